From an optimization exercise on the open Yosys and OpenROAD flow, aimed at small area; shortcuts taken in it are not production practice.
RTL that was checked went through simulation tests only; none was proved equivalent to the original.
The runs stand in the order in which they began. Some may have run side by side, so a run need not build on the results above it, and the first need not be the original design.
Not every run is shown, and edits may drop behaviour that the tests do not exercise.
Function not checked in runs 4 and 5: the RTL went through the layout flow alone.

===== design/flow/design.v =====
module flash_bus_controller #(
	parameter PERIOD			= 8,
	parameter NUM_OF_CHIPS 			= 4,
	parameter OP_WIDTH			= 5,
	parameter BUS_ADDR_WIDTH		= 40,
	parameter LENGTH_WIDTH			= 15
)
(
	input 	i_clk,
	input 	i_rst,
	output reg				o_busy,		 
	input 	[OP_WIDTH-1:0] 			i_operation,	 
	input 	[log2(NUM_OF_CHIPS)-1:0]	i_chip,		 
	input 	[BUS_ADDR_WIDTH-1:0] 		i_addr,		 
	input 	[LENGTH_WIDTH-1:0]		i_length,	 
	input 					i_start,	 
        output  [LENGTH_WIDTH-1:0]              o_sample_count,  
        output	[NUM_OF_CHIPS-1:0] 		o_chip_ready,	 
	output	[NUM_OF_CHIPS-1:0] 		o_chip_result,	 
	output	[NUM_OF_CHIPS-1:0] 		o_chip_exists,	 
        input [15:0] i_adc_sample_fifo_data,
        input        i_adc_sample_fifo_almost_empty,
        input        i_adc_sample_fifo_empty,
        output       o_adc_sample_fifo_re,
        input        i_adc_sample_fifo_valid,
	output [12:0] o_wr_buffer_addr,
	input  [15:0] i_wr_buffer_data,
	output [12:0] o_rd_buffer_addr,
	output [15:0] o_rd_buffer_data,
	output	      o_rd_buffer_we,
	input 	[7:0] 		  i_bus_data,
	output	[7:0]	 	  o_bus_data,
	output		 	  o_bus_data_tri_n,
	output			  o_bus_we_n,
	output			  o_bus_re_n,
	output [NUM_OF_CHIPS-1:0] o_bus_ces_n,
	output			  o_bus_cle,
	output			  o_bus_ale
);
function integer log2;
	input integer value;
begin
	if (value <= 2) begin
		log2 = 1;
	end else begin
		for (log2 = 0; value > 1; log2 = log2 + 1)
			value = value >> 1;
	end
end
endfunction
function integer ceil_division;
	input [31:0] a, b;
	integer remainder;
begin
	remainder = a % b;
	if (remainder != 0)
		ceil_division = (a-remainder)/b + 1;
	else
		ceil_division = a/b;
end
endfunction
localparam NAND_MFR_TOSHIBA  =      8'h98;
localparam NAND_MFR_TOSHIBA2 = 		8'h94;
localparam NAND_MFR_TOSHIBA3 =      8'h84;
localparam NAND_MFR_SAMSUNG  =      8'hec;
localparam NAND_MFR_FUJITSU  =      8'h04;
localparam NAND_MFR_NATIONAL =      8'h8f;
localparam NAND_MFR_RENESAS  =      8'h07;
localparam NAND_MFR_STMICRO  =      8'h20;
localparam NAND_MFR_HYNIX    =      8'had;
localparam NAND_MFR_MICRON   =      8'h2c;
localparam	DELAY_tADL				= ceil_division(70,PERIOD);	 
localparam 	DELAY_tALS 				= ceil_division(10,PERIOD);	 
localparam	DELAY_tALH				= ceil_division(5,PERIOD);	 
localparam 	DELAY_tCLS 				= ceil_division(10,PERIOD);	 
localparam	DELAY_tCLH				= ceil_division(5,PERIOD);	 
localparam	DELAY_tCLR				= ceil_division(10,PERIOD);	 
localparam	DELAY_tWW				= ceil_division(10,PERIOD);	 
localparam	DELAY_tRR				= ceil_division(20,PERIOD);	 
localparam	DELAY_tWHR				= ceil_division(60,PERIOD);	 
localparam	DELAY_tRHW				= ceil_division(100,PERIOD);	 
localparam	DELAY_tWB				= ceil_division(100,PERIOD);	 
localparam	DELAY_tWH				= ceil_division(10,PERIOD);	 
localparam	DELAY_tWP				= ceil_division(16,PERIOD);	 
localparam	DELAY_tWC				= ceil_division(44,PERIOD);	 
localparam	DELAY_tRP				= ceil_division(16,PERIOD);	 
localparam	DELAY_tREH				= ceil_division(10,PERIOD);	 
localparam	DELAY_tRC				= ceil_division(44,PERIOD);	 
localparam	DELAY_CMD_WELOW			= 30;	
localparam	DELAY_CMD_WEHIGH		= 30;	
localparam	DELAY_ADDR_WELOW		= 30;	
localparam	DELAY_ADDR_WEHIGH		= 30;	
localparam	DELAY_CMD_CLELOW		= 20;	
localparam	DELAY_ADDR_ALELOW		= 20;	
localparam	DELAY_tDBSY				= 200; 	 
localparam	DELAY_tADL_minus_tWC	= DELAY_tADL-DELAY_tWH-DELAY_tWP;	 
localparam	CMD_READID						= 8'h90;
localparam	CMD_RESET						= 8'hFF;
localparam	CMD_BLOCKERASE0					= 8'h60;
localparam	CMD_BLOCKERASE1					= 8'hD0;
localparam	CMD_WRITEPAGE0					= 8'h80;
localparam	CMD_WRITEPAGE1					= 8'h10;
localparam  CMD_PROGRAM_PAGE_CACHE_SEQ		= 8'h15;
localparam 	CMD_PROGRAM_PAGE_CACHE_0		= 8'h80;
localparam 	CMD_PROGRAM_PAGE_CACHE_1		= 8'h15;
localparam	CMD_READ_MODE					= 8'h00;
localparam	CMD_READPAGE0					= 8'h00;
localparam	CMD_READPAGE1					= 8'h30;
localparam 	CMD_READ_PAGE_CACHE_SEQUENTIAL	= 8'h31;
localparam 	CMD_READ_PAGE_CACHE_RANDOM_0	= 8'h00;
localparam 	CMD_READ_PAGE_CACHE_RANDOM_1	= 8'h31;
localparam 	CMD_READ_PAGE_CACHE_LAST		= 8'h3F;
localparam 	CMD_READ_PARAMPAGE				= 8'hEC;
localparam 	CMD_TWOPLANEBLOCKERASE0			= 8'h60;
localparam	CMD_TWOPLANEBLOCKERASE1 		= 8'h60;
localparam 	CMD_TWOPLANEBLOCKERASE2 		= 8'hD0;
localparam 	CMD_TWOPLANEWRITEPAGE0			= 8'h80;
localparam 	CMD_TWOPLANEWRITEPAGE1			= 8'h11;
localparam	CMD_TWOPLANEWRITEPAGE2			= 8'h80;
localparam	CMD_TWOPLANEWRITEPAGE3			= 8'h10;
localparam	CMD_TWOPLANEREADPAGE0			= 8'h00;
localparam	CMD_TWOPLANEREADPAGE1			= 8'h00;
localparam	CMD_TWOPLANEREADPAGE2			= 8'h30;
localparam	CMD_TWOPLANEREADPAGE3			= 8'h06;
localparam	CMD_TWOPLANEREADPAGE4			= 8'hE0;
localparam 	CMD_STATUS						= 8'h70;
localparam 	CMD_STATUS_ENHANCED				= 8'h78;
localparam 	CMD_SETFEATURES					= 8'hEF;
localparam	CMD_READPAGE_TOSH0				= 8'h00;
localparam 	CMD_READPAGE_TOSH1				= 8'h01;
localparam OP_READSTATUS 			= 0;
localparam OP_JUSTREADSTATUS 			= 1;
localparam OP_RESET 				= 2;
localparam OP_SET_TIMING_MODE			= 3;
localparam OP_STARTREAD 			= 4;
localparam OP_COMPLETEREAD 			= 5;
localparam OP_PROGRAM 				= 6;
localparam OP_ERASE 				= 7;
localparam OP_READID 				= 8;
localparam OP_READPARAM 			= 9;
localparam OP_CHECK_EXISTS      		= 10;
localparam OP_READ_ADC_SAMPLES      		= 11;
	localparam DIR_OUT = 0;
	localparam DIR_IN  = 1;
	integer i;
	reg [NUM_OF_CHIPS-1:0] chip_ready_reg, chip_ready_next;
	reg [NUM_OF_CHIPS-1:0] chip_result_reg, chip_result_next;
	reg [NUM_OF_CHIPS-1:0] chip_exists_reg, chip_exists_next;
	reg [OP_WIDTH-1:0]	     op_reg, op_next;
	reg [LENGTH_WIDTH-1:0]	     length_reg, length_next;
	reg [log2(NUM_OF_CHIPS)-1:0] chip_reg, chip_next;
	reg [BUS_ADDR_WIDTH-1:0]     addr_reg, addr_next;
	reg              [7:0] bus_data_in_reg;
	reg	               bus_dir_reg, bus_dir_next;
	reg              [7:0] bus_data_out_reg, bus_data_out_next;
	reg	               bus_we_n_reg, bus_we_n_next;
	reg	               bus_re_n_reg, bus_re_n_next;
	reg [NUM_OF_CHIPS-1:0] bus_ces_n_reg, bus_ces_n_next;
	reg	               bus_cle_reg, bus_cle_next;
	reg	               bus_ale_reg, bus_ale_next;
        reg adc_sample_fifo_re_reg, adc_sample_fifo_re_next;
        reg [13:0] wr_buffer_addr_reg, wr_buffer_addr_next;  
        wire [7:0] wr_buffer_data_out_byte;  
        reg [12:0] rd_buffer_addr_reg, rd_buffer_addr_next;  
        reg [15:0] rd_buffer_data_reg, rd_buffer_data_next;
        reg        rd_buffer_we_reg, rd_buffer_we_next;  
        localparam STATE_RESET              = 0;
        localparam STATE_STARTUP_0          = 1;
        localparam STATE_STARTUP_1          = 2;
        localparam STATE_IDLE               = 3;
        localparam STATE_SEND_COMMAND_0     = 4;
        localparam STATE_SEND_ADDRESS       = 5;
        localparam STATE_SEND_COMMAND_1     = 6;
        localparam STATE_READ_STATUS        = 7;
        localparam STATE_DELAY_ADL          = 8;
        localparam STATE_DELAY_WHR          = 9;
        localparam STATE_DELAY_RHW          = 10;
        localparam STATE_DELAY_WB           = 11;
        localparam STATE_WRITE_DATA         = 12;
        localparam STATE_READ_DATA          = 13;
        localparam STATE_READ_ADC_SAMPLES_0 = 14;
        localparam STATE_READ_ADC_SAMPLES_1 = 15;
        reg [4:0] state_reg, state_next;
	localparam DELAY_STATE_CTRL_RESET   = ceil_division(1000000,PERIOD);
        localparam DELAY_STATE_SEND_COMMAND = DELAY_tWC;  
        localparam DELAY_STATE_SEND_ADDRESS = DELAY_tWC;  
        localparam DELAY_STATE_READ_DATA = DELAY_tRC;  
        localparam DELAY_STATE_WRITE_DATA = DELAY_tWC;  
        localparam DELAY_STATE_WHR = DELAY_tWHR; 
        localparam DELAY_STATE_ADL = DELAY_tADL;  
        localparam DELAY_STATE_RHW = DELAY_tRHW; 
        localparam DELAY_STATE_WB = DELAY_tWB; 
        reg [19:0]  state_delay_count_reg;
	reg [LENGTH_WIDTH-1:0]	byte_count_reg, byte_count_next;
	reg [LENGTH_WIDTH-1:0]	sample_count_reg, sample_count_next;
	reg [39:0]		addr_out_reg, addr_out_next;  
	reg [2:0]		addr_bytes_reg, addr_bytes_next;  
        reg [log2(NUM_OF_CHIPS)-1:0] chip_counter_reg, chip_counter_next;
        reg [1:0] startup_op_reg, startup_op_next;
        reg  reading_status_reg, reading_status_next;
        wire [NUM_OF_CHIPS-1:0] chip_decode = 4'h1 << chip_reg;
        wire [NUM_OF_CHIPS-1:0] chip_decode_n = ~chip_decode;
	always @(posedge i_clk or posedge i_rst) begin
		if (i_rst) begin
			state_reg <= STATE_RESET;
                        chip_ready_reg <= 0;
                        chip_result_reg <= 0;
                        chip_exists_reg <= 0;
			op_reg <= 0;
			length_reg <= 0;
			chip_reg <= 0;
			addr_reg <= 0;
			byte_count_reg <= 0;
			sample_count_reg <= 0;
			addr_out_reg <= 0;
			addr_bytes_reg <= 0;
			bus_data_in_reg <= 0;
			bus_dir_reg <= DIR_OUT;
			bus_data_out_reg <= 0;
			bus_we_n_reg <= 1;
			bus_re_n_reg <= 1;
			bus_ces_n_reg <= 0;
			bus_cle_reg <= 0;
			bus_ale_reg <= 0;
		        adc_sample_fifo_re_reg <= 0;
                        wr_buffer_addr_reg <= 0;
		        rd_buffer_addr_reg <= 0;
		        rd_buffer_data_reg <= 0;
		        rd_buffer_we_reg <= 0;
                        chip_counter_reg <= 0;
                        startup_op_reg <= 0;
                        reading_status_reg <= 0;
                end else begin
			state_reg <= state_next;
                        chip_ready_reg <= chip_ready_next;
                        chip_result_reg <= chip_result_next;
                        chip_exists_reg <= chip_exists_next;
			op_reg <= op_next;
			length_reg <= length_next;
			chip_reg <= chip_next;
			addr_reg <= addr_next;
			byte_count_reg <= byte_count_next;
			sample_count_reg <= sample_count_next;
			addr_out_reg <= addr_out_next;
			addr_bytes_reg <= addr_bytes_next;
			bus_data_in_reg <= i_bus_data;
			bus_data_out_reg <= bus_data_out_next;
			bus_dir_reg <= bus_dir_next;
			bus_we_n_reg <= bus_we_n_next;
			bus_re_n_reg <= bus_re_n_next;
			bus_ces_n_reg <= bus_ces_n_next;
			bus_cle_reg <= bus_cle_next;
			bus_ale_reg <= bus_ale_next;
		        adc_sample_fifo_re_reg <= adc_sample_fifo_re_next;
		        wr_buffer_addr_reg <= wr_buffer_addr_next;
		        rd_buffer_addr_reg <= rd_buffer_addr_next;
		        rd_buffer_data_reg <= rd_buffer_data_next;
		        rd_buffer_we_reg <= rd_buffer_we_next;
                        chip_counter_reg <= chip_counter_next;
                        startup_op_reg <= startup_op_next;
                        reading_status_reg <= reading_status_next;
                end
	end
	always @* begin
		state_next = state_reg;
                chip_ready_next = chip_ready_reg;
                chip_result_next = chip_result_reg;
                chip_exists_next = chip_exists_reg;
                op_next = op_reg;
		length_next = length_reg;
		chip_next = chip_reg;
		addr_next = addr_reg;
                byte_count_next = byte_count_reg;
                sample_count_next = sample_count_reg;
		addr_out_next = addr_out_reg;
		addr_bytes_next = addr_bytes_reg;
		o_busy = 1'b1;
                adc_sample_fifo_re_next = 1'b0;
                wr_buffer_addr_next = wr_buffer_addr_reg;
                rd_buffer_addr_next[2:0] = (rd_buffer_we_reg) ? rd_buffer_addr_reg[2:0] - 3'd1 : rd_buffer_addr_reg[2:0];
                rd_buffer_addr_next[12:3] = (rd_buffer_we_reg && (rd_buffer_addr_reg[2:0] == 3'd0)) ? rd_buffer_addr_reg[12:3] + 10'd1 : rd_buffer_addr_reg[12:3];
		rd_buffer_data_next[15:8] = (!byte_count_reg[0]) ? bus_data_in_reg : rd_buffer_data_reg[15:8];
		rd_buffer_data_next[7:0] = (byte_count_reg[0]) ? bus_data_in_reg : rd_buffer_data_reg[7:0];
		rd_buffer_we_next = 1'b0;
                chip_counter_next = chip_counter_reg;
                startup_op_next = startup_op_reg;
                reading_status_next = reading_status_reg;
		case(state_reg)
                        STATE_RESET: begin  
                            if (state_delay_count_reg == DELAY_STATE_CTRL_RESET-1) begin
                                chip_ready_next = {NUM_OF_CHIPS{1'b1}};
                                chip_exists_next = 0;
                                chip_counter_next = 0;
                                startup_op_next = 0;
                                state_next = STATE_STARTUP_0;
                            end
			end
                        STATE_STARTUP_0: begin
                            if (startup_op_reg == 2'd3) begin
                                state_next = STATE_IDLE;
                            end else if (chip_ready_reg[chip_counter_reg]) begin
                                reading_status_next = 0;
                                state_next = STATE_STARTUP_1;
                            end else begin
                                reading_status_next = 1;
                                chip_next = chip_counter_reg;
                                op_next = (reading_status_reg) ? OP_JUSTREADSTATUS : OP_READSTATUS;
                                state_next = (reading_status_reg) ? STATE_READ_STATUS : STATE_SEND_COMMAND_0;
                            end
                        end
                        STATE_STARTUP_1: begin
                            op_next = (startup_op_reg == 2'd0) ? OP_RESET           :
                                      (startup_op_reg == 2'd1) ? OP_SET_TIMING_MODE : OP_CHECK_EXISTS;
                            chip_next = chip_counter_reg;
                            chip_counter_next = chip_counter_reg + 1;
                            startup_op_next = (chip_counter_reg == NUM_OF_CHIPS-1) ? startup_op_reg + 2'd1 : startup_op_reg;
                            state_next = STATE_SEND_COMMAND_0;
                        end
			STATE_IDLE: begin
                            o_busy = 0;
                            op_next = i_operation;
                            chip_next = i_chip;
                            addr_next = i_addr;
                            length_next = i_length;
                            rd_buffer_addr_next = 13'd7;
                            wr_buffer_addr_next = 14'd15;
                            if (i_start) begin
                                state_next = (i_operation == OP_JUSTREADSTATUS)   ? STATE_READ_STATUS        : 
                                             (i_operation == OP_READ_ADC_SAMPLES) ? STATE_READ_ADC_SAMPLES_0 : STATE_SEND_COMMAND_0;
                            end
			end
                        STATE_SEND_COMMAND_0: begin
                            addr_bytes_next = (op_reg == OP_SET_TIMING_MODE) ? 3'd1 : 
                                              (op_reg == OP_READID)          ? 3'd1 : 
                                              (op_reg == OP_CHECK_EXISTS)    ? 3'd1 : 
                                              (op_reg == OP_ERASE)           ? 3'd3 : 
                                              (op_reg == OP_READPARAM)       ? 3'd1 : 3'd5;
                            addr_out_next = (op_reg == OP_SET_TIMING_MODE) ? {32'h0, 8'h01}           :
                                            (op_reg == OP_READID)          ? {32'h0, 8'h00}           :
                                            (op_reg == OP_CHECK_EXISTS)    ? {32'h0, 8'h00}           :
                                            (op_reg == OP_READPARAM)       ? {32'h0, 8'h00}           :
                                            (op_reg == OP_ERASE)           ? {16'h0, addr_reg[39:16]} : addr_reg;
                            chip_ready_next[chip_reg] = (op_reg == OP_RESET) ? 0 : chip_ready_reg[chip_reg];
                            if (state_delay_count_reg == DELAY_STATE_SEND_COMMAND-1) begin                      
                                state_next = (op_reg == OP_READSTATUS)   ? STATE_DELAY_WHR    : 
                                             (op_reg == OP_RESET)        ? STATE_DELAY_WB     :
                                             (op_reg == OP_COMPLETEREAD) ? STATE_DELAY_WHR    : STATE_SEND_ADDRESS;
                            end
                        end
                        STATE_SEND_ADDRESS: begin
                            chip_ready_next[chip_reg] = (op_reg == OP_READPARAM) ? 1'b0 : chip_ready_reg[chip_reg];
                            if (state_delay_count_reg == DELAY_STATE_SEND_ADDRESS-1) begin
				if (addr_bytes_reg == 1) begin
                                    state_next = (op_reg == OP_PROGRAM)         ? STATE_DELAY_ADL :
                                                 (op_reg == OP_SET_TIMING_MODE) ? STATE_DELAY_ADL :
                                                 (op_reg == OP_READPARAM)       ? STATE_DELAY_WB  :
                                                 (op_reg == OP_READID)          ? STATE_DELAY_WHR : 
                                                 (op_reg == OP_CHECK_EXISTS)    ? STATE_DELAY_WHR : STATE_SEND_COMMAND_1;
				end else begin
                                    addr_bytes_next = addr_bytes_reg - 1;
                                    addr_out_next = {8'h0, addr_out_reg[39:8]};
				end
                            end
			end
                        STATE_SEND_COMMAND_1: begin
                            chip_ready_next[chip_reg] = (op_reg == OP_ERASE)     ? 1'b0 : 
                                                        (op_reg == OP_STARTREAD) ? 1'b0 : chip_ready_reg[chip_reg];
                            if (state_delay_count_reg == DELAY_STATE_SEND_COMMAND-1) begin
                               state_next = (op_reg == OP_ERASE)     ? STATE_DELAY_WB : 
                                            (op_reg == OP_PROGRAM)   ? STATE_DELAY_WB : 
                                            (op_reg == OP_STARTREAD) ? STATE_DELAY_WB : STATE_IDLE;
                            end
                        end
                        STATE_DELAY_WHR: begin
                            byte_count_next = (op_reg == OP_READID)       ? 3'd6 :
			                      (op_reg == OP_CHECK_EXISTS) ? 3'd6 : length_reg;
                            if (state_delay_count_reg == DELAY_STATE_WHR-1) begin
                                state_next = (op_reg == OP_READSTATUS)   ? STATE_READ_STATUS : 
                                             (op_reg == OP_READID)       ? STATE_READ_DATA   :
                                             (op_reg == OP_CHECK_EXISTS) ? STATE_READ_DATA   :
                                             (op_reg == OP_COMPLETEREAD) ? STATE_READ_DATA   : STATE_IDLE;
                            end
                        end
			STATE_READ_STATUS: begin
                            if (state_delay_count_reg == DELAY_STATE_READ_DATA-1) begin
                                chip_ready_next[chip_reg] = bus_data_in_reg[6];
                                chip_result_next[chip_reg] = bus_data_in_reg[0];
                                state_next = STATE_DELAY_RHW;
                            end
			end		
                        STATE_DELAY_ADL: begin
                            if (state_delay_count_reg == DELAY_STATE_ADL-1) begin
                                wr_buffer_addr_next[3:0] = wr_buffer_addr_reg[3:0] - 4'd1;
                                wr_buffer_addr_next[13:4] = (wr_buffer_addr_reg[3:0] == 4'd0) ? wr_buffer_addr_reg[13:4] +10'd1 : wr_buffer_addr_reg[13:4];
                                state_next = STATE_WRITE_DATA;
                                byte_count_next = (op_reg == OP_SET_TIMING_MODE) ? 4 : length_reg;
                            end
                        end
                        STATE_DELAY_RHW: begin
                            if (state_delay_count_reg == DELAY_STATE_RHW-1) begin
                                state_next = (startup_op_reg != 2'd3) ? STATE_STARTUP_0 : STATE_IDLE;
                            end
                        end
                        STATE_DELAY_WB: begin
                            if (state_delay_count_reg == DELAY_STATE_WB-1) begin
                                state_next = (startup_op_reg != 2'd3) ? STATE_STARTUP_0 : STATE_IDLE;
                            end
                        end
                        STATE_WRITE_DATA: begin
                            chip_ready_next[chip_reg] = 0;
                            if (state_delay_count_reg == DELAY_STATE_WRITE_DATA-1) begin
                                wr_buffer_addr_next[3:0] = wr_buffer_addr_reg[3:0] - 4'd1;
                                wr_buffer_addr_next[13:4] = (wr_buffer_addr_reg[3:0] == 4'd0) ? wr_buffer_addr_reg[13:4] +10'd1 : wr_buffer_addr_reg[13:4];
                                byte_count_next = byte_count_reg - 1;
                                if (byte_count_reg == 1) begin
                                    state_next = (op_reg == OP_PROGRAM)         ? STATE_SEND_COMMAND_1 :
                                                 (op_reg == OP_SET_TIMING_MODE) ? STATE_DELAY_WB       : STATE_IDLE;
                                end
                            end
                        end
			STATE_READ_DATA: begin
                            if (state_delay_count_reg == DELAY_STATE_READ_DATA-1) begin
                                rd_buffer_we_next = (op_reg == OP_CHECK_EXISTS) ? 1'b0 : (byte_count_reg[0]) ? 1'b1 : 1'b0;
                                if (((op_reg == OP_READID) || (op_reg == OP_CHECK_EXISTS)) && (byte_count_reg == 5) && (bus_data_in_reg != 0)) begin 
                                    chip_exists_next[chip_reg] = 1;
                                end
                                byte_count_next = byte_count_reg - 1;
                                if (byte_count_reg == 1) begin
                                    state_next = STATE_DELAY_RHW;
                                end
                            end
                        end
			STATE_READ_ADC_SAMPLES_0: begin
                            if (i_adc_sample_fifo_empty) begin
                                sample_count_next = 0;
                                state_next = STATE_READ_ADC_SAMPLES_1;
                            end else if (adc_sample_fifo_re_reg && i_adc_sample_fifo_valid) begin
                                rd_buffer_data_next = i_adc_sample_fifo_data;
                                rd_buffer_we_next = 1'b1;
                                sample_count_next = sample_count_reg + 1;
                                if (i_adc_sample_fifo_almost_empty) begin
                                    state_next = STATE_READ_ADC_SAMPLES_1;
                                end else begin
                                    adc_sample_fifo_re_next = 1'b1;
                                end
                            end else begin
                                sample_count_next = 0;
                                adc_sample_fifo_re_next = 1'b1;
                            end
                        end
			STATE_READ_ADC_SAMPLES_1: begin
                            rd_buffer_data_next = 16'hFFFF;
                            rd_buffer_we_next = 1'b1;
                            sample_count_next = sample_count_reg + 1;
                            state_next = STATE_IDLE;
                        end
		endcase
	end
        assign wr_buffer_data_out_byte = (byte_count_reg[0]) ? i_wr_buffer_data[7:0] : i_wr_buffer_data[15:8];  
        always @* begin
	    case (state_reg)
                STATE_RESET, STATE_STARTUP_0, STATE_STARTUP_1, STATE_IDLE, STATE_DELAY_WB, STATE_DELAY_RHW, STATE_READ_ADC_SAMPLES_0, STATE_READ_ADC_SAMPLES_1: begin
                    bus_dir_next = DIR_IN;
                    bus_data_out_next = 8'h0;
                    bus_we_n_next = 1;
                    bus_re_n_next = 1;
                    bus_ces_n_next = {NUM_OF_CHIPS{1'b1}};
                    bus_cle_next = 0;
                    bus_ale_next = 0;
                end
                STATE_SEND_COMMAND_0: begin 
                    bus_dir_next = DIR_OUT;
                    bus_data_out_next = (op_reg == OP_READSTATUS)      ? CMD_STATUS         :
                                        (op_reg == OP_RESET)           ? CMD_RESET          : 
                                        (op_reg == OP_READID)          ? CMD_READID         : 
                                        (op_reg == OP_CHECK_EXISTS)    ? CMD_READID         : 
                                        (op_reg == OP_READPARAM)       ? CMD_READ_PARAMPAGE : 
                                        (op_reg == OP_PROGRAM)         ? CMD_WRITEPAGE0     : 
                                        (op_reg == OP_STARTREAD)       ? CMD_READPAGE0      : 
                                        (op_reg == OP_COMPLETEREAD)    ? CMD_READ_MODE      : 
                                        (op_reg == OP_ERASE)           ? CMD_BLOCKERASE0    : 
                                        (op_reg == OP_SET_TIMING_MODE) ? CMD_SETFEATURES    : 8'h00;
                    bus_we_n_next = (state_delay_count_reg < DELAY_tWP) ? 0 : 1;
                    bus_re_n_next = 1;
                    bus_ces_n_next = chip_decode_n;
                    bus_cle_next = 1;
                    bus_ale_next = 0;
                end
                STATE_SEND_COMMAND_1: begin 
                    bus_dir_next = DIR_OUT;
                    bus_data_out_next = (op_reg == OP_STARTREAD)    ? CMD_READPAGE1   :
                                        (op_reg == OP_PROGRAM)      ? CMD_WRITEPAGE1  : 
                                        (op_reg == OP_ERASE)        ? CMD_BLOCKERASE1 : 8'h00;
                    bus_we_n_next = (state_delay_count_reg < DELAY_tWP) ? 0 : 1;
                    bus_re_n_next = 1;
                    bus_ces_n_next = chip_decode_n;
                    bus_cle_next = 1;
                    bus_ale_next = 0;
                end
                STATE_SEND_ADDRESS: begin
                    bus_dir_next = DIR_OUT;
                    bus_data_out_next = addr_out_reg[7:0];
                    bus_we_n_next = (state_delay_count_reg < DELAY_tWP) ? 0 : 1;
                    bus_re_n_next = 1;
                    bus_ces_n_next = chip_decode_n;
                    bus_cle_next = 0;
                    bus_ale_next = 1;
                end
                STATE_READ_STATUS, STATE_READ_DATA: begin
                    bus_dir_next = DIR_IN;
                    bus_data_out_next = 8'h00;
                    bus_we_n_next = 1;
                    bus_re_n_next = (state_delay_count_reg < DELAY_tRP) ? 0 : 1;
                    bus_ces_n_next = chip_decode_n;
                    bus_cle_next = 0;
                    bus_ale_next = 0;
                end
                STATE_WRITE_DATA: begin
                    bus_dir_next = DIR_OUT;
                    bus_data_out_next = (op_reg == OP_SET_TIMING_MODE) ? ((byte_count_reg == 4) ? 8'h04 : 8'h00) : wr_buffer_data_out_byte;
                    bus_we_n_next = (state_delay_count_reg < DELAY_tWP) ? 0 : 1;
                    bus_re_n_next = 1;
                    bus_ces_n_next = chip_decode_n;
                    bus_cle_next = 0;
                    bus_ale_next = 0;
                end
                default: begin
                    bus_dir_next = DIR_IN;
                    bus_data_out_next = 8'h0;
                    bus_we_n_next = 1;
                    bus_re_n_next = 1;
                    bus_ces_n_next = chip_decode_n;
                    bus_cle_next = 0;
                    bus_ale_next = 0;
                end
            endcase
        end
        always @(posedge i_clk or posedge i_rst) begin
            if (i_rst) begin
                state_delay_count_reg <= 0;
            end else begin
                state_delay_count_reg <= state_delay_count_reg + 1;
                case (state_reg)
                    STATE_RESET: begin
                        if (state_delay_count_reg == DELAY_STATE_CTRL_RESET-1) begin
                            state_delay_count_reg <= 0;
                        end
                    end
                    STATE_SEND_COMMAND_0, STATE_SEND_COMMAND_1: begin
                        if (state_delay_count_reg == DELAY_STATE_SEND_COMMAND-1) begin
                            state_delay_count_reg <= 0;
                        end
                    end
                    STATE_SEND_ADDRESS: begin
                        if (state_delay_count_reg == DELAY_STATE_SEND_ADDRESS-1) begin
                            state_delay_count_reg <= 0;
                        end
                    end
                    STATE_READ_STATUS, STATE_READ_DATA: begin
                        if (state_delay_count_reg == DELAY_STATE_READ_DATA-1) begin
                            state_delay_count_reg <= 0;
                        end
                    end
                    STATE_DELAY_WHR: begin
                        if (state_delay_count_reg == DELAY_STATE_WHR-1) begin
                            state_delay_count_reg <= 0;
                        end
                    end
                    STATE_DELAY_ADL: begin
                        if (state_delay_count_reg == DELAY_STATE_ADL-1) begin
                            state_delay_count_reg <= 0;
                        end
                    end
                    STATE_DELAY_RHW: begin
                        if (state_delay_count_reg == DELAY_STATE_RHW-1) begin
                            state_delay_count_reg <= 0;
                        end
                    end
                    STATE_DELAY_WB: begin
                        if (state_delay_count_reg == DELAY_STATE_WB-1) begin
                            state_delay_count_reg <= 0;
                        end
                    end
                    STATE_WRITE_DATA: begin
                        if (state_delay_count_reg == DELAY_STATE_WRITE_DATA-1) begin
                            state_delay_count_reg <= 0;
                        end
                    end
                    default: begin
                        state_delay_count_reg <= 0;
                    end
                endcase
            end
        end
	assign o_sample_count = sample_count_reg;
        assign o_adc_sample_fifo_re = adc_sample_fifo_re_reg;
        assign o_bus_data 	= bus_data_out_reg;
	assign o_bus_data_tri_n = bus_dir_reg;
	assign o_bus_we_n 	= bus_we_n_reg;
	assign o_bus_re_n 	= bus_re_n_reg;
	assign o_bus_ces_n 	= bus_ces_n_reg;
	assign o_bus_cle 	= bus_cle_reg;
	assign o_bus_ale 	= bus_ale_reg;
        assign o_chip_ready = chip_ready_reg;
        assign o_chip_result = chip_result_reg;
        assign o_chip_exists = chip_exists_reg;
        assign o_wr_buffer_addr = wr_buffer_addr_reg[13:1];
        assign o_rd_buffer_addr = rd_buffer_addr_reg;
        assign o_rd_buffer_data = rd_buffer_data_reg;
        assign o_rd_buffer_we = rd_buffer_we_reg;
endmodule

===== design/flow/run.sh =====
#!/bin/bash
# synth_recipe.tcl (not shown) runs the flow's synth.tcl, then flattens the netlist and writes it again
# the make line also repeats each setting of config.mk as NAME=value (left out here)
make -C /OpenROAD-flow-scripts/flow DESIGN_CONFIG=/design/flow/config.mk WORK_HOME=/design/flow/orfs CLKGATE_MAP_FILE= SYNTH_SCRIPT=/design/flow/synth_recipe.tcl finish

===== design/flow/config.mk =====
export PLATFORM = sky130hd
export DESIGN_NAME = flash_bus_controller
export DESIGN_NICKNAME = flash_bus_controller
export VERILOG_FILES = /design/flow/design.v
export SDC_FILE = /design/flow/constraint.sdc
export NUM_CORES = 4
export LEC_CHECK = 0
export CAP_MARGIN = 20
export CORE_MARGIN = 2
export CORE_UTILIZATION = 40
export SLEW_MARGIN = 20

===== design/flow/constraint.sdc =====
create_clock -name core_clock -period 8.0 [get_ports {i_clk}]
set_input_delay 1.6000 -clock core_clock [delete_from_list [all_inputs] [get_ports {i_clk}]]
set_output_delay 1.6000 -clock core_clock [all_outputs]
set_load 0.01 [all_outputs]

==> impl_results.md, run 1 <==
- Worst hold endpoint: length_reg[12]
- Status: no timing/DRC/antenna violations
- Drt initial violations: 789
- Worst path arrival time: 2.54 ns
- Final hold violation count: 0
- Final core occ: approximately 50%
- Grt ovf: 0
- Share of cells above drive strength 1: under 10%
- Final worst path period share: about half
- Clk Latency, worst-skew pair: about 0.54 ns
- CTS Root Cell: clkbuf_16
- Storage cell area: 6160 µm²
- RePlAce Congestion: slightly above 0.9
- Fmax: approximately 240 MHz
- #FFs+latches synth: roughly 250
- Ports: 197
- CTS resizes: 0
- Critical path fanouts, max: 30
- Die ar.: 33500 µm²
- Worst clock skew: roughly 0.0096 ns
- Synth unique cells: between 80 and 90
- Headroom to the max-slew limit: approximately 30%
- Drt total wl: approximately 35000 µm
- R2R Setup Slk: 4.29 ns
- First-pass GRT wire length: about 57000 µm
- DRC violations left: 0
- Startpoint types: register
- Worst-path clk slew: around 0.06 ns
- Async S/R FF share, synth: between 90% and 100%
- Core ar.: 31600 µm²
- Vias in the first global route: around 10000
- Cell area after synthesis: between 10000 and 15000 µm²
- Post-synth EDFFs: 0
- Maximum clock insertion buffer count: 3
- Initial antenna violation count: 0
- CTS buffer count: 28
- Setup Buffers After CTS: 0
- GRT Util Overall: a little over a fifth
- Reg-to-Reg End: state_reg[2]
- Crit end category: output pin
- H-tree levels: 1
- Yosys warning count: 1
- Number of nets in the layout: ~1700
- Crit path time final: slightly above 4 ns
- Largest net degree at the start of global routing: between 150 and 200
- Routed length per instance: 17.6 µm
- Synth Instances: 1442
- Die width: between 150 and 200 µm
- Design Area, Final: 15900 µm²
- Port bufs: roughly 200
- Origin of the critical flop-to-flop path: state_reg[1]
- Seq/Total Area, Yosys: between 40% and 50%
- Worst Hold Class: register to register
- Unrepaired setup endpoints after global routing: no
- Antenna cells: 0
- Hold Startpoint: length_reg[12]
- Die Ht: 183 µm
- Max-cap violations: 0
- Initial Utilization: 40.7%
- WP data required: 6.40 ns
- Dpl hpwl: between 20000 and 25000 µm
- Hold path depth: 2
- Setup TNS: 0 ns
- Fillers: between 2000 and 3000
- Area occupied by multi-input gates: ~6100 µm²
- # rows: 65
- Cell Area, Placed: around 15000 µm²
- Routed vias: between 10000 and 15000
- Drt via density: about 5.4
- Mapped Avg Cell Area: approximately 9 µm²
- Reg2reg path depth: 8
- Min Hold Slack: 0.474 ns
- Predominant post-synthesis flop cell: dfrtp_1
- Critical path class: register to output pin
- Clock sinks: approximately 250
- CTS tree: yes
- Worst Tran Pin Value: 1.05 ns
- Final setup fails: 0
- Cts hold-fix bufs: 0
- Count of pins over their slew limit: 0
- Antenna viol nets, final: 0
- P&R area growth vs syn: 24.2%
- DRT Pass-1 Iters: 7
stage by stage:
step / worst slack (ns) / cells
floorplan: 3.17 / 1442
global placement: 3.96 / 1958
detailed placement: 3.93 / 1958
CTS: 3.88 / 2008
global route: 3.71 / 2008
finish: 3.86 / 2008
cells in the final DEF (no fill, tap or decap), types with 13 or more instances in the layout:
cell type / n
a21oi_1: 54
a22oi_1: 13
a31oi_1: 14
clkbuf_16: 29
clkdlybuf4s50_1: 196
dfrtp_1: 244
ha_1: 26
inv_1: 33
mux2i_1: 55
nand2_1: 313
nand2b_1: 13
nand3_1: 45
nand4_1: 18
nor2_1: 143
nor3_1: 26
nor4_1: 15
o211ai_1: 13
o21ai_0: 119
xor2_1: 21
routing by layer:
metal / share of wire [%] / vias to the layer above / GRT usage, % / routed length, µm
met5: 0 / - / 0 / 0
met4: 2.6 / 0 / 5.44 / 905
met3: 5.5 / 60 / 2.86 / 1930
met2: 46 / 318 / 33.7 / 16300
met1: 46 / 5197 / 29.5 / 16200
li1: - / 5284 / - / -
worst max-delay path by stage:
stage / slack, ns / start / endpoint / cells after the start
after detailed placement: 3.93 / i_adc_sample_fifo_empty / sample_count_reg[10] / 6
after global placement: 3.96 / i_adc_sample_fifo_empty / sample_count_reg[10] / 6
after global routing: 3.71 / state_reg[1] / o_busy / 4
final: 3.86 / state_reg[1] / o_busy / 4
after floorplan: 3.17 / i_rst / adc_sample_fifo_re_reg / 1
after CTS: 3.88 / state_reg[1] / o_busy / 4
Yosys cell counts, drive strengths merged (12+ instances only):
cell type  instances  area share (%)
a31oi             14            0.68
mux2i             55             4.3
o21ai            131             5.1
a22oi             13            0.76
nand2            313             9.2
a21oi             56             2.2
clkbuf            51             1.5
ha                26             2.5
dfrtp            244              48
buf               44             2.0
inv               36             1.1
nand3             45             1.8
nor4              20             1.3
o211ai            14            0.86
nand2b            14            0.74
nor2             145             4.3
nand4             19            0.97
and3              12            0.58
nor3              28             1.2
xor2              21             1.4
final cells by class:
| type | instances | share of cell area, % |
|---|---|---|
| flip-flops and latches | 246 | 38.6 |
| multi-input cells | 1064 | 38.3 |
| repair buffers | 209 | 13.0 |
| clock buffers | 41 | 5.27 |
| well taps | 402 | 3.15 |
| inverters | 37 | 0.894 |
| clock inverters | 9 | 0.785 |
cell families after synthesis:
group / Yosys count / synth area share [%]
compound gates: 311 / 15.5
xor+xnor: 30 / 2.05
fa+ha+maj: 26 / 2.53
buf+inv: 132 / 4.62
flops: 246 / 48.0
mux: 61 / 4.99
simple gates: 636 / 22.3
critical path: stages (launching register included):
cell and delay [ns]:
dfrtp_1 0.99, nand2_1 0.27, nor2_4 0.15, inv_2 0.09, clkdlybuf4s50_1 0.49
Power of run 1 is not shown: the default activity estimate is doubtful for this run.
==> run 2: changes to the inputs <==
==> design/flow/design.v (replaced) <==
module flash_bus_controller #(
	parameter PERIOD			= 8,
	parameter NUM_OF_CHIPS 			= 4,
	parameter OP_WIDTH			= 5,
	parameter BUS_ADDR_WIDTH		= 40,
	parameter LENGTH_WIDTH			= 15
)
(
	input 	i_clk,
	input 	i_rst,
	output reg				o_busy,		 
	input 	[OP_WIDTH-1:0] 			i_operation,	 
	input 	[log2(NUM_OF_CHIPS)-1:0]	i_chip,		 
	input 	[BUS_ADDR_WIDTH-1:0] 		i_addr,		 
	input 	[LENGTH_WIDTH-1:0]		i_length,	 
	input 					i_start,	 
        output  [LENGTH_WIDTH-1:0]              o_sample_count,  
        output	[NUM_OF_CHIPS-1:0] 		o_chip_ready,	 
	output	[NUM_OF_CHIPS-1:0] 		o_chip_result,	 
	output	[NUM_OF_CHIPS-1:0] 		o_chip_exists,	 
        input [15:0] i_adc_sample_fifo_data,
        input        i_adc_sample_fifo_almost_empty,
        input        i_adc_sample_fifo_empty,
        output       o_adc_sample_fifo_re,
        input        i_adc_sample_fifo_valid,
	output [12:0] o_wr_buffer_addr,
	input  [15:0] i_wr_buffer_data,
	output [12:0] o_rd_buffer_addr,
	output [15:0] o_rd_buffer_data,
	output	      o_rd_buffer_we,
	input 	[7:0] 		  i_bus_data,
	output	[7:0]	 	  o_bus_data,
	output		 	  o_bus_data_tri_n,
	output			  o_bus_we_n,
	output			  o_bus_re_n,
	output [NUM_OF_CHIPS-1:0] o_bus_ces_n,
	output			  o_bus_cle,
	output			  o_bus_ale
);
function integer log2;
	input integer value;
begin
	if (value <= 2) begin
		log2 = 1;
	end else begin
		for (log2 = 0; value > 1; log2 = log2 + 1)
			value = value >> 1;
	end
end
endfunction
	localparam S_RESET = 4'd0;
	localparam S_SU0   = 4'd1;
	localparam S_SU1   = 4'd2;
	localparam S_IDLE  = 4'd3;
	localparam S_ADC0  = 4'd4;
	localparam S_ADC1  = 4'd5;
	localparam S_WB    = 4'd6;
	localparam S_RHW   = 4'd7;
	localparam S_ADL   = 4'd8;
	localparam S_WHR   = 4'd9;
	localparam S_RSTAT = 4'd10;
	localparam S_RDATA = 4'd11;
	localparam S_CMD0  = 4'd12;
	localparam S_CMD1  = 4'd13;
	localparam S_ADDR  = 4'd14;
	localparam S_WDATA = 4'd15;
	reg [3:0]  state;
	reg [3:0]  cnt;            
	reg [3:0]  op;             
	reg [1:0]  chip;
	reg [39:0] addr;
	reg [2:0]  ab;             
	reg [13:0] hi;             
	reg        b0;             
	reg        l0;             
	reg [1:0]  cc;             
	reg [1:0]  so;             
	reg        rs;             
	reg [3:0]  ready, result, exists;
	reg [14:0] scount;
	reg        adc_re;
	reg [13:0] wra;
	reg [12:0] rda;
	reg [15:0] rdd;
	reg        rdwe;
	reg [7:0]  bin;
	reg [7:0]  dout;
	reg        cle, ale, wd, act;
	wire is_w   = state[3] & state[2];
	wire is_r   = state[3] & ~state[2] & state[1];
	wire c12    = (cnt == 4'd1) | (cnt == 4'd2);
	wire op_rs  = (op == 4'd0);
	wire op_rst = (op == 4'd2);
	wire op_st  = (op == 4'd3);
	wire op_sr  = (op == 4'd4);
	wire op_cr  = (op == 4'd5);
	wire op_pg  = (op == 4'd6);
	wire op_er  = (op == 4'd7);
	wire op_id  = (op == 4'd8);
	wire op_rp  = (op == 4'd9);
	wire op_ck  = (op == 4'd10);
	wire [14:0] bc    = {hi, b0};
	wire [14:0] bc_m1 = bc - 15'd1;
	wire        bc_is1 = (hi == 14'd0) & b0;
	wire end6  = (cnt == 4'd5);
	wire end8  = (cnt == 4'd7);
	wire end9  = (cnt == 4'd8);
	wire end13 = (cnt == 4'd12);
	wire endrst = (cnt == 4'd7) & (hi == 14'd8572);
	wire [3:0] dec = 4'b0001 << chip;
	wire [7:0] abyte = (ab == 3'd5) ? addr[7:0]   :
	                   (ab == 3'd4) ? addr[15:8]  :
	                   (ab == 3'd3) ? addr[23:16] :
	                   (ab == 3'd2) ? addr[31:24] : addr[39:32];
	reg [3:0]  state_n, cnt_n, op_n;
	reg [1:0]  chip_n, cc_n, so_n;
	reg        rs_n;
	reg [2:0]  ab_n;
	reg [13:0] hi_n;
	reg        b0_n, l0_n;
	reg [3:0]  ready_n, result_n, exists_n;
	reg [14:0] scount_n;
	reg        adc_re_n;
	reg [13:0] wra_n;
	reg [12:0] rda_n;
	reg [15:0] rdd_n;
	reg        rdwe_n;
	reg [7:0]  dout_n;
	reg        wra_step;
	always @* begin
		state_n  = state;
		cnt_n    = cnt + 4'd1;
		op_n     = op;
		chip_n   = chip;
		cc_n     = cc;
		so_n     = so;
		rs_n     = rs;
		ab_n     = ab;
		hi_n     = hi;
		b0_n     = b0;
		l0_n     = l0;
		ready_n  = ready;
		result_n = result;
		exists_n = exists;
		scount_n = scount;
		adc_re_n = 1'b0;
		wra_step = 1'b0;
		rda_n[2:0]  = rdwe ? rda[2:0] - 3'd1 : rda[2:0];
		rda_n[12:3] = (rdwe && rda[2:0] == 3'd0) ? rda[12:3] + 10'd1 : rda[12:3];
		rdd_n[15:8] = b0 ? rdd[15:8] : bin;
		rdd_n[7:0]  = b0 ? bin : rdd[7:0];
		rdwe_n   = 1'b0;
		dout_n   = 8'h00;
		o_busy   = 1'b1;
		case (state)
		S_RESET: begin
			if (cnt == 4'd15)
				hi_n = hi - 14'd1;
			if (endrst) begin
				ready_n = 4'hF;
				cnt_n   = 4'd0;
				state_n = S_SU0;
			end
		end
		S_SU0: begin
			cnt_n = 4'd0;
			op_n  = 4'd0;
			if (so == 2'd3) begin
				state_n = S_IDLE;
			end else if (ready[cc]) begin
				rs_n    = 1'b0;
				state_n = S_SU1;
			end else begin
				rs_n    = 1'b1;
				chip_n  = cc;
				state_n = rs ? S_RSTAT : S_CMD0;
			end
		end
		S_SU1: begin
			cnt_n   = 4'd0;
			op_n    = (so == 2'd0) ? 4'd2 : (so == 2'd1) ? 4'd3 : 4'd10;
			chip_n  = cc;
			cc_n    = cc + 2'd1;
			if (cc == 2'd3)
				so_n = so + 2'd1;
			state_n = S_CMD0;
		end
		S_IDLE: begin
			cnt_n  = 4'd0;
			o_busy = 1'b0;
			op_n   = {i_operation[3] | i_operation[4], i_operation[2] | i_operation[4], i_operation[1:0]};
			chip_n = i_chip;
			hi_n   = i_length[14:1];
			l0_n   = i_length[0];
			rda_n  = 13'd7;
			if (i_start)
				state_n = (i_operation == 5'd1)  ? S_RSTAT :
				          (i_operation == 5'd11) ? S_ADC0  : S_CMD0;
		end
		S_CMD0: begin
			dout_n = op_rs  ? 8'h70 :
			         op_rst ? 8'hFF :
			         (op_id | op_ck) ? 8'h90 :
			         op_rp  ? 8'hEC :
			         op_pg  ? 8'h80 :
			         op_er  ? 8'h60 :
			         op_st  ? 8'hEF : 8'h00;
			ab_n = (op_st | op_id | op_ck | op_rp) ? 3'd1 : op_er ? 3'd3 : 3'd5;
			if (op_rst)
				ready_n = ready & ~dec;
			if (end6) begin
				cnt_n   = 4'd0;
				state_n = (op_rs | op_cr) ? S_WHR : op_rst ? S_WB : S_ADDR;
			end
		end
		S_ADDR: begin
			dout_n = (op_st | op_id | op_ck | op_rp) ? {7'd0, op_st} : abyte;
			if (op_rp)
				ready_n = ready & ~dec;
			if (end6) begin
				cnt_n = 4'd0;
				if (ab == 3'd1)
					state_n = (op_pg | op_st) ? S_ADL :
					          op_rp ? S_WB :
					          (op_id | op_ck) ? S_WHR : S_CMD1;
				else
					ab_n = ab - 3'd1;
			end
		end
		S_CMD1: begin
			dout_n = op_sr ? 8'h30 : op_pg ? 8'h10 : op_er ? 8'hD0 : 8'h00;
			if (op_er | op_sr)
				ready_n = ready & ~dec;
			if (end6) begin
				cnt_n   = 4'd0;
				state_n = (op_er | op_pg | op_sr) ? S_WB : S_IDLE;
			end
		end
		S_WHR: begin
			if (op_id | op_ck) begin
				hi_n = 14'd3;
				b0_n = 1'b0;
			end else begin
				b0_n = l0;
			end
			if (end8) begin
				cnt_n   = 4'd0;
				state_n = op_rs ? S_RSTAT : S_RDATA;
			end
		end
		S_RSTAT: begin
			if (end6) begin
				ready_n  = (ready  & ~dec) | (dec & {4{bin[6]}});
				result_n = (result & ~dec) | (dec & {4{bin[0]}});
				cnt_n    = 4'd0;
				state_n  = S_RHW;
			end
		end
		S_ADL: begin
			if (end9) begin
				wra_step = 1'b1;
				cnt_n    = 4'd0;
				state_n  = S_WDATA;
				if (op_st) begin
					hi_n = 14'd2;
					b0_n = 1'b0;
				end else begin
					b0_n = l0;
				end
			end
		end
		S_RHW, S_WB: begin
			if (end13) begin
				cnt_n   = 4'd0;
				state_n = (so != 2'd3) ? S_SU0 : S_IDLE;
			end
		end
		S_WDATA: begin
			dout_n  = op_st ? {5'd0, hi[1], 2'd0} : (b0 ? i_wr_buffer_data[7:0] : i_wr_buffer_data[15:8]);
			ready_n = ready & ~dec;
			if (end6) begin
				wra_step = 1'b1;
				{hi_n, b0_n} = bc_m1;
				cnt_n = 4'd0;
				if (bc_is1)
					state_n = op_pg ? S_CMD1 : S_WB;
			end
		end
		S_RDATA: begin
			if (end6) begin
				rdwe_n = ~op_ck & b0;
				if ((op_id | op_ck) && hi[1:0] == 2'd2 && b0 && bin != 8'd0)
					exists_n = exists | dec;
				{hi_n, b0_n} = bc_m1;
				cnt_n = 4'd0;
				if (bc_is1)
					state_n = S_RHW;
			end
		end
		S_ADC0: begin
			cnt_n = 4'd0;
			if (i_adc_sample_fifo_empty) begin
				scount_n = 15'd0;
				state_n  = S_ADC1;
			end else if (adc_re && i_adc_sample_fifo_valid) begin
				rdd_n    = i_adc_sample_fifo_data;
				rdwe_n   = 1'b1;
				scount_n = scount + 15'd1;
				if (i_adc_sample_fifo_almost_empty)
					state_n = S_ADC1;
				else
					adc_re_n = 1'b1;
			end else begin
				scount_n = 15'd0;
				adc_re_n = 1'b1;
			end
		end
		S_ADC1: begin
			cnt_n    = 4'd0;
			rdd_n    = 16'hFFFF;
			rdwe_n   = 1'b1;
			scount_n = scount + 15'd1;
			state_n  = S_IDLE;
		end
		endcase
		if (state == S_IDLE)
			wra_n = 14'd15;
		else if (wra_step) begin
			wra_n[3:0]  = wra[3:0] - 4'd1;
			wra_n[13:4] = (wra[3:0] == 4'd0) ? wra[13:4] + 10'd1 : wra[13:4];
		end else
			wra_n = wra;
	end
	always @(posedge i_clk or posedge i_rst) begin
		if (i_rst) begin
			state  <= S_RESET;
			cnt    <= 4'd0;
			hi     <= 14'd0;
			b0     <= 1'b0;
			l0     <= 1'b0;
			cc     <= 2'd0;
			so     <= 2'd0;
			rs     <= 1'b0;
			ready  <= 4'd0;
			result <= 4'd0;
			exists <= 4'd0;
			scount <= 15'd0;
			adc_re <= 1'b0;
			wra    <= 14'd0;
			rda    <= 13'd0;
			rdd    <= 16'd0;
			rdwe   <= 1'b0;
			bin    <= 8'd0;
			dout   <= 8'd0;
			cle    <= 1'b0;
			ale    <= 1'b0;
			wd     <= 1'b1;
			act    <= 1'b1;
		end else begin
			state  <= state_n;
			cnt    <= cnt_n;
			hi     <= hi_n;
			b0     <= b0_n;
			l0     <= l0_n;
			cc     <= cc_n;
			so     <= so_n;
			rs     <= rs_n;
			ready  <= ready_n;
			result <= result_n;
			exists <= exists_n;
			scount <= scount_n;
			adc_re <= adc_re_n;
			wra    <= wra_n;
			rda    <= rda_n;
			rdd    <= rdd_n;
			rdwe   <= rdwe_n;
			bin    <= i_bus_data;
			dout   <= dout_n;
			cle    <= (state == S_CMD0) | (state == S_CMD1);
			ale    <= (state == S_ADDR);
			wd     <= (state == S_WDATA);
			act    <= state[3];
		end
	end
	always @(posedge i_clk) begin
		op   <= op_n;
		chip <= chip_n;
		ab   <= ab_n;
		if (state == S_IDLE)
			addr <= i_addr;
	end
	assign o_sample_count       = scount;
	assign o_adc_sample_fifo_re = adc_re;
	assign o_bus_data           = dout;
	assign o_bus_data_tri_n     = ~(cle | ale | wd);
	assign o_bus_we_n           = ~(is_w & c12);
	assign o_bus_re_n           = ~(is_r & c12);
	assign o_bus_ces_n          = ~({4{act}} & ({4{state == S_RESET}} | dec));
	assign o_bus_cle            = cle;
	assign o_bus_ale            = ale;
	assign o_chip_ready         = ready;
	assign o_chip_result        = result;
	assign o_chip_exists        = exists;
	assign o_wr_buffer_addr     = wra[13:1];
	assign o_rd_buffer_addr     = rda;
	assign o_rd_buffer_data     = rdd;
	assign o_rd_buffer_we       = rdwe;
endmodule
==> impl_results.md, run 2 <==
- Startpoint types: register
- Initial antenna violation count: 0
- Routed vias: between 8000 and 9000
- Reg2reg path depth: 8
- Crit end category: output pin
- Cell taking the most area after synthesis: dfrtp_1
- Drt via density: around 5.4
- Port bufs: slightly below 200
- Setup TNS: 0 ns
- Hold path depth: 2
- P&R area growth vs syn: 28.8%
- CTS Root Cell: clkbuf_16
- Synth top area share: around a third
- GRT Util Overall: 21.6%
- Grt ovf: 0
- DRC violations left: 0
- WP depth: 4
- Max reg flops: 40
- Number of nets in the layout: 1271
- Critical path class: register to output pin
- Die Ht: ~160 µm
- Post-synth top cells: dfrtp_1, nand2_1, nor2_1
- Synth unique cells: 76
- Cts hold-fix bufs: 0
- Post-synth EDFFs: 49
- Seq/Total Area, Yosys: between 40% and 50%
- Largest net degree at the start of global routing: 63
- Dpl hpwl: between 15000 and 20000 µm
- Yosys warning count: 1
- Origin of the critical flop-to-flop path: state[3]
- Worst path arrival time: ~2.9 ns
- Vias in the first global route: between 7000 and 8000
- Routed length per instance: between 15 and 20 µm
- DRT Pass-1 Iters: 5
- Status: no timing/DRC/antenna violations
- Critical path fanouts, max: 25
- Area contributors post-synth: dfrtp_1, edfxtp_1, o21ai_0, a21oi_1, nand2_1
- Mapped Avg Cell Area: between 9 and 10 µm²
- First-pass GRT wire length: ~42000 µm
- Reg-to-Reg End: hi[9]
- Worst clock skew: slightly below 0.01 ns
- # rows: 56
- Worst setup path start: state[2]
- Crit-path leading delay family: simple AND/OR/NAND/NOR gates
- Final hold violation count: 0
- Crit path buf inv count: 1
- Antenna cells: 0
- Max-cap violations: 0
- H-tree levels: 4
- CTS buffer count: 17
- Drt initial violations: around 460
- Synth Instances: between 900 and 1000
- Ports: around 200
- CP Capture Point: o_bus_ces_n[3]
- RePlAce Congestion: approximately 0.86
- Count of pins over their slew limit: 0
- Unrepaired setup endpoints after global routing: no
- #FFs+latches synth: 170
- CP max-delay cell: dfrtp_1
- Maximum clock insertion buffer count: 2
- Final worst path period share: 55.9%
- Setup Buffers After CTS: 0
- CTS tree: yes
- Final setup fails: 0
- Predominant post-synthesis flop cell: dfrtp_1
- Share of cells above drive strength 1: approximately 6.9%
- Most common cell after layout, fill and taps aside: clkdlybuf4s50_1
- CP Cell Sequence: or2_2, nor3_1, o21ai_0, clkdlybuf4s50_1
- Core ar.: 23300 µm²
- Die ar.: between 20000 and 25000 µm²
- Crit path time final: about 4.5 ns
- Headroom to the max-slew limit: 25.6%
- Drt total wl: 26500 µm
- Clock sinks: between 150 and 200
- Clk Latency, worst-skew pair: around 0.43 ns
- Cell area after synthesis: 9380 µm²
- CP max stage delay: 0.67 ns
- Initial Utilization: approximately two fifths
- Antenna viol nets, final: 0
- WP data required: around 6.4 ns
- Worst Tran Pin Value: about 1.1 ns
- Commonest cells after routing, fill and taps aside: clkdlybuf4s50_1, dfrtp_1, nand2_1
- Async S/R FF share, synth: between 70% and 80%
- CTS resizes: 0
- Fmax: ~220 MHz
- Largest register by flop count: addr
- Fillers: roughly 2200
- Most frequent cell after synthesis: dfrtp_1
- Worst-path clk slew: around 0.070 ns
- Die width: around 160 µm
- Worst Hold Class: register to register
- R2R Setup Slk: 4.34 ns
==> run 2: how the worst min path moves through the flow <==
stage,start,to,slack [ns]
floorplan,state[3],act,0.39
global placement,exists[0],exists[0],0.45
detailed placement,exists[0],exists[0],0.45
CTS,exists[0],exists[0],0.47
global route,exists[0],exists[0],0.51
finish,exists[0],exists[0],0.47
==> run 2: per-layer routing <==
metal,part of all wire (%),up-vias,global-route usage (%),wire (µm)
met3,5.5,11,5.07,1460
li1,-,3876,-,-
met1,45,3921,29.3,12000
met5,0,-,0,0
met4,0.78,0,3.77,206
met2,48,207,36.0,12800
==> run 2: cell families (layout without fill, tap and decap cells) <==
group	Yosys count	count (layout)	synth area share, %
buffers and inverters	103	267	4.81
AND/OR/NAND/NOR	355	355	18.9
XOR/XNOR	37	37	3.45
flip-flops	170	170	48.0
multiplexers	33	33	3.73
adder cells (fa/ha/maj)	24	24	3.17
AO/OA/AOI/OAI	267	267	17.9
==> run 2: layout make-up <==
cell class,count,area [µm²],share of cell area [%]
flip-flops and latches,170,4500,37.3
repair buffers,206,2040,16.9
clock inverters,15,173,1.43
inverters,29,111,0.921
multi-input cells,716,4440,36.7
clock buffers,17,425,3.52
well taps,319,399,3.30
==> run 2: metrics by stage <==
| step | cells | instance area [µm²] | setup WS [ns] | hold WS (ns) | utilization [%] |
|---|---|---|---|---|---|
| 3_5_place_dp | 1440 | 11500 | 4.02 | 0.452 | 49.3 |
| 3_3_place_gp | 1440 | 11500 | 4.13 | 0.453 | 49.3 |
| 6_report | 1472 | 12100 | 3.53 | 0.465 | 52.0 |
| 4_1_cts | 1472 | 12100 | 3.56 | 0.469 | 51.9 |
| 5_1_grt | 1472 | 12100 | 3.35 | 0.514 | 52.0 |
| 2_1_floorplan | 989 | 9380 | 3.19 | 0.388 | - |
==> run 2: worst min-delay path, cell delays in order (launching register included) <==
cell     delay (ns)
dfrtp_1        0.34
inv_1          0.04
o31ai_1        0.05
Power of run 2 is not shown: the default activity estimate is doubtful for this run.
==> run 3: changes to the inputs <==
==> design/flow/flow/run.sh (new file) <==
#!/bin/bash
# Own layout flow: the standard synthesis unchanged, then the standard ORFS
# steps with smaller port buffers and no CTS dummy loads.
set -euo pipefail
bash standard.sh synth > synth_tool.log 2>&1
bash standard.sh \
  "BUFFER_PORTS_ARGS=-buffer_cell sky130_fd_sc_hd__buf_1" \
  "CTS_ARGS=-sink_clustering_enable -repair_clock_nets -dont_use_dummy_load" \
  finish > layout_tool.log 2>&1
==> design/flow/standard.sh (new file) <==
#!/bin/bash
# synth_recipe.tcl (not shown) runs the flow's synth.tcl, then flattens the netlist and writes it again
# the make line also repeats each setting of config.mk as NAME=value (left out here)
make -C /OpenROAD-flow-scripts/flow DESIGN_CONFIG=/design/flow/config.mk WORK_HOME=/design/flow/orfs CLKGATE_MAP_FILE= SYNTH_SCRIPT=/design/flow/synth_recipe.tcl "${@:-finish}"
removed: design/flow/run.sh
==> impl_results.md, run 3 <==
- Status: no timing/DRC/antenna violations
- Max-cap violations: 0
- Count of pins over their slew limit: 0
- WP data required: 6.40 ns
- CTS tree: yes
- Cell taking the most area after synthesis: dfrtp_1
- Drt initial violations: around 590
- Maximum clock insertion buffer count: 2
- Setup Buffers After CTS: 0
- Max reg flops: 40
- Inst Count DP: around 1400
- Crit end category: output pin
- Worst clock skew: around 0.034 ns
- Cts hold-fix bufs: 0
- Initial antenna violation count: 0
- Initial Utilization: 40.3%
- Final setup fails: 0
- Worst Hold Class: register to register
- Grt ovf: 0
- Headroom to the max-slew limit: ~34%
- Critical path class: register to output pin
- Async S/R FF share, synth: between 70 and 80%
- Routed length per instance: between 15 and 20 µm
- Worst Tran Pin Value: about 0.98 ns
- Synth top area share: a little under a third
- Number of nets in the layout: around 1300
- Crit path time final: 4.08 ns
- Die Ht: 157 µm
- Antenna cells: 0
- Mapped Avg Cell Area: roughly 9.5 µm²
- Unrepaired setup endpoints after global routing: no
- Antenna viol nets, final: 0
- Most common cell after layout, fill and taps aside: buf_1
- Vias in the first global route: between 7000 and 8000
- Ports: 197
- Startpoint types: register
- #FFs+latches synth: between 150 and 200
- DRT Pass-1 Iters: 5
- Core ar.: between 20000 and 25000 µm²
- First-pass GRT wire length: between 40000 and 50000 µm
- Die width: between 150 and 200 µm
- Origin of the critical flop-to-flop path: state[2]
- Setup TNS: 0 ns
- H-tree levels: 4
- Worst path arrival time: 2.48 ns
- Most frequent cell after synthesis: dfrtp_1
- Hold path depth: 2
- Reg2reg path depth: 7
- R2R Setup Slk: approximately 4.5 ns
- Synth Instances: between 900 and 1000
- Cell area after synthesis: about 9400 µm²
- Fillers: 2327
- Hold Startpoint: exists[0]
- Largest register by flop count: addr
- CTS buffer count: 17
- Post-synth EDFFs: 49
- Predominant post-synthesis flop cell: dfrtp_1
- Drt total wl: roughly 26000 µm
- Post-synth top cells: dfrtp_1, nand2_1, nor2_1
- CTS resizes: 0
- Non-Filler Instances: approximately 1500
- Fmax: around 250 MHz
- # rows: 56
- Yosys warning count: 1
- P&R area growth vs syn: 14.0%
- Clk Latency, worst-skew pair: 0.44 ns
- Setup ws final: between 3 and 4 ns
- Share of cells above drive strength 1: between 5 and 6%
- Setup WS pre-CTS: 4.37 ns
- Final hold violation count: 0
- Final worst path period share: 51.0%
- Clock sinks: 170
- GRT Util Overall: between 20% and 30%
- Worst-path clk slew: about 0.06 ns
- Port bufs: slightly below 200
- Dpl hpwl: approximately 18000 µm
- Seq/Total Area, Yosys: between 40% and 50%
- Die ar.: about 25000 µm²
- Area contributors post-synth: dfrtp_1, edfxtp_1, o21ai_0, a21oi_1, nand2_1
- DRC violations left: 0
- CTS Root Cell: clkbuf_16
- Largest net degree at the start of global routing: 66
- Routed vias: between 7000 and 8000
- RePlAce Congestion: about 0.86
- Synth unique cells: 76
- Commonest cells after routing, fill and taps aside: buf_1, dfrtp_1, nand2_1
- Drt via density: ~5.4
- Critical path fanouts, max: 25
- Worst setup path start: state[2]
[run 3: final cells by class]
class                   count  area, µm²  area share [%]
clock buffers              17        425            3.98
inverters                  29        111            1.04
multi-input cells         716       4430            41.4
flip-flops and latches    170       4500            42.1
well taps                 319        399            3.73
repair buffers            208        826            7.72
[run 3: metal layers]
layer | global-route usage [%] | vias up | share of wire (%)
met5 | 0 | - | 0
met3 | 4.85 | 23 | 6.3
li1 | - | 3848 | -
met1 | 28.9 | 3787 | 45
met2 | 33.4 | 244 | 47
met4 | 5.28 | 0 | 1.2
[run 3: cells by family after synthesis]
family          after synthesis  share of synthesized area, %
simple gates                355                          18.9
compound gates              267                          17.9
flops                       170                          48.0
buf+inv                     103                          4.81
xor+xnor                     37                          3.45
mux                          33                          3.73
fa+ha+maj                    24                          3.17
[run 3: worst max-delay path: stages (launching register included)]
cell,delay (ns)
dfrtp_1,0.66
or2_2,0.47
nor3_1,0.58
o21ai_0,0.19
buf_1,0.17
[run 3: worst paths after layout]
path | end
max reg2reg | hi[9]
min | exists[0]
min in group asynchronous | wra[4]
min reg2reg | exists[0]
max in group asynchronous | b0
max | o_bus_ces_n[3]
[run 3: metrics by stage]
step | area, µm² | utilization (%) | hold slack [ns]
6_report | 10700 | 46.0 | 0.470
3_3_place_gp | 10300 | 44.1 | 0.452
3_5_place_dp | 10300 | 44.1 | 0.455
5_1_grt | 10700 | 46.0 | 0.510
4_1_cts | 10700 | 46.0 | 0.470
2_1_floorplan | 9380 | - | 0.388
Power of run 3 is not shown: the default activity estimate is doubtful for this run.
==> run 4: changes to the inputs <==
--- a/design/flow/design.v
+++ b/design/flow/design.v
@@ -90,2 +90,3 @@
 	wire is_r   = state[3] & ~state[2] & state[1];
+	wire fresh  = act & (state == S_RESET);    
 	wire c12    = (cnt == 4'd1) | (cnt == 4'd2);
@@ -149,4 +150,4 @@
 		rda_n[12:3] = (rdwe && rda[2:0] == 3'd0) ? rda[12:3] + 10'd1 : rda[12:3];
-		rdd_n[15:8] = b0 ? rdd[15:8] : bin;
-		rdd_n[7:0]  = b0 ? bin : rdd[7:0];
+		rdd_n[15:8] = (b0 | fresh) ? rdd[15:8] : bin;
+		rdd_n[7:0]  = (b0 & ~fresh) ? bin : rdd[7:0];
 		rdwe_n   = 1'b0;
@@ -352,3 +353,2 @@
 			rdwe   <= 1'b0;
-			bin    <= 8'd0;
 			dout   <= 8'd0;
@@ -376,3 +376,2 @@
 			rdwe   <= rdwe_n;
-			bin    <= i_bus_data;
 			dout   <= dout_n;
@@ -388,2 +387,3 @@
 		ab   <= ab_n;
+		bin  <= i_bus_data;
 		if (state == S_IDLE)
@@ -397,3 +397,3 @@
 	assign o_bus_re_n           = ~(is_r & c12);
-	assign o_bus_ces_n          = ~({4{act}} & ({4{state == S_RESET}} | dec));
+	assign o_bus_ces_n          = ~({4{act}} & ({4{fresh}} | dec));
 	assign o_bus_cle            = cle;
==> design/flow/flow/run.sh (replaced) <==
#!/bin/bash
set -euo pipefail
bash standard.sh synth > synth_tool.log 2>&1
bash standard.sh \
  "BUFFER_PORTS_ARGS=-buffer_cell sky130_fd_sc_hd__buf_1" \
  "CTS_ARGS=-sink_clustering_enable -repair_clock_nets -dont_use_dummy_load -buf_list {sky130_fd_sc_hd__clkbuf_4 sky130_fd_sc_hd__clkbuf_8}" \
  finish > layout_tool.log 2>&1
--- a/design/flow/config.mk
+++ b/design/flow/config.mk
@@ -9,3 +9,3 @@
 export CORE_MARGIN = 2
-export CORE_UTILIZATION = 40
+export CORE_UTILIZATION = 65
 export SLEW_MARGIN = 20
==> impl_results.md, run 4 <==
- Status: no timing/DRC/antenna violations
- Async S/R FF share, synth: 66.5%
- Most frequent cell after synthesis: dfrtp_1
- Crit-path leading delay family: simple AND/OR/NAND/NOR gates
- R2R Setup Slk: 4.63 ns
- Commonest cells after routing, fill and taps aside: buf_1, dfrtp_1, nor2_1
- Hold Startpoint: exists[3]
- Final hold violation count: 0
- Worst clock skew: approximately 0.026 ns
- Largest register by flop count: addr
- Cell taking the most area after synthesis: dfrtp_1
- Routed vias: roughly 7700
- Worst-path clk slew: 0.07 ns
- #FFs+latches synth: 170
- Maximum clock insertion buffer count: 2
- Max-cap violations: 0
- Cts hold-fix bufs: 0
- Synth unique cells: just under 80
- CP Cell Sequence: or2_0, nor3_1, o21ai_0, buf_1
- Headroom to the max-slew limit: approximately 26%
- Worst path arrival time: 2.61 ns
- Reg2reg path depth: 6
- Non-Filler Instances: ~1300
- Port bufs: approximately 200
- Cell area after synthesis: approximately 9100 µm²
- Setup WS pre-CTS: 4.38 ns
- CP max stage delay: ~0.67 ns
- Ports: between 150 and 200
- P&R area growth vs syn: 10.0%
- Predominant post-synthesis flop cell: dfrtp_1
- Final setup fails: 0
- Mapped Avg Cell Area: roughly 9.7 µm²
- DRC violations left: 0
- Final worst path period share: a little over half
- Clk Latency, worst-skew pair: around 0.46 ns
- Initial antenna violation count: 0
- CTS resizes: 0
- Unrepaired setup endpoints after global routing: no
- H-tree levels: 4
- Critical path class: register to output pin
- Die width: approximately 120 µm
- Largest net degree at the start of global routing: just over 80
- Most common cell after layout, fill and taps aside: buf_1
- Die ar.: 15000 µm²
- DRT Pass-1 Iters: 7
- Worst Tran Pin Value: 1.12 ns
- Core ar.: 13800 µm²
- Post-synth top cells: dfrtp_1, nor2_1, nand2_1
- Hold path depth: 1
- Synth Instances: 939
- CP max-delay cell: nor3_1
- Grt ovf: 0
- Share of cells above drive strength 1: under 10%
- Crit end category: output pin
- Crit path time final: approximately 4.2 ns
- First-pass GRT wire length: 35000 µm
- Number of nets in the layout: 1226
- Seq/Total Area, Yosys: 49.0%
- Dpl hpwl: 15600 µm
- Drt initial violations: about 610
- Inst Count DP: ~1300
- Synth top area share: 30.5%
- RePlAce Congestion: 0.959
- Drt total wl: approximately 22000 µm
- Origin of the critical flop-to-flop path: state[1]
- Antenna cells: 0
- GRT Util Overall: slightly below 30%
- Worst hold endpoint: exists[3]
- Fmax: around 240 MHz
- Clock sinks: 170
- Post-synth EDFFs: 49
- Die Ht: between 100 and 150 µm
- Crit path buf inv count: 1
- CTS Root Cell: clkbuf_8
- Count of pins over their slew limit: 0
- Setup TNS: 0 ns
- Vias in the first global route: roughly 7100
- CTS tree: yes
- Antenna viol nets, final: 0
- Startpoint types: register
- Worst Hold Class: register to register
- # rows: 43
- Setup ws final: about 3.8 ns
- Critical path fanouts, max: 24
- Setup Buffers After CTS: 0
- WP data required: roughly 6.4 ns
- Area contributors post-synth: dfrtp_1, edfxtp_1, a21oi_1, nor2_1, o21ai_0
- Max reg flops: 40
- Yosys warning count: 1
- Reg-to-Reg End: hi[10]
- Routed length per instance: approximately 17 µm
- CTS buffer count: 17
- Drt via density: around 6.0
- Initial Utilization: roughly 66%
[run 4: routing by layer]
metal	wire length (µm)	up-vias	GRT usage, %
met5	0	-	0
met4	552	0	10.6
met3	1460	51	5.99
met2	10400	321	46.4
met1	9400	3641	42.0
li1	-	3679	-
[run 4: worst max path at each step]
stage | slack, ns | start | cells after the start | to
floorplan | 3.42 | i_rst | 1 | asynchronous set/reset pin
global placement | 4.40 | state[1] | 4 | o_busy
detailed placement | 4.38 | state[1] | 4 | o_busy
CTS | 3.87 | state[1] | 4 | o_busy
global route | 3.56 | state[2] | 4 | o_bus_ces_n[3]
finish | 3.79 | state[2] | 4 | o_bus_ces_n[2]
[run 4: layout make-up]
type | instances | area, µm²
Clock buffer | 17 | 234
Fill cell | 1102 | 3750
Inverter | 31 | 119
Multi-Input combinational cell | 675 | 4220
Sequential cell | 170 | 4460
Tap cell | 180 | 225
Timing Repair Buffer | 200 | 766
[run 4: through the flow]
step           utilization [%]  instance area, µm²  hold slack [ns]
3_3_place_gp              71.0                9780            0.438
2_1_floorplan                -                9110            0.390
6_report                  72.8               10000            0.458
3_5_place_dp              71.0                9780            0.444
5_1_grt                   72.8               10000            0.472
4_1_cts                   72.7               10000            0.460
[run 4: kinds of logic after synthesis]
| family | synth area share (%) |
|---|---|
| xor+xnor | 3.27 |
| compound gates | 16.9 |
| flops | 49.0 |
| mux | 3.54 |
| buf+inv | 4.85 |
| fa+ha+maj | 3.27 |
| simple gates | 19.2 |
Power of run 4 is not shown: the default activity estimate is doubtful for this run.
==> run 5: changes to the inputs <==
--- a/design/flow/design.v
+++ b/design/flow/design.v
@@ -109,3 +109,3 @@
 	wire end13 = (cnt == 4'd12);
-	wire endrst = (cnt == 4'd7) & (hi == 14'd8572);
+	wire endrst = (cnt == 4'd7) & (hi == 14'd0);
 	wire [3:0] dec = 4'b0001 << chip;
@@ -338,3 +338,3 @@
 			cnt    <= 4'd0;
-			hi     <= 14'd0;
+			hi     <= 14'd7812;
 			b0     <= 1'b0;
==> design/flow/flow/run.sh (replaced) <==
#!/bin/bash
# Own layout flow: the standard synthesis unchanged; its combinational
# cells re-mapped for area (flip-flops untouched, equivalence proved); then
# the standard ORFS steps with minimum-size port buffers and a CTS without
# dummy loads. If a layout attempt fails (e.g. a routing fault), the layout
# is redone from the floorplan at a lower utilization.
set -uo pipefail
WORK=$(pwd)
R=$WORK/orfs/results/$FLOW_PLATFORM/flash_bus_controller/base
mkdir -p "$WORK/resyn_logs"
bash standard.sh synth > synth_tool.log 2>&1 || exit 1
bash flow/resyn.sh "$R" "$WORK/resyn_logs" > resyn_tool.log 2>&1 || exit 1
n=0
for util in 65 58 50 45; do
  n=$((n+1))
  if bash standard.sh \
      "CORE_UTILIZATION=$util" \
      "BUFFER_PORTS_ARGS=-buffer_cell sky130_fd_sc_hd__buf_1" \
      "CTS_ARGS=-sink_clustering_enable -repair_clock_nets -dont_use_dummy_load -buf_list {sky130_fd_sc_hd__clkbuf_4 sky130_fd_sc_hd__clkbuf_8}" \
      finish > layout_tool_try$n.log 2>&1; then
    exit 0
  fi
  # keep the failed attempt's logs, then clear every result after synthesis
  mkdir -p "$WORK/failed_try$n"
  cp -r "$WORK/orfs/logs" "$WORK/failed_try$n/" 2>/dev/null || true
  find "$R" -maxdepth 1 -name '[2-6]_*' -exec rm -rf {} +
  rm -f "$R/route.guide" "$R/updated_clks.sdc" "$R/clock_period.txt.bak" "$WORK/out/final.def"
  find "$WORK/orfs/logs/$FLOW_PLATFORM/flash_bus_controller/base" -maxdepth 1 -name '[2-6]_*' -exec rm -f {} +
  find "$WORK/orfs/reports/$FLOW_PLATFORM/flash_bus_controller/base" -maxdepth 1 -name '[2-6]_*' -exec rm -f {} +
done
exit 1
==> design/flow/flow/abc1.script (new file) <==
&get -n
&st
&deepsyn -I 4 -T 60
&dch -f
&nf -a -R 1000
&put
==> design/flow/flow/abc2.script (new file) <==
&get -n
&st
&dch -f
&nf -a
&st
&dch -f
&nf -a
&st
&dch -f
&nf -a -R 1000
&put
==> design/flow/flow/cutff.py (new file) <==
import re,sys
# Replace every flip-flop instance by module ports: Q becomes an input ffq_<n>, every other pin an output.
src=open(sys.argv[1]).read()
pat=re.compile(r'^\s*(sky130_fd_sc_hd__(?:df|edf|sdf|sedf)\w*)\s+(\\\S+|\w+)\s*\((.*?)\);',re.M|re.S)
newports=[];decls=[];assigns=[]
idx=[0]
def rep(m):
    typ,inst,body=m.group(1),m.group(2),m.group(3)
    key=re.sub(r'[^A-Za-z0-9_]','_',inst.lstrip('\\'))
    for pm in re.finditer(r'\.(\w+)\(\s*(.*?)\s*\)\s*(?:,|$)',body,re.S):
        pin,net=pm.group(1),pm.group(2)
        if pin in ('Q','Q_N'):
            n='ffq_%s_%s'%(key,pin); newports.append(n); decls.append('  input %s;'%n)
            assigns.append('  assign %s = %s ;'%(net,n) if pin=='Q' else '  assign %s = ~%s ;'%(net,'ffq_%s_Q'%key))
        elif pin in ('CLK','CLK_N'):
            pass
        else:
            n='ffo_%s_%s'%(key,pin); newports.append(n); decls.append('  output %s;'%n)
            assigns.append('  assign %s = %s ;'%(n,net))
    return ''
out=pat.sub(rep,src)
# add ports to module header
out=re.sub(r'(module\s+\w+\s*\()',lambda m:m.group(1)+','.join(newports)+',',out,count=1)
out=out.replace('endmodule','\n'.join(decls+assigns)+'\nendmodule')
open(sys.argv[2],'w').write(out)
==> design/flow/flow/resyn.sh (new file) <==
#!/bin/bash
# Re-map the combinational cells of the standard synthesis netlist for area.
# Flip-flop instances (names, cell types, connections) are kept exactly as
# the standard synthesis made them. Each candidate is proved combinationally
# equivalent to the standard netlist (flip-flops cut by instance name) with a
# SAT proof; the smallest proven candidate replaces 1_2_yosys.v.
# usage: resyn.sh <results dir> <log dir>
set -uo pipefail
R=$1; LOGD=$2
HERE=$(cd "$(dirname "$0")" && pwd)
L=$FLOW_HOME/platforms/sky130hd/lib/sky130_fd_sc_hd__tt_025C_1v80.lib
YOSYS=${YOSYS_EXE:-$(command -v yosys || echo "$FLOW_HOME/../tools/install/yosys/bin/yosys")}
DU=""
for c in $(sed -n '/^export DONT_USE_CELLS += \\/,/^#/p' "$FLOW_HOME/platforms/sky130hd/config.mk" | tr -d '\\' | grep -o 'sky130_fd_sc_hd__[a-z0-9_]*'); do DU="$DU -dont_use $c"; done
cp "$R/1_2_yosys.v" "$LOGD/std_1_2_yosys.v"
GOLD=$LOGD/std_1_2_yosys.v
python3 "$HERE/cutff.py" "$GOLD" "$LOGD/gold_cut.v"
best=""; bestarea=""
area_of() {
  cat > "$LOGD/area_$2.ys" <<EOT
read_liberty -lib $L
read_verilog $1
hierarchy -top $FLOW_TOP
stat -liberty $L
EOT
  "$YOSYS" -q -l "$LOGD/area_$2.log" "$LOGD/area_$2.ys" >/dev/null 2>&1
  grep "Chip area" "$LOGD/area_$2.log" | tail -1 | awk '{print $NF}'
}
stdarea=$(area_of "$GOLD" std)
echo "standard netlist area: $stdarea"
for s in "$HERE"/abc*.script; do
  n=$(basename "$s" .script)
  out=$LOGD/resyn_$n.v
  cat > "$LOGD/resyn_$n.ys" <<EOT
read_liberty -ignore_miss_func $L
setattr -mod -set keep_hierarchy 1 sky130_fd_sc_hd__df* sky130_fd_sc_hd__edf* sky130_fd_sc_hd__sdf* sky130_fd_sc_hd__sedf* sky130_fd_sc_hd__dl*
read_verilog $GOLD
hierarchy -top $FLOW_TOP
flatten
opt_clean
select -module $FLOW_TOP
techmap
opt -fast
abc -liberty $L $DU -script $s
opt_clean -purge
select -clear
hilomap -singleton -hicell sky130_fd_sc_hd__conb_1 HI -locell sky130_fd_sc_hd__conb_1 LO
splitnets
opt_clean -purge
insbuf -buf sky130_fd_sc_hd__buf_4 A X
select $FLOW_TOP
write_verilog -noattr -noexpr -nohex -nodec -selected $out
EOT
  if ! timeout 600 "$YOSYS" -l "$LOGD/resyn_$n.log" "$LOGD/resyn_$n.ys" >/dev/null 2>&1; then echo "$n: resynthesis failed"; continue; fi
  a=$(area_of "$out" "$n")
  python3 "$HERE/cutff.py" "$out" "$LOGD/gate_cut_$n.v" || { echo "$n: cut failed"; continue; }
  cat > "$LOGD/eqv_$n.ys" <<EOT
read_liberty -ignore_miss_func $L
read_verilog $LOGD/gold_cut.v
rename $FLOW_TOP gold
read_verilog $LOGD/gate_cut_$n.v
rename $FLOW_TOP gate
flatten gold gate
miter -equiv -flatten -make_assert gold gate miter
hierarchy -top miter
sat -verify -prove-asserts miter
EOT
  if timeout 900 "$YOSYS" -l "$LOGD/eqv_$n.log" "$LOGD/eqv_$n.ys" >/dev/null 2>&1; then
    echo "$n: area $a, proved equivalent"
    if [ -z "$best" ] || awk "BEGIN{exit !($a < $bestarea)}"; then best=$out; bestarea=$a; fi
  else
    echo "$n: area $a, NOT proved equivalent, discarded"
  fi
done
if [ -n "$best" ] && awk "BEGIN{exit !($bestarea < $stdarea)}"; then
  echo "using $best ($bestarea < $stdarea)"
  cp "$best" "$R/1_2_yosys.v"
  rm -f "$R/1_synth.odb"
else
  echo "keeping the standard netlist"
fi
--- a/design/flow/config.mk
+++ b/design/flow/config.mk
@@ -9,3 +9,3 @@
 export CORE_MARGIN = 2
-export CORE_UTILIZATION = 65
+export CORE_UTILIZATION = 40
 export SLEW_MARGIN = 20
==> impl_results.md, run 5 <==
- Largest register by flop count: addr
- GRT Util Overall: between 20% and 30%
- Final worst path period share: roughly two thirds
- P&R area growth vs syn: 8.50%
- Die ar.: about 13000 µm²
- CTS resizes: 0
- WP data required: about 6.4 ns
- DRC violations left: 0
- Commonest cells after routing, fill and taps aside: buf_1, dfrtp_1, nor2_1
- Port bufs: around 200
- Die width: about 110 µm
- Final core occ: 73.1%
- Headroom to the max-slew limit: between 30% and 40%
- First-pass GRT wire length: 28300 µm
- RePlAce Congestion: 0.920
- Count of pins over their slew limit: 0
- R2R Setup Slk: approximately 3.6 ns
- Ports: between 150 and 200
- Area occupied by multi-input gates: ~2800 µm²
- Min Hold Slack: ~0.47 ns
- CTS buffer count: 17
- Dpl hpwl: about 13000 µm
- Setup Buffers After CTS: 0
- Vias in the first global route: just under 6000
- Max-cap violations: 0
- Storage cell area: around 4500 µm²
- Cts hold-fix bufs: 0
- Largest net degree at the start of global routing: 74
- Drt initial violations: between 400 and 500
- Drt via density: around 6
- Worst path arrival time: approximately 3.7 ns
- Initial Utilization: between 60% and 70%
- Initial antenna violation count: 0
- Antenna viol nets, final: 0
- Final setup fails: 0
- Routed vias: roughly 6300
- Critical path fanouts, max: 56
- Crit end category: output pin
- Routed length per instance: 17.0 µm
- DRT Pass-1 Iters: 6
- Worst clock skew: 0.0227 ns
- Number of nets in the layout: ~1000
- Share of cells above drive strength 1: roughly 3.5%
- # rows: 39
- CTS tree: yes
- CTS Root Cell: clkbuf_8
- Maximum clock insertion buffer count: 2
- Antenna cells: 0
- Grt ovf: 0
- Yosys warning count: 1
- Worst-path clk slew: ~0.070 ns
- Worst Tran Pin Value: 0.993 ns
- H-tree levels: 4
- Clock sinks: 170
- Core ar.: ~12000 µm²
- Die Ht: 113 µm
- Max reg flops: 40
- Crit path time final: ~5.3 ns
- Drt total wl: ~18000 µm
- Startpoint types: register
- Worst Hold Class: register to register
- Mapped Avg Cell Area: between 10 and 15 µm²
- Synth Instances: about 760
- Fmax: around 190 MHz
- Unrepaired setup endpoints after global routing: no
- Most common cell after layout, fill and taps aside: buf_1
- Cell area after synthesis: 7790 µm²
- Critical path class: register to output pin
- Status: no timing/DRC/antenna violations
- Clk Latency, worst-skew pair: approximately 0.45 ns
- Final hold violation count: 0
- Setup TNS: 0 ns
- Fillers: between 800 and 900
run 5: worst max-delay path: stages (launching register included):
cell and delay, ns:
dfrtp_1 0.83, nor2b_1 0.31, and2_2 0.43, buf_4 0.59, clkinv_1 0.73, buf_1 0.30
run 5: stage by stage:
step           worst slack [ns]  area (µm²)  instances
2_1_floorplan              2.17        7790        762
3_3_place_gp               3.24        8220       1035
3_5_place_dp               3.13        8220       1035
4_1_cts                    2.70        8450       1052
5_1_grt                    2.36        8450       1052
6_report                   2.69        8450       1052
run 5: routing by layer:
layer / track usage, % / vias to the layer above / routed length [µm]
met1: 38.5 / 2970 / 7780
met5: 0 / - / 0
met3: 6.70 / 23 / 1240
li1: - / 2988 / -
met2: 45.5 / 275 / 8680
met4: 8.70 / 0 / 221
run 5: area by class of cell:
type / count / share of cell area (%)
inverter: 8 / 0.385
multi-input combinational: 515 / 32.9
clock buffer: 17 / 2.77
tap: 143 / 2.12
timing repair buffer: 199 / 8.97
sequential: 170 / 52.9
run 5: path summary, 6_finish.rpt:
path,from,endpoint,cells past startpoint
worst max-delay path,state[0],o_busy,5
worst min-delay path,cnt[0],cnt[0],1
worst max register to register,state[2],rdd[14],10
worst min register to register,cnt[0],cnt[0],1
max in group asynchronous,i_rst,asynchronous set/reset pin,3
min in group asynchronous,i_rst,wra[1],2
Power of run 5 is not shown: the default activity estimate is doubtful for this run.
==> run 6: changes to the inputs <==
--- a/design/flow/design.v
+++ b/design/flow/design.v
@@ -75,3 +75,2 @@
 	reg        l0;             
-	reg [1:0]  cc;             
 	reg [1:0]  so;             
@@ -111,2 +110,3 @@
 	wire [3:0] dec = 4'b0001 << chip;
+	wire [1:0] nc  = rs ? chip : chip + 2'd1;
 	wire [7:0] abyte = (ab == 3'd5) ? addr[7:0]   :
@@ -116,3 +116,3 @@
 	reg [3:0]  state_n, cnt_n, op_n;
-	reg [1:0]  chip_n, cc_n, so_n;
+	reg [1:0]  chip_n, so_n;
 	reg        rs_n;
@@ -135,3 +135,2 @@
 		chip_n   = chip;
-		cc_n     = cc;
 		so_n     = so;
@@ -159,2 +158,3 @@
 				hi_n = hi - 14'd1;
+			chip_n = 2'd3;
 			if (endrst) begin
@@ -170,4 +170,3 @@
 				state_n = S_IDLE;
-			end else if (ready[cc]) begin
-				rs_n    = 1'b0;
+			end else if (ready[nc]) begin
 				state_n = S_SU1;
@@ -175,3 +174,3 @@
 				rs_n    = 1'b1;
-				chip_n  = cc;
+				chip_n  = nc;
 				state_n = rs ? S_RSTAT : S_CMD0;
@@ -182,5 +181,5 @@
 			op_n    = (so == 2'd0) ? 4'd2 : (so == 2'd1) ? 4'd3 : 4'd10;
-			chip_n  = cc;
-			cc_n    = cc + 2'd1;
-			if (cc == 2'd3)
+			chip_n  = nc;
+			rs_n    = 1'b0;
+			if (nc == 2'd3)
 				so_n = so + 2'd1;
@@ -341,3 +340,2 @@
 			l0     <= 1'b0;
-			cc     <= 2'd0;
 			so     <= 2'd0;
@@ -364,3 +362,2 @@
 			l0     <= l0_n;
-			cc     <= cc_n;
 			so     <= so_n;
==> impl_results.md, run 6 <==
- Status: no timing/DRC/antenna violations
- Worst-path clk slew: around 0.06 ns
- Setup ws final: 2.92 ns
- Largest net degree at the start of global routing: 70
- CTS resizes: 0
- Dpl hpwl: 13000 µm
- Setup Buffers After CTS: 0
- Drt via density: slightly below 6
- Mapped Avg Cell Area: a little over 10 µm²
- Number of nets in the layout: between 1000 and 1500
- Headroom to the max-slew limit: between 20 and 30%
- Fillers: a little under 900
- Cell area after synthesis: 7740 µm²
- Ports: 197
- CTS buffer count: 17
- Final worst path period share: between 60% and 70%
- Count of pins over their slew limit: 0
- Largest register by flop count: addr
- Unrepaired setup endpoints after global routing: no
- Antenna viol nets, final: 0
- Grt ovf: 0
- H-tree levels: 4
- Drt initial violations: 560
- Vias in the first global route: between 5000 and 6000
- Crit path time final: around 5 ns
- Setup TNS: 0 ns
- Final core occ: between 70% and 80%
- Final hold violation count: 0
- Worst path arrival time: 3.48 ns
- Fmax: ~200 MHz
- Most common cell after layout, fill and taps aside: buf_1
- Metal3 WL: between 1000 and 1500 µm
- Reg-to-Reg End: rdd[5]
- Routed wl met2: 8600 µm
- Crit end category: output pin
- Setup WS pre-CTS: about 3.2 ns
- CTS Root Cell: clkbuf_8
- Core ar.: roughly 12000 µm²
- Yosys warning count: 1
- Worst setup path start: state[0]
- Final setup fails: 0
- P&R area growth vs syn: 8.55%
- Startpoint types: register
- Origin of the critical flop-to-flop path: state[3]
- RePlAce Congestion: 0.926
- Drt total wl: approximately 18000 µm
- Die width: approximately 110 µm
- Port bufs: around 200
- CTS tree: yes
- Maximum clock insertion buffer count: 2
- DRT Pass-1 Iters: 26
- Max Used Layer: met4
- Cts hold-fix bufs: 0
- Clk Latency, worst-skew pair: between 0.4 and 0.5 ns
- Initial antenna violation count: 0
- Max-cap violations: 0
- Worst clock skew: approximately 0.020 ns
- CP Capture Point: o_busy
- Die Ht: ~110 µm
- Share of cells above drive strength 1: 3.29%
- Worst Hold Class: register to register
- Die ar.: between 10000 and 15000 µm²
- First-pass GRT wire length: between 20000 and 30000 µm
- # rows: 39
- R2R Setup Slk: approximately 3.6 ns
- Reg2reg path depth: 11
- WP data required: ~6.4 ns
- Routed length per instance: 16.7 µm
- Clock sinks: between 150 and 200
- Worst Tran Pin Value: roughly 1.0 ns
- Commonest cells after routing, fill and taps aside: buf_1, dfrtp_1, nor2_1
- Wl on met1: a little over 7000 µm
- Routed vias: ~6300
- Initial Utilization: 67.2%
- Critical path fanouts, max: 69
- Synth Instances: ~770
- Max reg flops: 40
- DRC violations left: 0
- Antenna cells: 0
- GRT Util Overall: between 20 and 30%
- Critical path class: register to output pin
-- run 6: worst min-delay path by stage --
stage                           end  startpoint  cells after the start  slack (ns)
after floorplan              cnt[0]      cnt[0]                      1        0.44
after detailed placement  exists[3]   exists[3]                      1        0.47
after CTS                    cnt[0]      cnt[0]                      1        0.49
final                     exists[3]   exists[3]                      1        0.48
after global placement       cnt[0]      cnt[0]                      1        0.45
after global routing      exists[3]   exists[3]                      1        0.51
-- run 6: cell type report --
class                   count  area (µm²)  share of cell area, %
well taps                 143         179                   2.13
inverters                  17        66.3                  0.789
clock buffers              17         234                   2.78
flip-flops and latches    168        4420                   52.6
repair buffers            198         751                   8.93
multi-input cells         511        2750                   32.8
-- run 6: metrics by stage --
step,cells,hold slack [ns],area [µm²]
after CTS,1054,0.488,8400
after global placement,1037,0.453,8160
after detailed placement,1037,0.474,8160
after global routing,1054,0.510,8400
final,1054,0.482,8400
after floorplan,765,0.435,7740
-- run 6: routing by layer --
metal / GRT usage (%) / up-vias
met5: 0 / -
li1: - / 2983
met4: 8.46 / 0
met3: 7.55 / 27
met2: 45.2 / 292
met1: 37.1 / 2955
-- run 6: critical path, stage by stage, from the launching register on --
cell	delay, ns
dfrtp_1	0.71
clkinv_1	0.38
nor2_4	0.17
buf_4	0.63
clkinv_1	0.82
buf_1	0.30
Power of run 6 is not shown: the default activity estimate is doubtful for this run.
==> run 7: changes to the inputs <==
--- a/design/flow/design.v
+++ b/design/flow/design.v
@@ -76,3 +76,2 @@
 	reg [1:0]  so;             
-	reg        rs;             
 	reg [3:0]  ready, result, exists;
@@ -110,3 +109,3 @@
 	wire [3:0] dec = 4'b0001 << chip;
-	wire [1:0] nc  = rs ? chip : chip + 2'd1;
+	wire [1:0] nc  = op_rs ? chip : chip + 2'd1;
 	wire [7:0] abyte = (ab == 3'd5) ? addr[7:0]   :
@@ -117,3 +116,2 @@
 	reg [1:0]  chip_n, so_n;
-	reg        rs_n;
 	reg [2:0]  ab_n;
@@ -136,3 +134,2 @@
 		so_n     = so;
-		rs_n     = rs;
 		ab_n     = ab;
@@ -159,2 +156,3 @@
 			chip_n = 2'd3;
+			op_n   = 4'd2;
 			if (endrst) begin
@@ -167,3 +165,2 @@
 			cnt_n = 4'd0;
-			op_n  = 4'd0;
 			if (so == 2'd3) begin
@@ -173,5 +170,5 @@
 			end else begin
-				rs_n    = 1'b1;
+				op_n    = 4'd0;
 				chip_n  = nc;
-				state_n = rs ? S_RSTAT : S_CMD0;
+				state_n = op_rs ? S_RSTAT : S_CMD0;
 			end
@@ -182,3 +179,2 @@
 			chip_n  = nc;
-			rs_n    = 1'b0;
 			if (nc == 2'd3)
@@ -341,3 +337,2 @@
 			so     <= 2'd0;
-			rs     <= 1'b0;
 			ready  <= 4'd0;
@@ -363,3 +358,2 @@
 			so     <= so_n;
-			rs     <= rs_n;
 			ready  <= ready_n;
==> impl_results.md, run 7 <==
- P&R area growth vs syn: 8.73%
- Max reg flops: 40
- Worst-path clk slew: ~0.08 ns
- Worst Hold Class: register to register
- Maximum clock insertion buffer count: 2
- Antenna viol nets, final: 0
- Core ar.: 11500 µm²
- Setup Buffers After CTS: 0
- Mapped Avg Cell Area: approximately 10 µm²
- # rows: 39
- First-pass GRT wire length: about 29000 µm
- H-tree levels: 4
- Die width: about 110 µm
- Final setup fails: 0
- Max-cap violations: 0
- WP data required: around 6.4 ns
- Die ar.: 12700 µm²
- Unrepaired setup endpoints after global routing: no
- Worst path arrival time: ~3.4 ns
- Critical path class: register to output pin
- Share of cells above drive strength 1: 3.58%
- RePlAce Congestion: approximately 0.93
- CTS resizes: 0
- Initial Utilization: between 60% and 70%
- Largest net degree at the start of global routing: roughly 70
- CTS tree: yes
- Vias in the first global route: ~6000
- Die Ht: 113 µm
- CTS buffer count: 17
- Status: no timing/DRC/antenna violations
- CTS Root Cell: clkbuf_8
- Worst Tran Pin Value: 1.05 ns
- Commonest cells after routing, fill and taps aside: buf_1, dfrtp_1, nor2_1
- Setup TNS: 0 ns
- Final hold violation count: 0
- Initial antenna violation count: 0
- Drt via density: approximately 6
- Synth Instances: between 700 and 800
- Critical path fanouts, max: 67
- Routed length per instance: 16.9 µm
- Routed vias: a little over 6000
- Drt initial violations: around 410
- Dpl hpwl: 12800 µm
- Grt ovf: 0
- Clk Latency, worst-skew pair: between 0.4 and 0.5 ns
- Antenna cells: 0
- Startpoint types: register
- GRT Util Overall: around 29%
- DRC violations left: 0
- Yosys warning count: 1
- Ports: between 150 and 200
- Count of pins over their slew limit: 0
- Number of nets in the layout: approximately 1000
- Worst clock skew: around 0.028 ns
- Fmax: ~200 MHz
- Crit path time final: approximately 5.0 ns
- Clock sinks: 167
- DRT Pass-1 Iters: 6
- Fillers: between 800 and 900
- Crit end category: output pin
- Cts hold-fix bufs: 0
- Most common cell after layout, fill and taps aside: buf_1
- Headroom to the max-slew limit: about 30%
- Port bufs: approximately 200
- Drt total wl: 17600 µm
- Cell area after synthesis: about 7700 µm²
- Largest register by flop count: addr
- Final worst path period share: around 63%
## run 7: worst max-delay path: stages, from the launching register on
cell and delay [ns]:
dfrtp_1 0.65, nor2_1 0.34, and3_2 0.21, buf_4 0.58
clkinv_1 0.79, buf_1 0.30
## run 7: final timing paths
check | from | endpoint | slack [ns] | cells after the start
worst max-delay path | state[2] | o_busy | 3.00 | 5
worst min-delay path | exists[1] | exists[1] | 0.46 | 1
max in group asynchronous | i_rst | dout[4] | 5.52 | 3
worst min register to register | exists[1] | exists[1] | 0.46 | 1
min in group asynchronous | i_rst | ready[1] | 1.21 | 2
worst max register to register | state[3] | wra[13] | 3.83 | 17
## run 7: per-layer routing
metal | GRT usage [%] | part of all wire [%] | vias to the layer above
met2 | 45.8 | 49 | 259
met3 | 7.34 | 7.3 | 42
met4 | 9.51 | 2.1 | 0
li1 | - | - | 2947
met5 | 0 | 0 | -
met1 | 38.9 | 42 | 2921
## run 7: area by class of cell
type / instances / area, µm² / area share (%)
sequential: 167 / 4390 / 52.6
multi-input combinational: 498 / 2730 / 32.6
timing repair buffer: 200 / 766 / 9.17
clock buffer: 17 / 234 / 2.80
tap: 143 / 179 / 2.14
inverter: 13 / 51.3 / 0.614
## run 7: stage by stage
step	area [µm²]	setup WS, ns	cells	utilization (%)	hold slack [ns]
final	8350	3.00	1038	72.8	0.458
after global routing	8350	2.71	1038	72.8	0.481
after CTS	8340	3.00	1038	72.8	0.461
after detailed placement	8110	3.51	1021	70.7	0.445
after global placement	8110	3.63	1021	70.7	0.438
after floorplan	7680	3.17	747	-	0.429
Power of run 7 is not shown: the default activity estimate is doubtful for this run.
==> run 8: changes to the inputs <==
--- a/design/flow/design.v
+++ b/design/flow/design.v
@@ -110,6 +110,7 @@
 	wire [1:0] nc  = op_rs ? chip : chip + 2'd1;
-	wire [7:0] abyte = (ab == 3'd5) ? addr[7:0]   :
-	                   (ab == 3'd4) ? addr[15:8]  :
-	                   (ab == 3'd3) ? addr[23:16] :
-	                   (ab == 3'd2) ? addr[31:24] : addr[39:32];
+	wire [7:0] abyte = (ab == 3'd0) ? addr[7:0]   :
+	                   (ab == 3'd1) ? addr[15:8]  :
+	                   (ab == 3'd2) ? addr[23:16] :
+	                   (ab == 3'd3) ? addr[31:24] :
+	                   (ab == 3'd4) ? addr[39:32] : {7'd0, ab == 3'd5};
 	reg [3:0]  state_n, cnt_n, op_n;
@@ -179,2 +180,3 @@
 			chip_n  = nc;
+			hi_n    = {12'd0, 1'b1, so[1]};    
 			if (nc == 2'd3)
@@ -188,4 +190,12 @@
 			chip_n = i_chip;
-			hi_n   = i_length[14:1];
-			l0_n   = i_length[0];
+			if (i_operation == 5'd8 || i_operation == 5'd10) begin
+				hi_n = 14'd3;
+				l0_n = 1'b0;
+			end else if (i_operation == 5'd3) begin
+				hi_n = 14'd2;
+				l0_n = 1'b0;
+			end else begin
+				hi_n = i_length[14:1];
+				l0_n = i_length[0];
+			end
 			rda_n  = 13'd7;
@@ -203,3 +213,3 @@
 			         op_st  ? 8'hEF : 8'h00;
-			ab_n = (op_st | op_id | op_ck | op_rp) ? 3'd1 : op_er ? 3'd3 : 3'd5;
+			ab_n = op_st ? 3'd5 : (op_id | op_ck | op_rp) ? 3'd6 : op_er ? 3'd2 : 3'd0;
 			if (op_rst)
@@ -212,3 +222,3 @@
 		S_ADDR: begin
-			dout_n = (op_st | op_id | op_ck | op_rp) ? {7'd0, op_st} : abyte;
+			dout_n = abyte;
 			if (op_rp)
@@ -217,3 +227,3 @@
 				cnt_n = 4'd0;
-				if (ab == 3'd1)
+				if (ab[2])
 					state_n = (op_pg | op_st) ? S_ADL :
@@ -222,3 +232,3 @@
 				else
-					ab_n = ab - 3'd1;
+					ab_n = ab + 3'd1;
 			end
@@ -235,8 +245,3 @@
 		S_WHR: begin
-			if (op_id | op_ck) begin
-				hi_n = 14'd3;
-				b0_n = 1'b0;
-			end else begin
-				b0_n = l0;
-			end
+			b0_n = l0;
 			if (end8) begin
@@ -259,8 +264,3 @@
 				state_n  = S_WDATA;
-				if (op_st) begin
-					hi_n = 14'd2;
-					b0_n = 1'b0;
-				end else begin
-					b0_n = l0;
-				end
+				b0_n     = l0;
 			end
==> impl_results.md, run 8 <==
- Status: no timing/DRC/antenna violations
- Antenna viol nets, final: 0
- Startpoint types: input port
- Final hold violation count: 0
- Die width: between 100 and 150 µm
- Setup Buffers After CTS: 0
- Final setup fails: 0
- CP max-delay cell: a21boi_0
- CP max stage delay: approximately 0.81 ns
- Cell Area, Placed: 8070 µm²
- Crit path buf inv count: 2
- Die Ht: between 100 and 150 µm
- GRT Util Overall: between 20 and 30%
- Routed length per instance: between 15 and 20 µm
- Commonest cells after routing, fill and taps aside: buf_1, dfrtp_1, nor2_1
- Crit end category: register
- CTS Root Cell: clkbuf_8
- H-tree levels: 4
- Final worst path period share: between 50% and 60%
- Count of pins over their slew limit: 0
- Critical path fanouts, max: 17
- Initial Utilization: 66.6%
- Clock sinks: approximately 170
- CTS buffer count: 17
- M2 GR Usage: between 40% and 50%
- Crit-path leading delay family: simple AND/OR/NAND/NOR gates
- CTS resizes: 0
- Fmax: 226 MHz
- RePlAce Congestion: 0.949
- DRC violations left: 0
- Cts hold-fix bufs: 0
- First-pass GRT wire length: between 20000 and 30000 µm
- Die ar.: about 13000 µm²
- Worst clock skew: ~0.030 ns
- Vias in the first global route: 5830
- Headroom to the max-slew limit: a little under two fifths
- Maximum clock insertion buffer count: 2
- Crit path time final: around 4.4 ns
- Worst path arrival time: about 4.7 ns
- Port bufs: a little under 200
- Setup TNS: 0 ns
- # rows: 39
- Worst Tran Pin Value: between 0.9 and 1 ns
- Largest net degree at the start of global routing: 71
- DRT Pass-1 Iters: 5
- Most common cell after layout, fill and taps aside: buf_1
- Clk Latency, worst-skew pair: ~0.46 ns
- Yosys warning count: 1
- Critical path class: input port to register
- Share of cells above drive strength 1: under 10%
- Largest register by flop count: addr
- Drt initial violations: 530
- Design Area, Final: 8310 µm²
- Core ar.: 11400 µm²
- Worst-path clk slew: approximately 0.06 ns
- Drt via density: 5.96
- Antenna cells: 0
- Worst Hold Class: register to register
- Mapped Avg Cell Area: 10.6 µm²
- Synth Instances: approximately 720
- Ports: between 150 and 200
- Routed vias: ~6000
- Grt ovf: 0
- Met1 usage: between 30% and 40%
- Cell area after synthesis: ~7600 µm²
- GRT Max-Usage Layer: met2
- P&R area growth vs syn: 9.21%
- Drt total wl: approximately 18000 µm
- Number of nets in the layout: between 900 and 1000
- CP Cell Sequence: buf_1, nor3_1, nand3_1, nor3b_1, buf_4, nand2b_1, a21boi_0, nand2_1, o22ai_1, nor2_1
- Max-cap violations: 0
- Dpl hpwl: about 13000 µm
- WP data required: 8.33 ns
- GR Util met3: 7.83%
- Initial antenna violation count: 0
- Unrepaired setup endpoints after global routing: no
- Max reg flops: 40
- CTS tree: yes
[run 8: final timing paths]
check / from / to / slack (ns) / cells past startpoint
max: i_adc_sample_fifo_empty / rdd[9] / 3.58 / 10
min: exists[2] / exists[2] / 0.46 / 1
max in group asynchronous: i_rst / dout[7] / 5.52 / 3
min in group asynchronous: i_rst / rdd[2] / 1.19 / 2
max reg2reg: state[1] / rdd[9] / 3.67 / 10
min reg2reg: exists[2] / exists[2] / 0.46 / 1
[run 8: metrics by stage]
step | cells | hold slack (ns) | setup WS (ns) | utilization, %
after CTS | 1011 | 0.464 | 3.64 | 72.8
after global routing | 1011 | 0.485 | 3.17 | 72.8
final | 1011 | 0.462 | 3.58 | 72.8
after detailed placement | 994 | 0.449 | 3.19 | 70.7
after global placement | 993 | 0.440 | 3.36 | 70.6
after floorplan | 716 | 0.425 | 2.14 | -
[run 8: routing by layer]
layer | share of wire (%) | wire length (µm) | up-vias
met2 | 46 | 8160 | 284
met5 | 0 | 0 | -
met4 | 1.8 | 326 | 0
met1 | 44 | 7720 | 2853
li1 | - | - | 2857
met3 | 8.5 | 1510 | 28
[run 8: area by class of cell]
type / count / area [µm²]
sequential: 167 / 4390
fill: 881 / 3110
multi-input combinational: 473 / 2680
timing repair buffer: 204 / 796
clock buffer: 17 / 234
tap: 143 / 179
inverter: 7 / 28.8
Power of run 8 is not shown: the default activity estimate is doubtful for this run.
==> run 9: changes to the inputs <==
--- a/design/flow/design.v
+++ b/design/flow/design.v
@@ -89,3 +89,3 @@
 	wire fresh  = act & (state == S_RESET);    
-	wire c12    = (cnt == 4'd1) | (cnt == 4'd2);
+	wire c12    = ~cnt[2] & (cnt[1] ^ cnt[0]);    
 	wire op_rs  = (op == 4'd0);
@@ -103,9 +103,9 @@
 	wire        bc_is1 = (hi == 14'd0) & b0;
-	wire end6  = (cnt == 4'd5);
-	wire end8  = (cnt == 4'd7);
-	wire end9  = (cnt == 4'd8);
-	wire end13 = (cnt == 4'd12);
+	wire end6  = cnt[2] & cnt[0];               
+	wire end8  = cnt[2] & cnt[1] & cnt[0];      
+	wire end9  = cnt[3];                        
+	wire end13 = cnt[3] & cnt[2];               
 	wire endrst = (cnt == 4'd7) & (hi == 14'd0);
 	wire [3:0] dec = 4'b0001 << chip;
-	wire [1:0] nc  = op_rs ? chip : chip + 2'd1;
+	wire [1:0] nc  = ~op[1] ? chip : chip + 2'd1;
 	wire [7:0] abyte = (ab == 3'd0) ? addr[7:0]   :
@@ -173,3 +173,3 @@
 				chip_n  = nc;
-				state_n = op_rs ? S_RSTAT : S_CMD0;
+				state_n = ~op[1] ? S_RSTAT : S_CMD0;
 			end
@@ -223,3 +223,3 @@
 			dout_n = abyte;
-			if (op_rp)
+			if (op[3] & ~op[2] & op[0])    
 				ready_n = ready & ~dec;
@@ -228,5 +228,4 @@
 				if (ab[2])
-					state_n = (op_pg | op_st) ? S_ADL :
-					          op_rp ? S_WB :
-					          (op_id | op_ck) ? S_WHR : S_CMD1;
+					state_n = (op[3] & ~op[2]) ? (op[0] ? S_WB : S_WHR) :         
+					          (~op[3] & op[1] & ~(op[2] & op[0])) ? S_ADL : S_CMD1;  
 				else
@@ -236,4 +235,4 @@
 		S_CMD1: begin
-			dout_n = op_sr ? 8'h30 : op_pg ? 8'h10 : op_er ? 8'hD0 : 8'h00;
-			if (op_er | op_sr)
+			dout_n = op[3] ? 8'h00 : op[0] ? 8'hD0 : op[1] ? 8'h10 : 8'h30;
+			if (~op[3] & (op[0] | ~op[1]))    
 				ready_n = ready & ~dec;
@@ -241,3 +240,3 @@
 				cnt_n   = 4'd0;
-				state_n = (op_er | op_pg | op_sr) ? S_WB : S_IDLE;
+				state_n = ~op[3] ? S_WB : S_IDLE;
 			end
@@ -248,3 +247,3 @@
 				cnt_n   = 4'd0;
-				state_n = op_rs ? S_RSTAT : S_RDATA;
+				state_n = (~op[3] & ~op[2]) ? S_RSTAT : S_RDATA;
 			end
@@ -274,3 +273,3 @@
 		S_WDATA: begin
-			dout_n  = op_st ? {5'd0, hi[1], 2'd0} : (b0 ? i_wr_buffer_data[7:0] : i_wr_buffer_data[15:8]);
+			dout_n  = op[0] ? {5'd0, hi[1], 2'd0} : (b0 ? i_wr_buffer_data[7:0] : i_wr_buffer_data[15:8]);
 			ready_n = ready & ~dec;
@@ -281,3 +280,3 @@
 				if (bc_is1)
-					state_n = op_pg ? S_CMD1 : S_WB;
+					state_n = op[0] ? S_WB : S_CMD1;
 			end
@@ -286,4 +285,4 @@
 			if (end6) begin
-				rdwe_n = ~op_ck & b0;
-				if ((op_id | op_ck) && hi[1:0] == 2'd2 && b0 && bin != 8'd0)
+				rdwe_n = ~op[1] & b0;
+				if (op[3] && hi[1:0] == 2'd2 && b0 && bin != 8'd0)
 					exists_n = exists | dec;
==> impl_results.md, run 9 <==
- Status: no timing/DRC/antenna violations
- Fmax: roughly 220 MHz
- DRC violations left: 0
- CTS tree: yes
- Worst clock skew: between 0.02 and 0.025 ns
- P&R area growth vs syn: 9.28%
- Max reg flops: 40
- Share of cells above drive strength 1: between 4 and 5%
- Worst Hold Class: register to register
- Headroom to the max-slew limit: approximately 30%
- H-tree levels: 4
- Largest net degree at the start of global routing: 61
- Startpoint types: register
- Cell Area, Placed: around 8000 µm²
- Cell area after synthesis: between 7000 and 8000 µm²
- CTS resizes: 0
- Crit path time final: around 4.6 ns
- Vias in the first global route: 5871
- Setup TNS: 0 ns
- Worst path arrival time: about 3.0 ns
- M2 GR Usage: a little under half
- Grt ovf: 0
- Synth Instances: between 700 and 800
- WP data required: 6.40 ns
- Drt total wl: roughly 18000 µm
- Ports: ~200
- Routed length per instance: 17.4 µm
- Largest register by flop count: addr
- GR Util met3: under 10%
- Core ar.: 11400 µm²
- GRT Util Overall: between 20% and 30%
- Worst Tran Pin Value: about 1.0 ns
- Worst-path clk slew: 0.08 ns
- Dpl hpwl: roughly 13000 µm
- First-pass GRT wire length: ~28000 µm
- Final worst path period share: 57.5%
- Reg2reg path depth: 15
- Commonest cells after routing, fill and taps aside: buf_1, dfrtp_1, nor2_1
- Maximum clock insertion buffer count: 2
- Drt via density: ~6
- Cts hold-fix bufs: 0
- Number of nets in the layout: ~990
- Mapped Avg Cell Area: 10.5 µm²
- Met1 usage: between 30% and 40%
- Min Hold Slack: roughly 0.47 ns
- Die ar.: 12600 µm²
- Clk Latency, worst-skew pair: around 0.45 ns
- Origin of the critical flop-to-flop path: state[3]
- RePlAce Congestion: between 0.9 and 1
- Most common cell after layout, fill and taps aside: buf_1
- Antenna cells: 0
- CP Capture Point: o_busy
- Critical path class: register to output pin
- Die width: 112 µm
- Max-cap violations: 0
- Crit end category: output pin
- Design Area, Final: approximately 8300 µm²
- Die Ht: about 110 µm
- # rows: 39
- Final setup fails: 0
- Port bufs: about 200
- R2R Setup Slk: between 3 and 4 ns
- Initial antenna violation count: 0
- Antenna viol nets, final: 0
- Unrepaired setup endpoints after global routing: no
- Count of pins over their slew limit: 0
- Worst setup path start: state[1]
- GRT Max-Usage Layer: met2
- Routed vias: between 6000 and 7000
- Reg-to-Reg End: wra[13]
- CTS buffer count: 17
- Yosys warning count: 1
- Setup Buffers After CTS: 0
- Initial Utilization: between 60 and 70%
- Final hold violation count: 0
- Clock sinks: approximately 170
- CTS Root Cell: clkbuf_8
- Critical path fanouts, max: 53
- Drt initial violations: 544
- DRT Pass-1 Iters: 5
-- run 9: changes by cell type in the layout (fill, tap and decap cells not counted), moves of 5 or more --
cell and change:
nand2b_1 -5, nor2_1 -8, a21oi_1 +14, clkinv_1 +5, a221oi_1 -6, nand2_1 +14
-- run 9: worst max-delay path, stage by stage (launching register included) --
cell      delay, ns
dfrtp_1        0.67
nand2_1        0.16
nor3_2         0.13
buf_4          0.54
clkinv_1       0.74
buf_1          0.31
-- run 9: per-layer routing --
layer	up-vias	share of wire (%)	wire (µm)
met5	-	0	0
met4	0	1.9	339
met3	29	9.1	1610
met2	298	47	8360
met1	2954	42	7350
li1	2871	-	-
-- run 9: final cells by class --
cell class / count / area [µm²]
clock buffer: 17 / 234
fill: 849 / 3130
inverter: 12 / 47.5
multi-input combinational: 477 / 2660
sequential: 167 / 4390
tap: 143 / 179
timing repair buffer: 202 / 781
-- run 9: worst min path at each step --
stage               slack (ns)  startpoint       to  depth (start not counted)
floorplan                 0.42    addr[27]  dout[3]                          2
global placement          0.44    addr[26]  dout[2]                          2
detailed placement        0.44    addr[26]  dout[2]                          2
CTS                       0.47    addr[12]  dout[4]                          2
global route              0.49    addr[12]  dout[4]                          2
finish                    0.47    addr[25]  dout[1]                          2
-- run 9: per-stage QoR --
step / setup WS (ns) / util, % / instances
floorplan: 0.515 / - / 725
global placement: 3.96 / 70.4 / 1001
detailed placement: 3.83 / 70.4 / 1001
CTS: 3.37 / 72.5 / 1018
global route: 3.17 / 72.6 / 1018
finish: 3.40 / 72.6 / 1018
Power of run 9 is not shown: the default activity estimate is doubtful for this run.
==> run 10: changes to the inputs <==
--- a/design/flow/flow/run.sh
+++ b/design/flow/flow/run.sh
@@ -4,3 +4,4 @@
 # the standard ORFS steps with minimum-size port buffers and a CTS without
-# dummy loads. If a layout attempt fails (e.g. a routing fault), the layout
+# dummy loads; synthesis buffers are removed at the floorplan and global
+# placement is not timing driven (the design has ample slack). If a layout attempt fails (e.g. a routing fault), the layout
 # is redone from the floorplan at a lower utilization.
@@ -17,2 +18,4 @@
       "CORE_UTILIZATION=$util" \
+      "REMOVE_ABC_BUFFERS=1" \
+      "GPL_TIMING_DRIVEN=0" \
       "BUFFER_PORTS_ARGS=-buffer_cell sky130_fd_sc_hd__buf_1" \
==> impl_results.md, run 10 <==
- CP max stage delay: between 0.7 and 0.8 ns
- Status: no timing/DRC/antenna violations
- R2R Setup Slk: 3.77 ns
- Cell area after synthesis: roughly 7600 µm²
- Routed vias: 6119
- Mapped Avg Cell Area: between 10 and 15 µm²
- Headroom to the max-slew limit: 22.5%
- Vias in the first global route: between 5000 and 6000
- Reg2reg path depth: 16
- Worst-path clk slew: approximately 0.09 ns
- Antenna cells: 0
- Die ar.: about 13000 µm²
- CTS tree: yes
- Crit end category: output pin
- Critical path class: register to output pin
- Largest net degree at the start of global routing: 63
- CTS Root Cell: clkbuf_8
- Share of cells above drive strength 1: 4.67%
- RePlAce Congestion: slightly below 0.9
- Worst clock skew: 0.0245 ns
- Fmax: ~220 MHz
- Unrepaired setup endpoints after global routing: no
- CP Cell Sequence: nand2_1, nor3_2, buf_4, clkinv_1, buf_1
- Most common cell after layout, fill and taps aside: buf_1
- Crit path time final: around 4.5 ns
- Synth Instances: between 700 and 800
- Dpl hpwl: approximately 13000 µm
- Ports: between 150 and 200
- Clk Latency, worst-skew pair: about 0.44 ns
- Number of nets in the layout: approximately 990
- Setup Buffers After CTS: 0
- Hold path depth: 2
- Core ar.: 11400 µm²
- Yosys warning count: 1
- Drt initial violations: between 500 and 600
- Largest register by flop count: addr
- Worst Hold Class: register to register
- WP data required: between 6 and 7 ns
- DRT Pass-1 Iters: 6
- Worst hold endpoint: dout[3]
- CTS resizes: 0
- Worst path arrival time: approximately 3 ns
- CP max-delay cell: dfrtp_1
- Max reg flops: 40
- Drt via density: 5.99
- Drt total wl: roughly 17000 µm
- CTS buffer count: 17
- Min Hold Slack: 0.469 ns
- Commonest cells after routing, fill and taps aside: buf_1, dfrtp_1, nor2_1
- Maximum clock insertion buffer count: 2
- Critical path fanouts, max: 23
- P&R area growth vs syn: 9.93%
- Cts hold-fix bufs: 0
- Final hold violation count: 0
- DRC violations left: 0
- Final setup fails: 0
- # rows: 39
- Initial antenna violation count: 0
- Initial Utilization: about 66%
- Port bufs: slightly below 200
- Final worst path period share: between 50 and 60%
- Reg-to-Reg End: wra[13]
- Clock sinks: between 150 and 200
- Origin of the critical flop-to-flop path: state[2]
- Grt ovf: 0
- Startpoint types: register
- Hold Startpoint: addr[27]
- GRT Util Overall: between 20 and 30%
- Max-cap violations: 0
- First-pass GRT wire length: roughly 28000 µm
- H-tree levels: 4
- Worst Tran Pin Value: about 1.2 ns
- Die width: 112 µm
- Antenna viol nets, final: 0
- Count of pins over their slew limit: 0
- Routed length per instance: 17.0 µm
- Die Ht: 112 µm
## run 10: final cells by class
class                           instances  area [µm²]
Sequential cell                       167        4390
Tap cell                              143         179
Inverter                               12        50.0
Fill cell                             836        3080
Clock buffer                           17         234
Timing Repair Buffer                  205         821
Multi-Input combinational cell        477        2660
## run 10: layer usage
layer  track usage, %  up-vias  share of wire (%)
li1                 -     2881                  -
met4             10.7        0                2.2
met3             8.64       36                8.5
met5                0        -                  0
met2             44.4      279                 48
met1             36.9     2923                 42
## run 10: how the worst max path moves through the flow
stage / start / slack (ns) / endpoint / cells after the start
finish: state[1] / 3.47 / o_busy / 5
floorplan: state[1] / 0.52 / o_busy / 3
CTS: state[0] / 3.47 / o_busy / 5
global placement: state[1] / -2.56 / o_busy / 4
global route: state[0] / 3.23 / o_busy / 5
detailed placement: state[3] / 3.83 / wra[13] / 15
## run 10: stage by stage
step,worst slack [ns],area (µm²),cells,setup TNS [ns],utilization (%)
finish,3.47,8340,1021,0,73.1
global route,3.23,8340,1021,0,73.1
detailed placement,3.83,8090,1004,0,70.9
global placement,-2.56,7990,995,-61.81,69.9
CTS,3.47,8330,1021,0,72.9
floorplan,0.515,7070,656,0,-
## run 10: worst max-delay path: cells and delay by family (launching register included)
family        cells  cell delay (ns)
flops             1             0.72
buf+inv           3             1.21
simple gates      2             0.55
Power of run 10 is not shown: the default activity estimate is doubtful for this run.
==> run 11: changes to the inputs <==
--- a/design/flow/design.v
+++ b/design/flow/design.v
@@ -236,3 +236,3 @@
 			dout_n = op[3] ? 8'h00 : op[0] ? 8'hD0 : op[1] ? 8'h10 : 8'h30;
-			if (~op[3] & (op[0] | ~op[1]))    
+			if (~op[3])    
 				ready_n = ready & ~dec;
--- a/design/flow/flow/run.sh
+++ b/design/flow/flow/run.sh
@@ -4,4 +4,3 @@
 # the standard ORFS steps with minimum-size port buffers and a CTS without
-# dummy loads; synthesis buffers are removed at the floorplan and global
-# placement is not timing driven (the design has ample slack). If a layout attempt fails (e.g. a routing fault), the layout
+# dummy loads. If a layout attempt fails (e.g. a routing fault), the layout
 # is redone from the floorplan at a lower utilization.
@@ -18,4 +17,2 @@
       "CORE_UTILIZATION=$util" \
-      "REMOVE_ABC_BUFFERS=1" \
-      "GPL_TIMING_DRIVEN=0" \
       "BUFFER_PORTS_ARGS=-buffer_cell sky130_fd_sc_hd__buf_1" \
==> impl_results.md, run 11 <==
- Status: no timing/DRC/antenna violations
- Critical path class: register to output pin
- DRT Pass-1 Iters: 6
- Maximum clock insertion buffer count: 2
- Critical path fanouts, max: between 50 and 60
- Core ar.: ~11000 µm²
- H-tree levels: 4
- Fillers: 870
- First-pass GRT wire length: approximately 28000 µm
- Synth Instances: between 700 and 800
- Setup TNS: 0 ns
- Max-cap violations: 0
- Ports: 197
- Grt ovf: 0
- Die width: 112 µm
- Reg2reg path depth: 9
- GRT Max-Usage Layer: met2
- Share of cells above drive strength 1: 3.93%
- Cell area after synthesis: roughly 7600 µm²
- Worst path arrival time: roughly 3.3 ns
- Met1 usage: between 30% and 40%
- Number of nets in the layout: between 900 and 1000
- Mapped Avg Cell Area: about 11 µm²
- RePlAce Congestion: ~0.88
- Worst-path clk slew: 0.08 ns
- Yosys warning count: 1
- R2R Setup Slk: 3.59 ns
- Final hold violation count: 0
- Antenna viol nets, final: 0
- # rows: 39
- Headroom to the max-slew limit: 32.5%
- Antenna cells: 0
- Startpoint types: register
- CTS resizes: 0
- Commonest cells after routing, fill and taps aside: buf_1, dfrtp_1, nor2_1
- Clk Latency, worst-skew pair: between 0.4 and 0.5 ns
- Reg-to-Reg End: rdd[15]
- Cts hold-fix bufs: 0
- Storage cell area: 4390 µm²
- Fmax: 206 MHz
- Dpl hpwl: approximately 12000 µm
- CTS Root Cell: clkbuf_8
- Unrepaired setup endpoints after global routing: no
- Die ar.: 12600 µm²
- Largest register by flop count: addr
- CP Capture Point: o_busy
- Drt initial violations: between 600 and 700
- Max reg flops: 40
- Clock sinks: 167
- Hold path depth: 1
- DRC violations left: 0
- Crit path time final: a little under 5 ns
- Final worst path period share: between 60% and 70%
- Crit end category: output pin
- Most common cell after layout, fill and taps aside: buf_1
- P&R area growth vs syn: 9.11%
- Largest net degree at the start of global routing: 82
- GR Util met3: between 7 and 8%
- Worst Hold Class: register to register
- Origin of the critical flop-to-flop path: state[2]
- GRT Util Overall: 28.6%
- Drt via density: between 6 and 7
- Routed length per instance: 17.4 µm
- Die Ht: between 100 and 150 µm
- Drt total wl: approximately 18000 µm
- M2 GR Usage: roughly 45%
- Port bufs: roughly 200
- Worst clock skew: between 0.02 and 0.025 ns
- Routed vias: 6101
- Worst setup path start: state[0]
- Vias in the first global route: a little under 6000
- Initial antenna violation count: 0
- CTS buffer count: 17
- WP data required: ~6.4 ns
- Initial Utilization: 66.7%
- Setup Buffers After CTS: 0
- Worst Tran Pin Value: around 1 ns
- Final setup fails: 0
- Count of pins over their slew limit: 0
- Area occupied by multi-input gates: ~2700 µm²
- CTS tree: yes
[run 11: cell count changes in the layout (fill, tap and decap cells not counted), moves of 4 or more]
cell,delta
a21oi_1,-16
nand2_1,-8
a221o_1,-5
or3_1,+5
nand4_1,-4
nor3_1,+4
[run 11: final cells by class]
class                   instances  area share [%]
multi-input cells             468            32.1
repair buffers                202            9.45
well taps                     143            2.15
clock buffers                  17            2.82
flip-flops and latches        167            52.9
inverters                      12           0.573
[run 11: layer usage]
layer | share of wire, % | up-vias
met1 | 43 | 2952
met3 | 8.2 | 24
li1 | - | 2865
met5 | 0 | -
met2 | 48 | 260
met4 | 1.6 | 0
[run 11: worst min path at each step]
stage | from | end | slack [ns]
final | exists[1] | exists[1] | 0.46
after detailed placement | exists[1] | exists[1] | 0.45
after floorplan | addr[21] | dout[5] | 0.43
after global placement | addr[21] | dout[5] | 0.43
after global routing | exists[1] | exists[1] | 0.48
after CTS | exists[1] | exists[1] | 0.46
[run 11: metrics by stage]
step / setup WS (ns) / hold slack, ns / instance area (µm²) / std cells / utilization [%]
5_1_grt: 2.89 / 0.483 / 8300 / 1009 / 72.7
3_5_place_dp: 2.88 / 0.451 / 8070 / 992 / 70.6
2_1_floorplan: 0.460 / 0.427 / 7610 / 716 / -
4_1_cts: 3.13 / 0.464 / 8300 / 1009 / 72.7
6_report: 3.15 / 0.461 / 8300 / 1009 / 72.7
3_3_place_gp: 3.05 / 0.433 / 8070 / 992 / 70.6
[run 11: worst max-delay path: stages, from the launching register on]
cell	delay [ns]
dfrtp_1	0.78
nand2_1	0.27
nor3_2	0.17
buf_4	0.55
clkinv_1	0.70
buf_1	0.28
Power of run 11 is not shown: the default activity estimate is doubtful for this run.
==> run 12: changes to the inputs <==
--- a/design/flow/flow/run.sh
+++ b/design/flow/flow/run.sh
@@ -13,3 +13,3 @@
 n=0
-for util in 65 58 50 45; do
+for util in 78 65 58 50; do
   n=$((n+1))
==> impl_results.md, run 12 <==
- Fmax: 204 MHz
- WP data required: around 6.4 ns
- Drt total wl: between 15000 and 20000 µm
- Setup TNS: 0 ns
- Fillers: between 400 and 500
- CTS resizes: 0
- Grt ovf: 0
- Cts hold-fix bufs: 0
- Count of pins over their slew limit: 0
- Routed vias: 6479
- Synth Instances: 709
- Drt initial violations: about 730
- First-pass GRT wire length: just under 30000 µm
- Die Ht: 102 µm
- Cell area after synthesis: about 7500 µm²
- Cell Area, Placed: roughly 8000 µm²
- Final hold violation count: 0
- Origin of the critical flop-to-flop path: state[1]
- Worst clock skew: 0.0375 ns
- CP Capture Point: o_busy
- Ports: between 150 and 200
- Worst path arrival time: between 3 and 4 ns
- Antenna cells: 0
- CTS tree: yes
- Clk Latency, worst-skew pair: 0.45 ns
- Worst setup path start: state[1]
- Status: no timing/DRC/antenna violations
- H-tree levels: 4
- Vias in the first global route: about 6000
- Critical path class: register to output pin
- Hold Startpoint: exists[0]
- Reg-to-Reg End: wra[13]
- Die width: 102 µm
- Largest net degree at the start of global routing: 59
- Die ar.: roughly 10000 µm²
- Headroom to the max-slew limit: between 20% and 30%
- # rows: 35
- Antenna viol nets, final: 0
- Yosys warning count: 1
- DRT Pass-1 Iters: 9
- Routed length per instance: between 15 and 20 µm
- CTS Root Cell: clkbuf_8
- Setup Buffers After CTS: 0
- Number of nets in the layout: ~970
- P&R area growth vs syn: 8.90%
- Core ar.: around 9300 µm²
- Critical path fanouts, max: 56
- Worst Hold Class: register to register
- CTS buffer count: 17
- Share of cells above drive strength 1: approximately 4%
- DRC violations left: 0
- Mapped Avg Cell Area: between 10 and 15 µm²
- Drt via density: about 6.6
- R2R Setup Slk: between 3 and 4 ns
- Dpl hpwl: about 14000 µm
- Non-Filler Instances: roughly 990
- Startpoint types: register
- Unrepaired setup endpoints after global routing: no
- Worst Tran Pin Value: approximately 1.1 ns
- Crit path time final: between 4 and 5 ns
- Inst Count DP: between 900 and 1000
- Initial antenna violation count: 0
- Initial Utilization: around four fifths
- Largest register by flop count: addr
- Max reg flops: 40
- Port bufs: slightly below 200
- Reg2reg path depth: 13
- RePlAce Congestion: 0.980
- Max-cap violations: 0
- Maximum clock insertion buffer count: 2
- Crit end category: output pin
- Final worst path period share: 61.3%
- Commonest cells after routing, fill and taps aside: buf_1, dfrtp_1, nor2_1
- Worst-path clk slew: ~0.070 ns
- Clock sinks: between 150 and 200
- Design Area, Final: between 8000 and 9000 µm²
- GRT Util Overall: between 30% and 40%
- Final setup fails: 0
- Most common cell after layout, fill and taps aside: buf_1
[run 12: area by class of cell]
class	count	area, µm²	share of cell area, %
tap	129	161	1.97
timing repair buffer	201	773	9.42
sequential	167	4390	53.5
inverter	9	36.3	0.442
multi-input combinational	464	2610	31.8
clock buffer	17	234	2.85
[run 12: worst min path at each step]
stage                endpoint  slack, ns  cells after the start
floorplan           exists[0]       0.43                      1
global placement    exists[0]       0.44                      1
detailed placement  exists[0]       0.46                      1
CTS                 exists[0]       0.48                      1
global route        exists[1]       0.50                      1
finish              exists[0]       0.47                      1
[run 12: stage by stage]
| step | util, % | setup slack, ns | hold WS [ns] |
|---|---|---|---|
| 2_1_floorplan | - | 0.293 | 0.429 |
| 3_3_place_gp | 85.4 | 3.88 | 0.438 |
| 3_5_place_dp | 85.4 | 3.65 | 0.464 |
| 4_1_cts | 87.9 | 3.20 | 0.475 |
| 5_1_grt | 88.0 | 2.88 | 0.501 |
| 6_report | 88.0 | 3.09 | 0.474 |
[run 12: routing by layer]
layer	vias up	track usage [%]	part of all wire (%)
li1	2859	-	-
met1	3057	46.9	36
met2	488	59.7	49
met3	75	12.5	11
met4	0	15.2	3.1
met5	-	0	0
[run 12: worst max-delay path, cell delays in order (launching register included)]
cell and delay, ns:
dfrtp_1 0.69, nand2_1 0.32, nor3_2 0.21, buf_4 0.59, clkinv_1 0.75, buf_1 0.30
Power of run 12 is not shown: the default activity estimate is doubtful for this run.
==> run 13: changes to the inputs <==
--- a/design/flow/flow/run.sh
+++ b/design/flow/flow/run.sh
@@ -13,3 +13,3 @@
 n=0
-for util in 78 65 58 50; do
+for util in 86 78 65 58; do
   n=$((n+1))
==> impl_results.md, run 13 <==
- Status: no timing/DRC/antenna violations
- Ports: 197
- CP max stage delay: around 0.90 ns
- Crit path time final: between 4 and 5 ns
- Worst clock skew: slightly above 0.03 ns
- Design Area, Final: between 8000 and 9000 µm²
- Clock sinks: approximately 170
- Setup Buffers After CTS: 0
- WP depth: 12
- Final hold violation count: 0
- CTS tree: yes
- Commonest cells after routing, fill and taps aside: buf_1, dfrtp_1, nor2_1
- Grt ovf: 0
- Worst Hold Class: register to register
- Storage cell area: 4390 µm²
- Worst setup path start: state[0]
- Mapped Avg Cell Area: ~11 µm²
- Crit path buf inv count: 0
- Core ar.: about 8600 µm²
- CP Capture Point: hi[12]
- Vias in the first global route: between 7000 and 8000
- Max-cap violations: 0
- Drt total wl: between 20000 and 25000 µm
- Routed length per instance: 25.0 µm
- Fmax: about 210 MHz
- Final setup fails: 0
- Reg-to-Reg End: hi[12]
- Antenna viol nets, final: 0
- Fillers: approximately 230
- Largest register by flop count: addr
- GRT Util Overall: 51.5%
- Maximum clock insertion buffer count: 2
- Critical path class: register to register
- Largest net degree at the start of global routing: 58
- Final worst path period share: about three fifths
- Crit end category: register
- Worst Tran Pin Value: slightly above 1 ns
- Count of pins over their slew limit: 0
- Critical path fanouts, max: 19
- Die ar.: 9530 µm²
- RePlAce Congestion: 1.09
- CTS buffer count: 17
- Drt initial violations: 1761
- Crit-path leading delay family: simple AND/OR/NAND/NOR gates
- Hold Startpoint: exists[0]
- # rows: 34
- Drt via density: between 7 and 8
- DRT Pass-1 Iters: 13
- Initial antenna violation count: 1
- CTS resizes: 0
- Headroom to the max-slew limit: a little under a third
- Die width: 97.6 µm
- Worst path arrival time: a little over 5 ns
- Cts hold-fix bufs: 0
- Worst-path clk slew: 0.06 ns
- Yosys warning count: 1
- CP max-delay cell: nor4_1
- Port bufs: ~200
- Routed vias: roughly 7300
- WP data required: about 8.4 ns
- DRC violations left: 0
- Cell Area, Placed: roughly 7900 µm²
- Synth Instances: 709
- Startpoint types: register
- Initial Utilization: between 80% and 90%
- Max reg flops: 40
- Unrepaired setup endpoints after global routing: no
- CP Cell Sequence: nor4_1, nand3_1, o31ai_1, nand2b_1, nor4_1, nand2b_1, or3_1, nor4_1, nand2b_1, nor3_1, a21oi_1, nand2_1
- Share of cells above drive strength 1: around 3.8%
- Die Ht: between 90 and 100 µm
- R2R Setup Slk: between 3 and 4 ns
- Antenna cells: 0
- Setup TNS: 0 ns
- Most common cell after layout, fill and taps aside: buf_1
- P&R area growth vs syn: 8.58%
- CTS Root Cell: clkbuf_8
- Area occupied by multi-input gates: around 2600 µm²
- First-pass GRT wire length: roughly 38000 µm
- Reg2reg path depth: 12
- Number of nets in the layout: between 900 and 1000
- Clk Latency, worst-skew pair: ~0.48 ns
- H-tree levels: 4
- Dpl hpwl: 14500 µm
- Origin of the critical flop-to-flop path: state[0]
- Cell area after synthesis: around 7500 µm²
-- run 13: routing by layer --
layer / up-vias / share of wire, % / global-route usage (%)
met1: 3241 / 29 / 62.2
met4: 2 / 9.4 / 28.8
met2: 935 / 46 / 81.4
li1: 2846 / - / -
met5: - / 0.054 / 0
met3: 294 / 16 / 18.3
-- run 13: how the worst min path moves through the flow --
stage                           end  slack [ns]  cells after the start
after floorplan           exists[0]        0.43                      1
after global placement    exists[1]        0.44                      1
after detailed placement  exists[2]        0.44                      1
after CTS                 exists[0]        0.46                      1
after global routing      exists[2]        0.48                      1
final                     exists[0]        0.46                      1
-- run 13: final cells by class --
cell class | instances | share of cell area, %
flip-flops and latches | 167 | 53.7
well taps | 108 | 1.65
clock buffers | 17 | 2.86
repair buffers | 201 | 9.45
multi-input cells | 464 | 31.9
inverters | 9 | 0.443
-- run 13: stage by stage --
stage	util, %	setup slack, ns	hold slack, ns	cells
after floorplan	-	0.293	0.429	709
after global placement	92.4	4.34	0.440	949
after detailed placement	92.4	3.96	0.443	949
after CTS	95.1	3.65	0.456	966
after global routing	95.2	3.16	0.481	966
final	95.2	3.21	0.456	966
Power of run 13 is not shown: the default activity estimate is doubtful for this run.

[re-timing with driven ports]
How much do the figures lean on ideal ports? The routed layouts below were timed once more, with nothing changed but the port constraints.
Step 1 assumes that a clkbuf_16 drives the clock port and a buf_2 every other input.
Step 2 times the ports against the registers' clock, not the clock port: input delays grow and output delays shrink by t, the midpoint of the rising clock arrivals with the driver on.
Slacks: ideal ports / drivers / drivers and shift; pairs: ideal ports / drivers.
run | t (ns) | setup WS [ns] | worst slew at a driven data input, ns
run 1 | 0.587 | 3.858 / 3.807 / 3.896 | 0.07
run 2 | 0.475 | 3.529 / 3.480 / 3.955 | 0.06
run 3 | 0.469 | 3.920 / 3.873 / 4.342 | 0.06
run 4 | 0.486 | 3.792 / 3.749 / 4.235 | 0.05
run 5 | 0.479 | 2.690 / 2.652 / 3.069 | 0.04
run 6 | 0.486 | 2.916 / 2.880 / 3.093 | 0.05
run 7 | 0.478 | 2.999 / 2.960 / 3.438 | 0.06
run 8 | 0.487 | 3.582 / 3.595 / 3.108 | 0.05
run 9 | 0.475 | 3.399 / 3.362 / 3.809 | 0.06
run 10 | 0.474 | 3.465 / 3.425 / 3.770 | 0.05
run 11 | 0.480 | 3.145 / 3.105 / 2.891 | 0.06
run 12 | 0.472 | 3.092 / 3.055 / 3.527 | 0.05
run 13 | 0.498 | 3.210 / 3.210 / 3.210 | 0.06
After both steps every run listed still meets setup and hold. For run 8, which loses most, drivers alone change the setup slack by +0.013 ns; drivers and shift together by -0.474 ns.
